What follows belongs to an exercise in optimizing a design on an open flow for small area; a production flow would make more cautious choices.
The RTL was checked by simulation tests, not by an equivalence proof against the original design.
Runs are listed by start time; runs that overlapped did not see each other's results, and the first one shown may already differ from the original design.
Not every run is shown, and edits may drop behaviour that the tests do not exercise.
Power and IR drop assume default switching activity.

<file path="flow/run.sh">
#!/bin/bash
# synth_recipe.tcl (not shown) runs the flow's synth.tcl, then flattens the netlist and writes it again
# the make line also repeats each setting of config.mk as NAME=value (left out here)
make -C /OpenROAD-flow-scripts/flow DESIGN_CONFIG=/design/flow/config.mk WORK_HOME=/design/flow/orfs CLKGATE_MAP_FILE= SYNTH_SCRIPT=/design/flow/synth_recipe.tcl finish
</file>
<file path="flow/config.mk">
export PLATFORM = sky130hd
export DESIGN_NAME = pacman_rules
export DESIGN_NICKNAME = pacman_rules
export VERILOG_FILES = /design/flow/design.v
export SDC_FILE = /design/flow/constraint.sdc
export NUM_CORES = 4
export LEC_CHECK = 0
export CAP_MARGIN = 20
export CORE_MARGIN = 2
export CORE_UTILIZATION = 40
export PLACE_DENSITY = 0.6
export SLEW_MARGIN = 20
</file>
<file path="flow/constraint.sdc">
create_clock -name core_clock -period 10.0 [get_ports {clk}]
set_input_delay 2.0000 -clock core_clock [delete_from_list [all_inputs] [get_ports {clk}]]
set_output_delay 2.0000 -clock core_clock [all_outputs]
set_load 0.01 [all_outputs]
</file>
<file path="flow/design.v">
module game_logic (input logic Clk, Reset,
						 input [7:0] keycode,
						 input [31:0] counter,
						 input [31:0] dots_left,
						 input logic [9:0] pX, pY, rgX, rgY, bgX, bgY, ogX, ogY,
						 input logic [9:0] pSize, gSize,
						 input logic [9:0] score_from_reg,
						 input logic [3:0] fruits_from_reg,
						 input logic [7:0] lives_from_reg,
						 output logic Load_S,
						 output logic Load_F,
						 output logic Load_L,
						 output logic win, lose, pause, lifeDown,
						 output logic [3:0] fruits_to_reg,
						 output logic [9:0] score_to_reg,
						 output logic [7:0] lives_to_reg
);
	enum logic [4:0] {  Pause, 
							  Restart,
							  Run,
							  Fruit,
							  LifeDown,
							  LifeDownHold,
							  Game_over,
							  Game_won
						  }   State, Next_state;
	always_ff @ (posedge Clk)
	begin
		if (Reset) 
			State <= Restart;
		else 
			State <= Next_state;
	end
	always_comb
	begin 
		win = 1'b0;
		lose = 1'b0;
		pause = 1'b0;
		lifeDown = 1'b0;
		fruits_to_reg = 4'b0000;
		score_to_reg = 10'b0000000000;
		lives_to_reg = 8'b0;
		Load_S = 1'b0;
		Load_F = 1'b0;
		Load_L = 1'b0;
		Next_state = State;
		unique case (State)
			Restart:
				Next_state = Pause;
			Pause:
				begin
					if(keycode == 8'h28)
						Next_state = Run;
					else
						Next_state = Pause;
				end
			Run: 
				begin
					if(dots_left == 32'b11111111111111111111111111111111)
						Next_state = Game_won;
					else if(((pY+pSize) == (rgY-gSize) || (pY+pSize + 10'd1) == (rgY-gSize) || (pY+pSize - 10'd1) == (rgY-gSize) || (pY+pSize+10'd2) == (rgY-gSize) || (pY+pSize-10'd2) == (rgY-gSize)) &&
						(pX == rgX || (pX + 10'd1) == rgX || (pX - 10'd1) == rgX || (pX+10'd2) == rgX || (pX-10'd2) == rgX))
							Next_state = LifeDown;
					else if(((pY-pSize) == (rgY+gSize) || (pY-pSize + 10'd1) == (rgY+gSize) || (pY-pSize - 10'd1) == (rgY+gSize) || (pY-pSize+10'd2) == (rgY+gSize) || (pY-pSize-10'd2) == (rgY+gSize)) &&
							  (pX == rgX || (pX + 10'd1) == rgX || (pX - 10'd1) == rgX || (pX+10'd2) == rgX || (pX-10'd2) == rgX))
							Next_state = LifeDown;
					else if(((pX-pSize) == (rgX+gSize) || (pX-pSize + 10'd1) == (rgX+gSize) || (pX-pSize - 10'd1) == (rgX+gSize) || (pX-pSize+10'd2) == (rgX+gSize) || (pX-pSize-10'd2) == (rgX+gSize)) &&
							  (pY == rgY || (pY + 10'd1) == rgY || (pY - 10'd1) == rgY || (pY+10'd2) == rgY || (pY-10'd2) == rgY))
							Next_state = LifeDown;
					else if(((pX+pSize) == (rgX-gSize) || (pX+pSize + 10'd1) == (rgX-gSize) || (pX+pSize - 10'd1) == (rgX-gSize) || (pX+pSize+10'd2) == (rgX-gSize) || (pX+pSize-10'd2) == (rgX-gSize)) &&
							  (pY == rgY || (pY + 10'd1) == rgY || (pY - 10'd1) == rgY || (pY+10'd2) == rgY || (pY-10'd2) == rgY))
							Next_state = LifeDown;
					else if(((pY+pSize) == (ogY-gSize) || (pY+pSize + 10'd1) == (ogY-gSize) || (pY+pSize - 10'd1) == (ogY-gSize) || (pY+pSize+10'd2) == (ogY-gSize) || (pY+pSize-10'd2) == (ogY-gSize)) &&
						(pX == ogX || (pX + 10'd1) == ogX || (pX - 10'd1) == ogX || (pX+10'd2) == ogX || (pX-10'd2) == ogX))
							Next_state = LifeDown;
					else if(((pY-pSize) == (ogY+gSize) || (pY-pSize + 10'd1) == (ogY+gSize) || (pY-pSize - 10'd1) == (ogY+gSize) || (pY-pSize+10'd2) == (ogY+gSize) || (pY-pSize-10'd2) == (ogY+gSize)) &&
							  (pX == ogX || (pX + 10'd1) == ogX || (pX - 10'd1) == ogX || (pX+10'd2) == ogX || (pX-10'd2) == ogX))
							Next_state = LifeDown;
					else if(((pX-pSize) == (ogX+gSize) || (pX-pSize + 10'd1) == (ogX+gSize) || (pX-pSize - 10'd1) == (ogX+gSize) || (pX-pSize+10'd2) == (ogX+gSize) || (pX-pSize-10'd2) == (ogX+gSize)) &&
							  (pY == ogY || (pY + 10'd1) == ogY || (pY - 10'd1) == ogY || (pY+10'd2) == ogY || (pY-10'd2) == ogY))
							Next_state = LifeDown;
					else if(((pX+pSize) == (ogX-gSize) || (pX+pSize + 10'd1) == (ogX-gSize) || (pX+pSize - 10'd1) == (ogX-gSize) || (pX+pSize+10'd2) == (ogX-gSize) || (pX+pSize-10'd2) == (ogX-gSize)) &&
							  (pY == ogY || (pY + 10'd1) == ogY || (pY - 10'd1) == ogY || (pY+10'd2) == ogY || (pY-10'd2) == ogY))
							Next_state = LifeDown;
					else if(((pY+pSize) == (bgY-gSize) || (pY+pSize + 10'd1) == (bgY-gSize) || (pY+pSize - 10'd1) == (bgY-gSize) || (pY+pSize+10'd2) == (bgY-gSize) || (pY+pSize-10'd2) == (bgY-gSize)) &&
						(pX == bgX || (pX + 10'd1) == bgX || (pX - 10'd1) == bgX || (pX+10'd2) == bgX || (pX-10'd2) == bgX))
							Next_state = LifeDown;
					else if(((pY-pSize) == (bgY+gSize) || (pY-pSize + 10'd1) == (bgY+gSize) || (pY-pSize - 10'd1) == (bgY+gSize) || (pY-pSize+10'd2) == (bgY+gSize) || (pY-pSize-10'd2) == (bgY+gSize)) &&
							  (pX == bgX || (pX + 10'd1) == bgX || (pX - 10'd1) == bgX || (pX+10'd2) == bgX || (pX-10'd2) == bgX))
							Next_state = LifeDown;
					else if(((pX-pSize) == (bgX+gSize) || (pX-pSize + 10'd1) == (bgX+gSize) || (pX-pSize - 10'd1) == (bgX+gSize) || (pX-pSize+10'd2) == (bgX+gSize) || (pX-pSize-10'd2) == (bgX+gSize)) &&
							  (pY == bgY || (pY + 10'd1) == bgY || (pY - 10'd1) == bgY || (pY+10'd2) == bgY || (pY-10'd2) == bgY))
							Next_state = LifeDown;
					else if(((pX+pSize) == (bgX-gSize) || (pX+pSize + 10'd1) == (bgX-gSize) || (pX+pSize - 10'd1) == (bgX-gSize) || (pX+pSize+10'd2) == (bgX-gSize) || (pX+pSize-10'd2) == (bgX-gSize)) &&
							  (pY == bgY || (pY + 10'd1) == bgY || (pY - 10'd1) == bgY || (pY+10'd2) == bgY || (pY-10'd2) == bgY))
							Next_state = LifeDown;
					else
						begin
							if(pX >= 12 && pX <= 37 && pY >= 10 && pY <= 35)
								Next_state = Fruit;
							if(pX >= 370 && pX <= 395 && pY >= 10 && pY <= 35)
								Next_state = Fruit;
							if(pX >= 12 && pX <= 37 && pY >= 413 && pY <= 438)
								Next_state = Fruit;
							if(pX >= 370 && pX <= 395 && pY >= 413 && pY <= 438)
								Next_state = Fruit;
						end
					if(counter == 32'd0)
						Next_state = Game_over;
				end
			LifeDown: 
				begin
					if(lives_from_reg == 8'd2)
						Next_state = Game_over;
					else
						Next_state = LifeDownHold;
				end
			LifeDownHold:
				begin
					if(((pY+pSize) == (rgY-gSize) || (pY+pSize + 10'd1) == (rgY-gSize) || (pY+pSize - 10'd1) == (rgY-gSize) || (pY+pSize+10'd2) == (rgY-gSize) || (pY+pSize-10'd2) == (rgY-gSize)) &&
						(pX == rgX || (pX + 10'd1) == rgX || (pX - 10'd1) == rgX || (pX+10'd2) == rgX || (pX-10'd2) == rgX))
							Next_state = LifeDownHold;
					else if(((pY-pSize) == (rgY+gSize) || (pY-pSize + 10'd1) == (rgY+gSize) || (pY-pSize - 10'd1) == (rgY+gSize) || (pY-pSize+10'd2) == (rgY+gSize) || (pY-pSize-10'd2) == (rgY+gSize)) &&
							  (pX == rgX || (pX + 10'd1) == rgX || (pX - 10'd1) == rgX || (pX+10'd2) == rgX || (pX-10'd2) == rgX))
							Next_state = LifeDownHold;
					else if(((pX-pSize) == (rgX+gSize) || (pX-pSize + 10'd1) == (rgX+gSize) || (pX-pSize - 10'd1) == (rgX+gSize) || (pX-pSize+10'd2) == (rgX+gSize) || (pX-pSize-10'd2) == (rgX+gSize)) &&
							  (pY == rgY || (pY + 10'd1) == rgY || (pY - 10'd1) == rgY || (pY+10'd2) == rgY || (pY-10'd2) == rgY))
							Next_state = LifeDownHold;
					else if(((pX+pSize) == (rgX-gSize) || (pX+pSize + 10'd1) == (rgX-gSize) || (pX+pSize - 10'd1) == (rgX-gSize) || (pX+pSize+10'd2) == (rgX-gSize) || (pX+pSize-10'd2) == (rgX-gSize)) &&
							  (pY == rgY || (pY + 10'd1) == rgY || (pY - 10'd1) == rgY || (pY+10'd2) == rgY || (pY-10'd2) == rgY))
							Next_state = LifeDownHold;
					else if(((pY+pSize) == (ogY-gSize) || (pY+pSize + 10'd1) == (ogY-gSize) || (pY+pSize - 10'd1) == (ogY-gSize) || (pY+pSize+10'd2) == (ogY-gSize) || (pY+pSize-10'd2) == (ogY-gSize)) &&
						(pX == ogX || (pX + 10'd1) == ogX || (pX - 10'd1) == ogX || (pX+10'd2) == ogX || (pX-10'd2) == ogX))
							Next_state = LifeDownHold;
					else if(((pY-pSize) == (ogY+gSize) || (pY-pSize + 10'd1) == (ogY+gSize) || (pY-pSize - 10'd1) == (ogY+gSize) || (pY-pSize+10'd2) == (ogY+gSize) || (pY-pSize-10'd2) == (ogY+gSize)) &&
							  (pX == ogX || (pX + 10'd1) == ogX || (pX - 10'd1) == ogX || (pX+10'd2) == ogX || (pX-10'd2) == ogX))
							Next_state = LifeDownHold;
					else if(((pX-pSize) == (ogX+gSize) || (pX-pSize + 10'd1) == (ogX+gSize) || (pX-pSize - 10'd1) == (ogX+gSize) || (pX-pSize+10'd2) == (ogX+gSize) || (pX-pSize-10'd2) == (ogX+gSize)) &&
							  (pY == ogY || (pY + 10'd1) == ogY || (pY - 10'd1) == ogY || (pY+10'd2) == ogY || (pY-10'd2) == ogY))
							Next_state = LifeDownHold;
					else if(((pX+pSize) == (ogX-gSize) || (pX+pSize + 10'd1) == (ogX-gSize) || (pX+pSize - 10'd1) == (ogX-gSize) || (pX+pSize+10'd2) == (ogX-gSize) || (pX+pSize-10'd2) == (ogX-gSize)) &&
							  (pY == ogY || (pY + 10'd1) == ogY || (pY - 10'd1) == ogY || (pY+10'd2) == ogY || (pY-10'd2) == ogY))
							Next_state = LifeDownHold;
					else if(((pY+pSize) == (bgY-gSize) || (pY+pSize + 10'd1) == (bgY-gSize) || (pY+pSize - 10'd1) == (bgY-gSize) || (pY+pSize+10'd2) == (bgY-gSize) || (pY+pSize-10'd2) == (bgY-gSize)) &&
						(pX == bgX || (pX + 10'd1) == bgX || (pX - 10'd1) == bgX || (pX+10'd2) == bgX || (pX-10'd2) == bgX))
							Next_state = LifeDownHold;
					else if(((pY-pSize) == (bgY+gSize) || (pY-pSize + 10'd1) == (bgY+gSize) || (pY-pSize - 10'd1) == (bgY+gSize) || (pY-pSize+10'd2) == (bgY+gSize) || (pY-pSize-10'd2) == (bgY+gSize)) &&
							  (pX == bgX || (pX + 10'd1) == bgX || (pX - 10'd1) == bgX || (pX+10'd2) == bgX || (pX-10'd2) == bgX))
							Next_state = LifeDownHold;
					else if(((pX-pSize) == (bgX+gSize) || (pX-pSize + 10'd1) == (bgX+gSize) || (pX-pSize - 10'd1) == (bgX+gSize) || (pX-pSize+10'd2) == (bgX+gSize) || (pX-pSize-10'd2) == (bgX+gSize)) &&
							  (pY == bgY || (pY + 10'd1) == bgY || (pY - 10'd1) == bgY || (pY+10'd2) == bgY || (pY-10'd2) == bgY))
							Next_state = LifeDownHold;
					else if(((pX+pSize) == (bgX-gSize) || (pX+pSize + 10'd1) == (bgX-gSize) || (pX+pSize - 10'd1) == (bgX-gSize) || (pX+pSize+10'd2) == (bgX-gSize) || (pX+pSize-10'd2) == (bgX-gSize)) &&
							  (pY == bgY || (pY + 10'd1) == bgY || (pY - 10'd1) == bgY || (pY+10'd2) == bgY || (pY-10'd2) == bgY))
							Next_state = LifeDownHold;
					else
						Next_state = Run;
				end
			Fruit:
				Next_state = Run;
			Game_over: ;
			Game_won: ;
			default: ;
		endcase
		case (State)
			Restart: ;
			Pause: 
				pause = 1'b1;
			LifeDown: 
				begin
					lives_to_reg = lives_from_reg + 8'd1;
					Load_L = 1'b1;
					lifeDown = 1'b1;
				end
			LifeDownHold: 
				lifeDown = 1'b1;
			Game_over:
				begin
					lose = 1'b1;
					pause = 1'b1;
				end
			Game_won:
				begin
					win = 1'b1;
					pause = 1'b1;
				end
			Run: ;
			Fruit:
				begin
					if (fruits_from_reg[0] == 0 && (pX >= 12 && pX <= 37 && pY >= 10 && pY <= 35))
						begin
							fruits_to_reg = fruits_from_reg + 4'b0001;
							Load_F = 1'b1;
							score_to_reg <= score_from_reg + 10'd50;
							Load_S <= 1'b1;
						end
					else if (fruits_from_reg[1] == 0 && (pX >= 370 && pX <= 395 && pY >= 10 && pY <= 35))
						begin
							fruits_to_reg = fruits_from_reg + 4'b0010;
							Load_F = 1'b1;
							score_to_reg <= score_from_reg + 10'd50;
							Load_S <= 1'b1;
						end
					else if (fruits_from_reg[2] == 0 && (pX >= 12 && pX <= 37 && pY >= 413 && pY <= 438))
						begin
							fruits_to_reg = fruits_from_reg + 4'b0100;
							Load_F = 1'b1;
							score_to_reg <= score_from_reg + 10'd50;
							Load_S <= 1'b1;
						end
					else if (fruits_from_reg[3] == 0 && (pX >= 370 && pX <= 395 && pY >= 413 && pY <= 438))
						begin
							fruits_to_reg = fruits_from_reg + 4'b1000;
							Load_F = 1'b1;
							score_to_reg <= score_from_reg + 10'd50;
							Load_S <= 1'b1;
						end
				end
			default: ;
		endcase
	end 
endmodule
module dot(input [9:0] x, y, pX, pY, pS,
			  input Clk, Reset,
			  output logic eaten
);
	logic Load_D, data_to_load;
	dot_reg dr(.Clk(Clk), .Reset(Reset), .Load(Load_D), .Data_in(data_to_load), .Data_out(eaten));
	always_comb
	begin
		Load_D = 1'b0;
		data_to_load = 1'b0;
		if((x == pX || x == pX+10'd1 || x == pX-10'd1 || x == pX+10'd2 || x == pX-10'd2 || x == pX+10'd3 || x == pX-10'd3 || x == pX+10'd4 || x == pX-10'd4 || x == pX+10'd5 || x == pX-10'd5) && 
			(y == pY || y == pY+10'd1 || y == pY-10'd1 || y == pY+10'd2 || y == pY-10'd2 || y == pY+10'd3 || y == pY-10'd3 || y == pY+10'd4 || y == pY-10'd4 || y == pY+10'd5 || y == pY-10'd5))
			begin
				data_to_load <= 1'b1;
				Load_D <= 1'b1;
			end
	end	  
endmodule
module dots(input Clk, Reset,
				input [9:0] pX, pY, pS,
				output logic [31:0] dots_left
);
	logic [0:31][9:0] dX;
	logic [0:31][9:0] dY;
	assign dX = {
		10'd90,    
		10'd175,
		10'd220,
		10'd307,
		10'd18,
		10'd90,
		10'd307,
		10'd379,
		10'd18,
		10'd135,
		10'd258,
		10'd379,
		10'd90,
		10'd307,
		10'd90,
		10'd307,
		10'd90,
		10'd307,
		10'd90,
		10'd307,
		10'd18,
		10'd135,
		10'd262,
		10'd379,
		10'd18,
		10'd135,
		10'd258,
		10'd379,
		10'd85,    
		10'd175,
		10'd220,
		10'd302
	};
	assign dY = {
		10'd20,
		10'd20,
		10'd20,
		10'd20,
		10'd48,
		10'd48,
		10'd48,
		10'd48,
		10'd120,
		10'd120,
		10'd120,
		10'd120,
		10'd148,
		10'd148,
		10'd186,
		10'd186,
		10'd228,
		10'd228,
		10'd258,
		10'd258,
		10'd292,
		10'd292,
		10'd292,
		10'd292,
		10'd380,
		10'd380,
		10'd380,
		10'd380,
		10'd423,
		10'd423,
		10'd423,
		10'd423
	};
	logic [31:0] data_to_dlr;
	logic [31:0] data_from_dlr;
	dot d0(.Clk(Clk), .Reset(Reset), .x(dX[0]), .y(dY[0]), .pX(pX), .pY(pY), .pS(pS), .eaten(data_to_dlr[0]));
	dot d1(.Clk(Clk), .Reset(Reset), .x(dX[1]), .y(dY[1]), .pX(pX), .pY(pY), .pS(pS), .eaten(data_to_dlr[1]));
	dot d2(.Clk(Clk), .Reset(Reset), .x(dX[2]), .y(dY[2]), .pX(pX), .pY(pY), .pS(pS), .eaten(data_to_dlr[2]));
	dot d3(.Clk(Clk), .Reset(Reset), .x(dX[3]), .y(dY[3]), .pX(pX), .pY(pY), .pS(pS), .eaten(data_to_dlr[3]));
	dot d4(.Clk(Clk), .Reset(Reset), .x(dX[4]), .y(dY[4]), .pX(pX), .pY(pY), .pS(pS), .eaten(data_to_dlr[4]));
	dot d5(.Clk(Clk), .Reset(Reset), .x(dX[5]), .y(dY[5]), .pX(pX), .pY(pY), .pS(pS), .eaten(data_to_dlr[5]));
	dot d6(.Clk(Clk), .Reset(Reset), .x(dX[6]), .y(dY[6]), .pX(pX), .pY(pY), .pS(pS), .eaten(data_to_dlr[6]));
	dot d7(.Clk(Clk), .Reset(Reset), .x(dX[7]), .y(dY[7]), .pX(pX), .pY(pY), .pS(pS), .eaten(data_to_dlr[7]));
	dot d8(.Clk(Clk), .Reset(Reset), .x(dX[8]), .y(dY[8]), .pX(pX), .pY(pY), .pS(pS), .eaten(data_to_dlr[8]));
	dot d9(.Clk(Clk), .Reset(Reset), .x(dX[9]), .y(dY[9]), .pX(pX), .pY(pY), .pS(pS), .eaten(data_to_dlr[9]));
	dot d10(.Clk(Clk), .Reset(Reset), .x(dX[10]), .y(dY[10]), .pX(pX), .pY(pY), .pS(pS), .eaten(data_to_dlr[10]));
	dot d11(.Clk(Clk), .Reset(Reset), .x(dX[11]), .y(dY[11]), .pX(pX), .pY(pY), .pS(pS), .eaten(data_to_dlr[11]));
	dot d12(.Clk(Clk), .Reset(Reset), .x(dX[12]), .y(dY[12]), .pX(pX), .pY(pY), .pS(pS), .eaten(data_to_dlr[12]));
	dot d13(.Clk(Clk), .Reset(Reset), .x(dX[13]), .y(dY[13]), .pX(pX), .pY(pY), .pS(pS), .eaten(data_to_dlr[13]));
	dot d14(.Clk(Clk), .Reset(Reset), .x(dX[14]), .y(dY[14]), .pX(pX), .pY(pY), .pS(pS), .eaten(data_to_dlr[14]));
	dot d15(.Clk(Clk), .Reset(Reset), .x(dX[15]), .y(dY[15]), .pX(pX), .pY(pY), .pS(pS), .eaten(data_to_dlr[15]));
	dot d16(.Clk(Clk), .Reset(Reset), .x(dX[16]), .y(dY[16]), .pX(pX), .pY(pY), .pS(pS), .eaten(data_to_dlr[16]));
	dot d17(.Clk(Clk), .Reset(Reset), .x(dX[17]), .y(dY[17]), .pX(pX), .pY(pY), .pS(pS), .eaten(data_to_dlr[17]));
	dot d18(.Clk(Clk), .Reset(Reset), .x(dX[18]), .y(dY[18]), .pX(pX), .pY(pY), .pS(pS), .eaten(data_to_dlr[18]));
	dot d19(.Clk(Clk), .Reset(Reset), .x(dX[19]), .y(dY[19]), .pX(pX), .pY(pY), .pS(pS), .eaten(data_to_dlr[19]));
	dot d20(.Clk(Clk), .Reset(Reset), .x(dX[20]), .y(dY[20]), .pX(pX), .pY(pY), .pS(pS), .eaten(data_to_dlr[20]));
	dot d21(.Clk(Clk), .Reset(Reset), .x(dX[21]), .y(dY[21]), .pX(pX), .pY(pY), .pS(pS), .eaten(data_to_dlr[21]));
	dot d22(.Clk(Clk), .Reset(Reset), .x(dX[22]), .y(dY[22]), .pX(pX), .pY(pY), .pS(pS), .eaten(data_to_dlr[22]));
	dot d23(.Clk(Clk), .Reset(Reset), .x(dX[23]), .y(dY[23]), .pX(pX), .pY(pY), .pS(pS), .eaten(data_to_dlr[23]));
	dot d24(.Clk(Clk), .Reset(Reset), .x(dX[24]), .y(dY[24]), .pX(pX), .pY(pY), .pS(pS), .eaten(data_to_dlr[24]));
	dot d25(.Clk(Clk), .Reset(Reset), .x(dX[25]), .y(dY[25]), .pX(pX), .pY(pY), .pS(pS), .eaten(data_to_dlr[25]));
	dot d26(.Clk(Clk), .Reset(Reset), .x(dX[26]), .y(dY[26]), .pX(pX), .pY(pY), .pS(pS), .eaten(data_to_dlr[26]));
	dot d27(.Clk(Clk), .Reset(Reset), .x(dX[27]), .y(dY[27]), .pX(pX), .pY(pY), .pS(pS), .eaten(data_to_dlr[27]));
	dot d28(.Clk(Clk), .Reset(Reset), .x(dX[28]), .y(dY[28]), .pX(pX), .pY(pY), .pS(pS), .eaten(data_to_dlr[28]));
	dot d29(.Clk(Clk), .Reset(Reset), .x(dX[29]), .y(dY[29]), .pX(pX), .pY(pY), .pS(pS), .eaten(data_to_dlr[29]));
	dot d30(.Clk(Clk), .Reset(Reset), .x(dX[30]), .y(dY[30]), .pX(pX), .pY(pY), .pS(pS), .eaten(data_to_dlr[30]));
	dot d31(.Clk(Clk), .Reset(Reset), .x(dX[31]), .y(dY[31]), .pX(pX), .pY(pY), .pS(pS), .eaten(data_to_dlr[31]));
	dots_left_reg dlr(.Clk(Clk), .Reset(Reset), .Load(1'b1), .Data_in(data_to_dlr), .Data_out(data_from_dlr));
	assign dots_left = data_from_dlr;
endmodule
module dot_reg (input Clk, Reset, Load,
					input Data_in,
					output logic Data_out
);
			always_ff @(posedge Clk)
			begin
				if(Reset)
					Data_out <= 1'b0;
				else if(Load)
					Data_out <= Data_in;
			end
endmodule
module dots_left_reg (input Clk, Reset, Load,
					input [31:0] Data_in,
					output logic [31:0] Data_out
);
			always_ff @(posedge Clk)
			begin
				if(Reset)
					Data_out <= 32'b0;
				else if(Load)
					Data_out <= Data_in;
			end
endmodule
module score_reg (input Clk, Reset, Load,
					input [9:0] Data_in,
					output logic [9:0] Data_out
);
			always_ff @(posedge Clk)
			begin
				if(Reset)
					Data_out <= 10'b0000000000;
				else if(Load)
					Data_out <= Data_in;
			end
endmodule
module lives_reg (input Clk, Reset, Load,
					input [7:0] Data_in,
					output logic [7:0] Data_out
);
			always_ff @(posedge Clk)
			begin
				if(Reset)
					Data_out <= 8'b0;
				else if(Load)
					Data_out <= Data_in;
			end
endmodule
module fruits_reg (input Clk, Reset, Load,
					input [3:0] Data_in,
					output logic [3:0] Data_out
);
			always_ff @(posedge Clk)
			begin
				if(Reset)
					Data_out <= 4'b0000;
				else if(Load)
					Data_out <= Data_in;
			end
endmodule
module pacman_rules (
	input  logic        clk,
	input  logic        reset,
	input  logic [7:0]  keycode,
	input  logic [31:0] timer,
	input  logic [9:0]  pac_x, pac_y,
	input  logic [9:0]  rg_x, rg_y,
	input  logic [9:0]  og_x, og_y,
	input  logic [9:0]  bg_x, bg_y,
	output logic        win, lose, pause, life_down,
	output logic [9:0]  score,
	output logic [3:0]  fruits,
	output logic [7:0]  lives,
	output logic [31:0] dots_left
);
	logic [9:0] pSize, gSize;
	assign pSize = 10'd13;
	assign gSize = 10'd13;
	logic Load_score, Load_fruits, Load_lives;
	logic [9:0] score_to_reg;
	logic [3:0] fruits_to_reg;
	logic [7:0] lives_to_reg;
	game_logic gl(.Clk(clk), .Reset(reset), .dots_left(dots_left), .counter(timer), .keycode(keycode),
		.pX(pac_x), .pY(pac_y), .pSize(pSize), .gSize(gSize),
		.rgX(rg_x), .rgY(rg_y), .ogX(og_x), .ogY(og_y), .bgX(bg_x), .bgY(bg_y),
		.win(win), .lose(lose), .lifeDown(life_down), .pause(pause),
		.fruits_to_reg(fruits_to_reg), .fruits_from_reg(fruits), .Load_F(Load_fruits),
		.score_to_reg(score_to_reg), .Load_S(Load_score), .score_from_reg(score),
		.lives_from_reg(lives), .Load_L(Load_lives), .lives_to_reg(lives_to_reg));
	dots d(.Clk(clk), .Reset(reset), .pX(pac_x), .pY(pac_y), .pS(pSize), .dots_left(dots_left));
	score_reg  sr(.Clk(clk), .Reset(reset), .Load(Load_score),  .Data_in(score_to_reg),  .Data_out(score));
	fruits_reg fr(.Clk(clk), .Reset(reset), .Load(Load_fruits), .Data_in(fruits_to_reg), .Data_out(fruits));
	lives_reg  lr(.Clk(clk), .Reset(reset), .Load(Load_lives),  .Data_in(lives_to_reg),  .Data_out(lives));
endmodule
</file>
==> summary.txt, run 1 <==
Run status
  – Status: no timing/DRC/antenna violations

Layout
  – Layout cells sized above 1: 5.77%
  – Post-route cell area: 26,300 µm²
  – Util after Layout: 44.9%
  – # fillers: slightly above 6,000
  – Synth-to-layout area growth: 11.3%
  – Nets: 3,564

Clocking
  – CTS buffer count: 9
  – Htree depth: 3
  – Skew-Pair Late Insertion Delay: 0.35 ns
  – Post-CTS sizing: 0
  – Cts hold-fix bufs: 0
  – CTS Sinks: 88
  – CTS Root Cell: clkbuf_16
  – Post-CTS Setup Bufs: 0
  – Longest Clk Path Bufs: 2
  – CTS clk-pin slew, worst paths: 0.07 ns
  – CTS tree: yes

Synth
  – Ys Warns: 7
  – Primary FF master, synth: dfxtp_1
  – Post-synthesis compound-gate area fraction: 18.8%
  – Main combinational cell family by area after synthesis: simple AND/OR/NAND/NOR gates
  – Register area share after synthesis: 7.45%
  – Unique masters post-synth: 109
  – Main area contributors after synthesis: xnor2_1 (19%), xor2_1 (8.6%), dfxtp_1 (7.4%)
  – Number of synthesized flops with an enable pin: 0
  – Synth Instances: 3,351
  – Syn avg cell area: approximately 7.1 µm²
  – Simple-gate portion of the synthesized area: 33.0%
  – Post-Synth XOR/XNOR Area: a little under a third
  – Post-synthesis mux area share: 1.17%
  – Synth area leader: xnor2_1
  – Asr flop ratio synth: 0%
  – Seq cells post-synth: 88
  – Cell Area, Synth: 23,700 µm²
  – Adder and majority cell fraction of the synthesized area: 2.75%
  – Top-area cell type share of the netlist area: 19.3%

STA
  – Relative slew margins: 17.2%
  – Final Skew: 0.00880 ns
  – Fin. Hold Viols: 0
  – Setup repair after global routing missed its margin: false
  – F_max: 123 MHz
  – Setup Viol. Count Final: 0
  – Max-slew violations: 0
  – Worst-margin pin slew: 1.23 ns
  – Final setup TNS: 0 ns
  – Fin crit share: 81.2%
  – Post-route worst setup slack: 1.88 ns
  – Min Tclk post-route: roughly 8 ns

Place
  – Port bufs: 178
  – Placed inst area: ~26,000 µm²
  – Post-place setup slack: 1.66 ns
  – Final GP Congestion: 1.05
  – Hpwl dp: 97,600 µm

GRT
  – Antenna violations before repair: 6
  – Number of global-route vias before repair: 26,400
  – GRT Total Usage: 39.3%
  – Global-route wire length before repair: about 180,000 µm
  – Pin count of the biggest net entering global routing: 62
  – GR Overflow Total: 0

Die
  – Initial Utilization: between 40% and 50%
  – Core area: 58,700 µm²
  – Cell row count: 89
  – Die Height: 247 µm
  – Die area: 61,100 µm²
  – Die W: 247 µm
  – I/O pins: 180

Flow run
  – Max-cap viol count: 0

Worst setup path
  – Worst-path cell chain: clkdlybuf4s50_1 -> inv_1 -> ha_1 -> xnor2_1 -> buf_4 -> inv_2 -> ha_1 -> clkinv_1 -> nor4_2 -> nand3_1 -> xnor2_1 -> nor4_1 -> a2111oi_0 -> a31oi_1 -> a221o_1 -> nor4_4 -> a41o_1 -> nor3b_1 -> a221o_1
  – R2r startpoint: fr.Data_out[0]
  – Critical Path RT: 10.23 ns
  – End of the worst register-to-register path: sr.Data_out[8]
  – Critical path class: input port to flop
  – WP data arrival: roughly 8.4 ns
  – Worst setup SP type: input port
  – Crit-path slowest cell: clkdlybuf4s50_1
  – CP Capture Type: flop
  – CP max stage delay: 0.88 ns
  – Worst reg-to-reg path cell count: 8
  – Crit Path Max Fanout: 19
  – FF-to-FF setup slack: 7.85 ns

Hold path
  – Hold endpoint: d.dlr.Data_out[22]
  – Hold Crit Start: d.d22.dr.Data_out
  – HP Class: flop to flop
  – Hold Crit Depth: 2

Power and ir drop
  – Power Dens Cells: 87.2 nW/µm²
  – Static leakage: 8.50 nW
  – Worst vdd ir: 0.0000877 V

Routing
  – Vias: 27,800
  – Via-to-Cell Ratio: 6.66
  – Drc violations: 0
  – ANT nets after route: 0
  – 1st-iter DRT viols: a little over 4,000
  – First-pass detailed-route iteration total: 7
  – Final wirelength: 124,000 µm
  – Drt wl/cell: 29.8 µm
==> layout by cell type, fill, tap and decap left out, drive strengths merged, types with 13 or more instances in the layout <==
cell,synthesis,routed
a2111oi,16,16
a211oi,32,32
a21boi,15,15
a21o,15,15
a21oi,87,87
a22oi,17,17
a31oi,54,54
and2,23,23
and3,31,31
buf,96,94
clkdlybuf4s50,0,162
dfxtp,88,88
ha,52,52
inv,60,65
mux2i,21,21
nand2,268,268
nand2b,35,35
nand3,182,182
nand3b,16,16
nand4,117,117
nor2,256,256
nor2b,63,63
nor3,173,173
nor3b,30,30
nor4,109,109
nor4b,16,16
o211ai,26,26
o21ai,121,121
o21bai,26,26
o22ai,29,29
o311ai,13,13
o31ai,27,27
or2,26,26
or3,40,40
or4,37,37
xnor2,525,525
xnor3,34,34
xor2,232,232
==> worst max-delay path by stage <==
| stage | startpoint | to | slack, ns | depth (start not counted) |
|---|---|---|---|---|
| 2_1_floorplan | pac_x[0] | gl.State[0] | 3.01 | 23 |
| 3_3_place_gp | pac_y[1] | gl.State[0] | 1.69 | 18 |
| 3_5_place_dp | pac_y[1] | gl.State[0] | 1.66 | 18 |
| 4_1_cts | pac_y[1] | gl.State[0] | 2.00 | 16 |
| 5_1_grt | pac_x[1] | gl.State[0] | 1.62 | 19 |
| 6_report | pac_x[1] | gl.State[0] | 1.88 | 19 |
==> metal layers <==
| metal | vias up | track usage, % | part of all wire (%) |
|---|---|---|---|
| li1 | 12300 | - | - |
| met3 | 490 | 8.70 | 11 |
| met4 | 10 | 24.0 | 7.6 |
| met2 | 1913 | 61.8 | 43 |
| met5 | - | 0 | 0.054 |
| met1 | 13100 | 48.9 | 38 |
==> cell usage after synthesis, types with 16 or more instances <==
master,n
a211oi_1,28
a21oi_1,84
a22oi_1,17
a31oi_1,54
and2_1,21
and3_1,31
buf_1,46
buf_2,46
clkbuf_1,132
dfxtp_1,88
ha_1,52
inv_1,56
mux2i_1,21
nand2_1,268
nand2b_1,35
nand3_1,182
nand3b_1,16
nand4_1,117
nor2_1,255
nor2b_1,63
nor3_1,168
nor3b_1,29
nor4_1,104
nor4b_1,16
o211ai_1,25
o21ai_0,111
o21bai_1,26
o22ai_1,29
o31ai_1,27
or2_2,25
or3_1,40
or4_1,36
xnor2_1,521
xnor3_1,33
xor2_1,232
==> critical path: cells and delay by family <==
family / cells / cell delay [ns]
buffers and inverters: 5 / 1.99
AO/OA/AOI/OAI: 5 / 1.47
AND/OR/NAND/NOR: 5 / 1.74
XOR/XNOR: 2 / 0.39
adder cells (fa/ha/maj): 2 / 0.73
==> power by group <==
| group | switching, mW | total, mW | internal, mW |
|---|---|---|---|
| combinational | 1.06 | 1.62 | 0.557 |
| clock | 0.152 | 0.329 | 0.176 |
| sequential | 0.000820 | 0.351 | 0.351 |
| total | 1.21 | 2.30 | 1.08 |
==> through the flow <==
stage / hold WS [ns] / std cells / power (mW)
2_1_floorplan: 0.416 / 3351 / 1.41
3_3_place_gp: 0.431 / 4152 / 1.93
3_5_place_dp: 0.444 / 4152 / 1.90
4_1_cts: 0.451 / 4168 / 2.24
5_1_grt: 0.462 / 4168 / 2.39
6_report: 0.446 / 4169 / 2.30
==> layout make-up <==
cell class / count / area (µm²) / area share, %
antenna: 1 / 2.50 / 0.00950
clock buffer: 9 / 225 / 0.855
clock inverter: 7 / 72.6 / 0.276
inverter: 63 / 236 / 0.898
multi-input combinational: 2972 / 20800 / 78.9
sequential: 88 / 1760 / 6.69
tap: 773 / 967 / 3.67
timing repair buffer: 256 / 2290 / 8.69
==> sequential cells by signal (all words and copies together) (netlist names), 3 cells and up <==
| register | flops |
|---|---|
| fr.Data_out | 4 |
| gl.State | 3 |
| d.dlr.Data_out | 32 |
| sr.Data_out | 9 |
| lr.Data_out | 8 |
==> cell families after synthesis <==
| family | count (synthesis) |
|---|---|
| simple gates | 1470 |
| xor+xnor | 795 |
| compound gates | 627 |
| buf+inv | 291 |
| flops | 88 |
| fa+ha+maj | 52 |
| mux | 27 |
| other cells | 1 |
==> inputs of run 2 (changes only) <==
==> flow/design.v (replaced) <==
module pacman_rules (
	input  logic        clk,
	input  logic        reset,
	input  logic [7:0]  keycode,
	input  logic [31:0] timer,
	input  logic [9:0]  pac_x, pac_y,
	input  logic [9:0]  rg_x, rg_y,
	input  logic [9:0]  og_x, og_y,
	input  logic [9:0]  bg_x, bg_y,
	output logic        win, lose, pause, life_down,
	output logic [9:0]  score,
	output logic [3:0]  fruits,
	output logic [7:0]  lives,
	output logic [31:0] dots_left
);
	localparam logic [2:0] S_RUN     = 3'b000,
	                       S_FRUIT   = 3'b001,
	                       S_LD      = 3'b010,
	                       S_LDH     = 3'b011,
	                       S_PAUSE   = 3'b100,
	                       S_GWON    = 3'b101,
	                       S_GOVER   = 3'b110,
	                       S_RESTART = 3'b111;
	logic [2:0] state, state_n;
	logic [1:0] lv;
	function automatic logic [9:0] rsub(input logic [9:0] a, b);
		logic br;
		br = 1'b0;
		for (int i = 0; i < 10; i++) begin
			rsub[i] = a[i] ^ b[i] ^ br;
			br = (~a[i] & b[i]) | (~(a[i] ^ b[i]) & br);
		end
	endfunction
	function automatic logic ge_c(input logic [9:0] p, input logic [9:0] c);
		ge_c = 1'b1;
		for (int i = 0; i < 10; i++)
			ge_c = c[i] ? (p[i] & ge_c) : (p[i] | ge_c);
	endfunction
	function automatic logic le_c(input logic [9:0] p, input logic [9:0] c);
		le_c = 1'b1;
		for (int i = 0; i < 10; i++)
			le_c = c[i] ? (~p[i] | le_c) : (~p[i] & le_c);
	endfunction
	function automatic logic near2(input logic [9:0] d);
		near2 = (d[9:2] == 8'h00 && !(d[1] && d[0])) || (d[9:1] == 9'h1ff);
	endfunction
	function automatic logic side26(input logic [9:0] d);
		side26 = (d[9:3] == 7'b0000011 && (!d[2] || d[1:0] == 2'b00)) ||
		         (d[9:5] == 5'b11111 && ((d[4:3] == 2'b00 && d[2]) || d[4:0] == 5'b01000));
	endfunction
	function automatic logic ghost_hit(input logic [9:0] gx, gy, px, py);
		logic [9:0] dx, dy;
		dx = rsub(gx, px);
		dy = rsub(gy, py);
		ghost_hit = (near2(dx) && side26(dy)) || (near2(dy) && side26(dx));
	endfunction
	logic hit;
	assign hit = ghost_hit(rg_x, rg_y, pac_x, pac_y) ||
	             ghost_hit(og_x, og_y, pac_x, pac_y) ||
	             ghost_hit(bg_x, bg_y, pac_x, pac_y);
	logic xl, xr, yt, yb;
	assign xl = ge_c(pac_x, 10'd12)  && le_c(pac_x, 10'd37);
	assign xr = ge_c(pac_x, 10'd370) && le_c(pac_x, 10'd395);
	assign yt = ge_c(pac_y, 10'd10)  && le_c(pac_y, 10'd35);
	assign yb = ge_c(pac_y, 10'd413) && le_c(pac_y, 10'd438);
	logic [3:0] box;
	assign box = {xr & yb, xl & yb, xr & yt, xl & yt};
	logic all_dots, time_up, go_key;
	assign all_dots = &dots_left;
	assign time_up  = timer == 32'd0;
	assign go_key   = keycode == 8'h28;
	always_comb begin
		state_n = state;
		case (state)
			S_RESTART: state_n = S_PAUSE;
			S_PAUSE:   if (go_key) state_n = S_RUN;
			S_RUN: begin
				if (time_up)       state_n = S_GOVER;
				else if (all_dots) state_n = S_GWON;
				else if (hit)      state_n = S_LD;
				else if (|box)     state_n = S_FRUIT;
			end
			S_FRUIT:   state_n = S_RUN;
			S_LD:      state_n = (lv == 2'd2) ? S_GOVER : S_LDH;
			S_LDH:     state_n = hit ? S_LDH : S_RUN;
			default:   state_n = state;
		endcase
	end
	always_ff @(posedge clk) begin
		if (reset) begin
			state  <= S_RESTART;
			lv     <= 2'd0;
			fruits <= 4'd0;
		end else begin
			state <= state_n;
			if (state == S_LD) lv <= lv + 2'd1;
			if (state == S_FRUIT) fruits <= fruits | box;
		end
	end
	assign pause     = state[2] & ~(state[1] & state[0]);
	assign lose      = state == S_GOVER;
	assign win       = state == S_GWON;
	assign life_down = ~state[2] & state[1];
	assign lives     = {6'd0, lv};
	logic [2:0] nf;
	assign nf = {2'd0, fruits[0]} + {2'd0, fruits[1]} + {2'd0, fruits[2]} + {2'd0, fruits[3]};
	always_comb begin
		case (nf)
			3'd0: score = 10'd0;
			3'd1: score = 10'd50;
			3'd2: score = 10'd100;
			3'd3: score = 10'd150;
			default: score = 10'd200;
		endcase
	end
	function automatic logic win5(input logic [9:0] p, input logic [9:0] c);
		win5 = ge_c(p, c - 10'd5) && le_c(p, c + 10'd5);
	endfunction
	localparam logic [319:0] DX = {
		10'd90, 10'd175, 10'd220, 10'd307,
		10'd18, 10'd90, 10'd307, 10'd379,
		10'd18, 10'd135, 10'd258, 10'd379,
		10'd90, 10'd307, 10'd90, 10'd307,
		10'd90, 10'd307, 10'd90, 10'd307,
		10'd18, 10'd135, 10'd262, 10'd379,
		10'd18, 10'd135, 10'd258, 10'd379,
		10'd85, 10'd175, 10'd220, 10'd302};
	localparam logic [319:0] DY = {
		10'd20, 10'd20, 10'd20, 10'd20,
		10'd48, 10'd48, 10'd48, 10'd48,
		10'd120, 10'd120, 10'd120, 10'd120,
		10'd148, 10'd148, 10'd186, 10'd186,
		10'd228, 10'd228, 10'd258, 10'd258,
		10'd292, 10'd292, 10'd292, 10'd292,
		10'd380, 10'd380, 10'd380, 10'd380,
		10'd423, 10'd423, 10'd423, 10'd423};
	logic [31:0] dhit;
	logic [4:0]  didx;
	always_comb begin
		didx = 5'd0;
		for (int i = 0; i < 32; i++) begin
			dhit[i] = win5(pac_x, DX[(31-i)*10 +: 10]) && win5(pac_y, DY[(31-i)*10 +: 10]);
			if (dhit[i]) didx = didx | 5'(i);
		end
	end
	logic       pend_v;
	logic [4:0] pend_i;
	always_ff @(posedge clk) begin
		if (reset) pend_v <= 1'b0;
		else       pend_v <= |dhit;
		pend_i <= didx;
	end
	always_ff @(posedge clk) begin
		for (int i = 0; i < 32; i++) begin
			if (reset) dots_left[i] <= 1'b0;
			else if (pend_v && pend_i == 5'(i)) dots_left[i] <= 1'b1;
		end
	end
endmodule
==> summary.txt, run 2 <==
Run status
  – Status: no timing/DRC/antenna violations

Clocking
  – CTS clk-pin slew, worst paths: 0.06 ns
  – Post-CTS Setup Bufs: 0
  – Post-CTS sizing: 0
  – CTS tree: yes
  – CTS Root Cell: clkbuf_16
  – CTS Sinks: 47
  – CTS buffer count: 5
  – Cts hold-fix bufs: 0
  – Htree depth: 2
  – Longest Clk Path Bufs: 2
  – Skew-Pair Late Insertion Delay: 0.29 ns

STA
  – Fin. Hold Viols: 0
  – Max-slew violations: 0
  – Final Skew: about 0.0076 ns
  – Setup Viol. Count Final: 0
  – Worst-margin pin slew: 0.707 ns
  – Fin crit share: 72.1%
  – F_max: 139 MHz
  – Relative slew margins: 52.7%
  – Min Tclk post-route: a little over 7 ns
  – Final setup TNS: 0 ns
  – Setup repair after global routing missed its margin: false

Layout
  – Commonest non-fill, non-tap cell in the layout: clkdlybuf4s50_1
  – Ant diodes: 0
  – Layout cells sized above 1: under 10%
  – Cell Count, Final, Fillers Out: 877
  – Largest registers: dots_left: 32 flops, pend_i: 5 flops, fruits: 4 flops
  – Synth-to-layout area growth: 37.5%
  – Most frequent cells in the layout: clkdlybuf4s50_1 (170), nor2_1 (65), a21oi_1 (55)
  – Max reg flops: 32
  – Nets: 909
  – Biggest register: dots_left

Routing
  – 1st-iter DRT viols: 293
  – Vias: 4,792
  – Final wirelength: about 14,000 µm
  – ANT nets after route: 0
  – First-pass detailed-route iteration total: 5
  – Drt wl/cell: 15.7 µm
  – Drc violations: 0
  – Via-to-Cell Ratio: between 5 and 6

Synth
  – Commonest cells post-synth: nor2_1 (65), a21oi_1 (55), inv_1 (50), fa_1 (49), dfxtp_1 (47)
  – Synth area leader: fa_1
  – Main area contributors after synthesis: fa_1 (20%), dfxtp_1 (19%), a21oi_1 (5.6%)
  – Syn avg cell area: roughly 8.5 µm²
  – Most frequent cell after synthesis: nor2_1
  – Ys Warns: 1
  – Cell Area, Synth: 4880 µm²
  – Primary FF master, synth: dfxtp_1
  – Seq cells post-synth: 47
  – Register area share after synthesis: 19.3%
  – Asr flop ratio synth: 0%
  – Unique masters post-synth: 73
  – Synth Instances: 576
  – Number of synthesized flops with an enable pin: 0
  – Top-area cell type share of the netlist area: roughly a fifth

Power and ir drop
  – Net switching power: about 0.18 mW
  – Combinational power share: 37.4%
  – Flop pwr share: 33.3%
  – Switch share: 31.1%
  – Clock power frac: 29.3%
  – P_int: 0.391 mW
  – Worst vdd ir: between 0.00006 and 0.00007 V
  – Static leakage: 2.50 nW
  – Power Dens Cells: 84.7 nW/µm²

Die
  – Core area: between 10,000 and 15,000 µm²
  – Die area: 13,100 µm²
  – Die W: 114 µm
  – I/O pins: 180
  – Initial Utilization: slightly above 40%
  – Cell row count: 40
  – Die Height: 114 µm

Worst setup path
  – CP Capture Type: flop
  – WP data arrival: 7.42 ns
  – Critical Path RT: 10.22 ns
  – Crit Path Max Fanout: 9
  – Worst setup SP type: input port
  – Critical path class: input port to flop

GRT
  – Pin count of the biggest net entering global routing: 44
  – GR Overflow Total: 0
  – Antenna violations before repair: 0
  – Global-route wire length before repair: 22,400 µm
  – Number of global-route vias before repair: ~4,800
  – GRT Total Usage: between 20% and 30%

Place
  – Port bufs: 170
  – Final GP Congestion: between 0.8 and 0.9
  – Placed cells: 869
  – Hpwl dp: 11,400 µm

Flow run
  – Max-cap viol count: 0

Hold path
  – HP Class: flop to flop
==> run 2: critical path: stages <==
cell and delay, ns:
clkdlybuf4s50_1 0.65, inv_1 0.24, fa_1 0.48, fa_1 0.39
fa_1 0.39, fa_1 0.39, fa_1 0.39, fa_1 0.36
inv_1 0.08, fa_1 0.17, fa_1 0.42, or4bb_1 0.54
nor3_1 0.20, mux2i_1 0.10, o22a_1 0.22, o2111ai_1 0.19
a21oi_1 0.07, o21ai_1 0.14
==> run 2: cells by family after synthesis <==
logic type,Yosys count,share of synthesized area (%)
DFF,47,19.3
xor gates and xnor gates,14,2.51
adders and majority gates,58,22.4
muxes,10,2.08
other,1,0.0769
and+or+nand+nor,235,27.5
AOI/OAI and AO/OA,125,17.0
buffers and inverters,86,9.08
==> run 2: cell type report <==
cell class,count,area (µm²)
well taps,147,184
fillers,1084,5260
clock buffers,5,125
clock inverters,3,25.0
flip-flops and latches,47,941
inverters,53,199
repair buffers,171,1710
multi-input cells,451,3520
==> run 2: per-layer routing <==
metal	up-vias	part of all wire (%)	track usage, %
li1	2343	-	-
met1	2250	44	28.0
met2	192	48	37.1
met3	7	7.1	3.49
met4	0	0.46	2.76
met5	-	0	0
==> run 2: power by group through the flow <==
stage                     Combinational, mW  Clock (mW)  Sequential [mW]
after floorplan                       0.132           0            0.192
after global placement                0.205           0            0.193
after detailed placement              0.211           0            0.193
after CTS                             0.212       0.171            0.189
after global routing                  0.237       0.177            0.189
final                                 0.212       0.166            0.189
==> run 2: final timing paths <==
| path | depth (start not counted) | end | from | slack (ns) |
|---|---|---|---|---|
| max | 18 | state[1] | pac_x[1] | 2.79 |
| max reg2reg | 7 | state[0] | dots_left[16] | 8.21 |
| min | 2 | dots_left[8] | dots_left[8] | 0.50 |
| min reg2reg | 2 | dots_left[8] | dots_left[8] | 0.50 |
==> run 2: stage by stage <==
step / cell area (µm²) / power (mW) / util (%) / setup slack [ns] / hold slack (ns)
floorplan: 4910 / 0.325 / - / 3.46 / 0.523
global placement: 6560 / 0.398 / 54.8 / 2.61 / 0.479
detailed placement: 6560 / 0.404 / 54.8 / 2.46 / 0.486
CTS: 6710 / 0.572 / 56.1 / 2.79 / 0.503
global route: 6710 / 0.603 / 56.1 / 2.46 / 0.523
finish: 6710 / 0.568 / 56.1 / 2.79 / 0.495
==> inputs of run 3 (changes only) <==
==> flow/flow/run.sh (new file) <==
#!/bin/bash
# Standard ORFS layout, with the port buffers made from the smallest buffer
# cell (sky130_fd_sc_hd__buf_1) instead of the cell buffer_ports picks itself.
set -o pipefail
cp standard.sh standard.sh.txt
export BUFFER_PORTS_ARGS="-buffer_cell sky130_fd_sc_hd__buf_1"
bash standard.sh > standard.log 2>&1
==> flow/standard.sh (new file) <==
#!/bin/bash
# synth_recipe.tcl (not shown) runs the flow's synth.tcl, then flattens the netlist and writes it again
# the make line also repeats each setting of config.mk as NAME=value (left out here)
make -C /OpenROAD-flow-scripts/flow DESIGN_CONFIG=/design/flow/config.mk WORK_HOME=/design/flow/orfs CLKGATE_MAP_FILE= SYNTH_SCRIPT=/design/flow/synth_recipe.tcl "${@:-finish}"
removed: flow/run.sh
==> summary.txt, run 3 <==
STA
  – Fin. Hold Viols: 0
  – Min Tclk post-route: 6.98 ns
  – Relative slew margins: 52.7%
  – Setup repair after global routing missed its margin: false
  – Final Skew: 0.00430 ns
  – Worst-margin pin slew: 0.710 ns
  – Fin crit share: 69.8%
  – Setup Viol. Count Final: 0
  – Max-slew violations: 0
  – F_max: 143 MHz
  – Post-route worst setup slack: 3.02 ns
  – Final setup TNS: 0 ns

Worst setup path
  – Worst setup SP type: input port
  – Worst-path cell chain: buf_1 -> inv_1 -> fa_1 -> fa_1 -> fa_1 -> fa_1 -> fa_1 -> fa_1 -> inv_1 -> fa_1 -> fa_1 -> or4bb_1 -> nor3_1 -> mux2i_1 -> o22a_1 -> o2111ai_1 -> nor4_1 -> a21oi_1
  – CP max stage delay: 0.54 ns
  – Critical Path RT: 10.21 ns
  – CP Launch Point: pac_x[1]
  – WP data arrival: between 7 and 8 ns
  – Crit-path slowest cell: or4bb_1
  – Worst reg-to-reg path cell count: 7
  – FF-to-FF setup slack: 8.24 ns
  – Crit path to: state[0]
  – End of the worst register-to-register path: state[0]
  – Crit-path most repeated cell: fa_1
  – Crit Path Max Fanout: 9
  – CP Capture Type: flop
  – Critical path class: input port to flop
  – R2r startpoint: dots_left[25]

Run status
  – Status: no timing/DRC/antenna violations

GRT
  – GR Overflow Total: 0
  – GRT Total Usage: 20.5%
  – Number of global-route vias before repair: 4,654
  – Global-route wire length before repair: 21,800 µm
  – Pin count of the biggest net entering global routing: 44
  – Antenna violations before repair: 0

Hold path
  – HP Class: flop to flop
  – Hold Crit Depth: 2

Layout
  – Nets: 909
  – Commonest non-fill, non-tap cell in the layout: buf_1
  – Synth-to-layout area growth: 16.2%
  – Most frequent cells in the layout: buf_1 (170), nor2_1 (65), a21oi_1 (55)
  – # fillers: between 1,000 and 1,500
  – Layout cells sized above 1: about 3.7%
  – Max reg flops: 32
  – Biggest register: dots_left
  – Post-route cell area: around 5700 µm²
  – Cell Count, Final, Fillers Out: 877
  – Util after Layout: a little under half
  – Largest registers: dots_left: 32 flops, pend_i: 5 flops, fruits: 4 flops
  – Ant diodes: 0

Die
  – Die Height: 114 µm
  – Cell row count: 40
  – Core area: between 10,000 and 15,000 µm²
  – Die area: 13,100 µm²
  – I/O pins: 180
  – Die W: 114 µm
  – Initial Utilization: between 40% and 50%

Synth
  – Post-Synth XOR/XNOR Area: 2.51%
  – Register area share after synthesis: 19.3%
  – Primary FF master, synth: dfxtp_1
  – Main area contributors after synthesis: fa_1 (20%), dfxtp_1 (19%), a21oi_1 (5.6%)
  – Synth area leader: fa_1
  – Main combinational cell family by area after synthesis: simple AND/OR/NAND/NOR gates
  – Ys Warns: 1
  – Seq cells post-synth: 47
  – Simple-gate portion of the synthesized area: 27.5%
  – Adder and majority cell fraction of the synthesized area: around 22%
  – Unique masters post-synth: 73
  – Commonest cells post-synth: nor2_1 (65), a21oi_1 (55), inv_1 (50), fa_1 (49), dfxtp_1 (47)
  – Synth Instances: about 580
  – Post-synthesis compound-gate area fraction: 17.0%
  – Number of synthesized flops with an enable pin: 0
  – Asr flop ratio synth: 0%
  – Post-synthesis mux area share: 2.08%
  – Most frequent cell after synthesis: nor2_1
  – Syn avg cell area: 8.47 µm²
  – Top-area cell type share of the netlist area: roughly 20%
  – Cell Area, Synth: just under 5000 µm²

Power and ir drop
  – Static leakage: 2.08 nW
  – Power Dens Cells: 99.2 nW/µm²
  – Worst vdd ir: 0.0000607 V

Clocking
  – Post-CTS sizing: 0
  – CTS tree: yes
  – CTS buffer count: 5
  – Htree depth: 2
  – CTS Sinks: between 40 and 50
  – Longest Clk Path Bufs: 2
  – CTS Root Cell: clkbuf_16
  – Skew-Pair Late Insertion Delay: about 0.28 ns
  – CTS clk-pin slew, worst paths: 0.06 ns
  – Cts hold-fix bufs: 0
  – Post-CTS Setup Bufs: 0

Flow run
  – Max-cap viol count: 0

Place
  – Placed cells: roughly 870
  – Post-place setup slack: between 2 and 3 ns
  – Final GP Congestion: 0.873
  – Placed inst area: around 5500 µm²
  – Hpwl dp: 11,100 µm
  – Port bufs: 170

Routing
  – 1st-iter DRT viols: 262
  – Via-to-Cell Ratio: 5.44
  – Final wirelength: 13,400 µm
  – Vias: 4,769
  – Drt wl/cell: 15.2 µm
  – Drc violations: 0
  – First-pass detailed-route iteration total: 4
  – ANT nets after route: 0
-- run 3: worst max-delay path, delay by kind of cell --
| kind | cells | cell delay, ns |
|---|---|---|
| fa+ha+maj | 8 | 3.04 |
| simple gates | 3 | 0.83 |
| buf+inv | 3 | 0.66 |
| mux | 1 | 0.10 |
| compound gates | 3 | 0.56 |
-- run 3: area by class of cell --
| type | count | area [µm²] | share of cell area, % |
|---|---|---|---|
| flip-flops and latches | 47 | 941 | 16.6 |
| clock buffers | 6 | 139 | 2.45 |
| inverters | 53 | 199 | 3.51 |
| well taps | 147 | 184 | 3.25 |
| multi-input cells | 451 | 3520 | 62.2 |
| repair buffers | 171 | 646 | 11.4 |
| clock inverters | 2 | 35.0 | 0.618 |
-- run 3: stage by stage --
step | hold WS [ns] | total power [mW]
after global routing | 0.528 | 0.597
after global placement | 0.474 | 0.366
after floorplan | 0.523 | 0.325
after CTS | 0.507 | 0.565
after detailed placement | 0.484 | 0.373
final | 0.508 | 0.562
-- run 3: worst min path at each step --
stage                                to          start
final                     dots_left[17]  dots_left[17]
after global routing      dots_left[29]  dots_left[29]
after CTS                 dots_left[17]  dots_left[17]
after detailed placement  dots_left[28]  dots_left[28]
after global placement    dots_left[24]  dots_left[24]
after floorplan           dots_left[14]  dots_left[14]
-- run 3: layer usage --
layer  global-route usage [%]  vias up  share of wire (%)
li1                         -     2333                  -
met1                     28.4     2264                 46
met2                     34.5      159                 48
met3                     2.91       13                5.4
met4                     3.74        0                1.1
met5                        0        -                  0
-- run 3: cell families (layout without fill, tap and decap cells) --
kind of cell | Yosys count | in the layout
adders and majority gates | 58 | 58
DFF | 47 | 47
buffers and inverters | 86 | 232
muxes | 10 | 10
other | 1 | 9
and+or+nand+nor | 235 | 235
AOI/OAI and AO/OA | 125 | 125
xor gates and xnor gates | 14 | 14
-- run 3: report_power, final --
group / switching [mW] / internal (mW)
logic: 0.103 / 0.0784
clock network: 0.0678 / 0.124
registers: 0.00139 / 0.188
==> inputs of run 4 (changes only) <==
==> flow/flow/run.sh (replaced) <==
#!/bin/bash
set -o pipefail
export BUFFER_PORTS_ARGS="-buffer_cell sky130_fd_sc_hd__buf_1"
export CTS_ARGS="-sink_clustering_enable -repair_clock_nets -dont_use_dummy_load -buf_list sky130_fd_sc_hd__clkbuf_8"
bash standard.sh > standard.log 2>&1
==> summary.txt, run 4 <==
Run status
  – Status: no timing/DRC/antenna violations

Clocking
  – Post-CTS Setup Bufs: 0
  – Htree depth: 2
  – Longest Clk Path Bufs: 2
  – Cts hold-fix bufs: 0
  – CTS tree: yes
  – Skew-Pair Late Insertion Delay: 0.29 ns
  – CTS buffer count: 5
  – CTS clk-pin slew, worst paths: 0.08 ns
  – CTS Sinks: 47
  – CTS Root Cell: clkbuf_8
  – Post-CTS sizing: 0

STA
  – Worst-margin pin slew: 0.700 ns
  – Min Tclk post-route: around 7 ns
  – Setup repair after global routing missed its margin: false
  – Final Skew: 0.0131 ns
  – WHS: 0.494 ns
  – Relative slew margins: around 53%
  – Setup Viol. Count Final: 0
  – Fin crit share: 69.3%
  – Max-slew violations: 0
  – Post-route worst setup slack: 3.07 ns
  – F_max: 144 MHz
  – Fin. Hold Viols: 0
  – Final setup TNS: 0 ns

Layout
  – Area taken by multi-input logic gates: 3520 µm²
  – Synth-to-layout area growth: 14.0%
  – Most frequent cells in the layout: buf_1 (170), nor2_1 (65), a21oi_1 (55)
  – Max reg flops: 32
  – Commonest non-fill, non-tap cell in the layout: buf_1
  – Register area: 941 µm²
  – Biggest register: dots_left
  – Largest registers: dots_left: 32 flops, pend_i: 5 flops, fruits: 4 flops
  – Nets: approximately 900
  – # fillers: 1,203
  – Layout cells sized above 1: 3.30%
  – Post-route cell area: 5560 µm²
  – Util after Layout: between 40% and 50%
  – Ant diodes: 0

Routing
  – Final wirelength: approximately 13,000 µm
  – Drt wl/cell: 15.2 µm
  – Routed wl met3: roughly 790 µm
  – Via-to-Cell Ratio: 5.45
  – Highest metal used: met4
  – WL met2: 6360 µm
  – 1st-iter DRT viols: 253
  – Drc violations: 0
  – First-pass detailed-route iteration total: 4
  – Metal-1 WL: 5990 µm
  – ANT nets after route: 0
  – Vias: between 4,000 and 5,000

Worst setup path
  – Crit Path Max Fanout: 9
  – CP Launch Point: pac_x[1]
  – Crit-path slowest cell: or4bb_1
  – Critical path class: input port to flop
  – Worst setup SP type: input port
  – Worst-path cell chain: buf_1 -> inv_1 -> fa_1 -> fa_1 -> fa_1 -> fa_1 -> fa_1 -> fa_1 -> inv_1 -> fa_1 -> fa_1 -> or4bb_1 -> nor3_1 -> mux2i_1 -> o22a_1 -> o2111ai_1 -> nor4_1 -> a21oi_1
  – Worst reg-to-reg path cell count: 7
  – End of the worst register-to-register path: state[0]
  – R2r startpoint: dots_left[25]
  – CP max stage delay: 0.54 ns
  – Crit-path most repeated cell: fa_1
  – WP data arrival: around 7.2 ns
  – CP Capture Type: flop
  – FF-to-FF setup slack: about 8.2 ns
  – Critical Path RT: 10.22 ns

GRT
  – GRT Total Usage: 20.6%
  – Pin count of the biggest net entering global routing: 44
  – Global-route wire length before repair: ~22,000 µm
  – Antenna violations before repair: 0
  – GR Overflow Total: 0
  – Number of global-route vias before repair: 4,649

Synth
  – Commonest cells post-synth: nor2_1 (65), a21oi_1 (55), inv_1 (50), fa_1 (49), dfxtp_1 (47)
  – Post-Synth XOR/XNOR Area: between 2 and 3%
  – Syn avg cell area: 8.47 µm²
  – Register area share after synthesis: 19.3%
  – Asr flop ratio synth: 0%
  – Post-synthesis compound-gate area fraction: 17.0%
  – Most frequent cell after synthesis: nor2_1
  – Post-synthesis mux area share: 2.08%
  – Main area contributors after synthesis: fa_1 (20%), dfxtp_1 (19%), a21oi_1 (5.6%)
  – Number of synthesized flops with an enable pin: 0
  – Unique masters post-synth: 73
  – Top-area cell type share of the netlist area: 20.1%
  – Synth Instances: 576
  – Seq cells post-synth: 47
  – Cell Area, Synth: 4880 µm²
  – Synth area leader: fa_1
  – Adder and majority cell fraction of the synthesized area: between 20% and 30%
  – Simple-gate portion of the synthesized area: ~27%
  – Main combinational cell family by area after synthesis: simple AND/OR/NAND/NOR gates
  – Ys Warns: 1
  – Primary FF master, synth: dfxtp_1

Die
  – Core area: 12,000 µm²
  – Die Height: 114 µm
  – Cell row count: 40
  – Initial Utilization: 40.8%
  – Die W: 114 µm
  – Die area: about 13,000 µm²
  – I/O pins: 180

Power and ir drop
  – Power Dens Cells: 84.8 nW/µm²
  – Static leakage: 2.03 nW
  – Worst vdd ir: 0.0000401 V

Hold path
  – Hold endpoint: dots_left[28]
  – Hold Crit Depth: 2
  – HP Class: flop to flop
  – Hold Crit Start: dots_left[28]

Place
  – Port bufs: 170
  – Post-place setup slack: roughly 2.7 ns
  – Placed inst area: 5490 µm²
  – Hpwl dp: 11,100 µm
  – Final GP Congestion: 0.873

Flow run
  – Max-cap viol count: 0
## run 4: worst max path at each step
stage | end | slack (ns) | cells after the start
after floorplan | state[1] | 3.46 | 18
after global placement | state[1] | 2.89 | 18
after detailed placement | state[0] | 2.72 | 17
after CTS | state[0] | 3.04 | 17
after global routing | state[0] | 2.73 | 18
final | state[0] | 3.07 | 18
## run 4: layer usage
metal | vias to the layer above | GRT usage (%)
met4 | 0 | 3.01
met1 | 2246 | 28.4
met2 | 173 | 34.5
li1 | 2333 | -
met3 | 13 | 3.55
met5 | - | 0
## run 4: area by class of cell
class	instances	share of cell area, %
repair buffers	171	11.6
flip-flops and latches	47	16.9
clock buffers	5	1.24
multi-input cells	451	63.3
inverters	53	3.58
well taps	147	3.31
## run 4: cells by family (layout without fill, tap and decap cells)
kind of cell    after synthesis  in the layout
compound gates              125            125
xor+xnor                     14             14
fa+ha+maj                    58             58
buf+inv                      86            229
flops                        47             47
mux                          10             10
other cells                   1              9
simple gates                235            235
## run 4: through the flow
step | total power [mW] | instances
2_1_floorplan | 0.325 | 584
3_5_place_dp | 0.373 | 869
4_1_cts | 0.474 | 874
6_report | 0.471 | 874
5_1_grt | 0.506 | 874
3_3_place_gp | 0.366 | 869
## run 4: report_power, final
group | total, mW | internal [mW] | switching, mW
Clock | 0.102 | 0.0452 | 0.0565
Combinational | 0.181 | 0.0784 | 0.102
Sequential | 0.189 | 0.188 | 0.00139
Total | 0.471 | 0.311 | 0.160
## run 4: critical path: cells and delay by family
family,cells,cell delay (ns)
buffers and inverters,3,0.63
AND/OR/NAND/NOR,3,0.84
adder cells (fa/ha/maj),8,3.04
multiplexers,1,0.10
AO/OA/AOI/OAI,3,0.55
==> inputs of run 5 (changes only) <==
==> flow/design.v (replaced) <==
module pacman_rules (
	input  logic        clk,
	input  logic        reset,
	input  logic [7:0]  keycode,
	input  logic [31:0] timer,
	input  logic [9:0]  pac_x, pac_y,
	input  logic [9:0]  rg_x, rg_y,
	input  logic [9:0]  og_x, og_y,
	input  logic [9:0]  bg_x, bg_y,
	output logic        win, lose, pause, life_down,
	output logic [9:0]  score,
	output logic [3:0]  fruits,
	output logic [7:0]  lives,
	output logic [31:0] dots_left
);
	function automatic logic ge_c(input logic [9:0] p, input logic [9:0] c);
		ge_c = 1'b1;
		for (int i = 0; i < 10; i++)
			ge_c = c[i] ? (p[i] & ge_c) : (p[i] | ge_c);
	endfunction
	function automatic logic le_c(input logic [9:0] p, input logic [9:0] c);
		le_c = 1'b1;
		for (int i = 0; i < 10; i++)
			le_c = c[i] ? (~p[i] | le_c) : (~p[i] & le_c);
	endfunction
	function automatic logic rng(input logic [9:0] p, input logic [9:0] lo, input logic [9:0] hi);
		logic [9:0] pl, lol, hil;
		pl  = {6'd0, p[3:0]};
		lol = {6'd0, lo[3:0]};
		hil = {6'd0, hi[3:0]};
		if (lo[9:4] == hi[9:4])
			rng = p[9:4] == lo[9:4] && ge_c(pl, lol) && le_c(pl, hil);
		else
			rng = (p[9:4] == lo[9:4] && ge_c(pl, lol)) ||
			      (p[9:4] == hi[9:4] && le_c(pl, hil)) ||
			      (p[9:4] > lo[9:4] && p[9:4] < hi[9:4]);
	endfunction
	function automatic logic win5(input logic [9:0] p, input logic [9:0] c);
		win5 = rng(p, c - 10'd5, c + 10'd5);
	endfunction
	function automatic logic [9:0] rsub(input logic [9:0] a, b);
		logic br;
		br = 1'b0;
		for (int i = 0; i < 10; i++) begin
			rsub[i] = a[i] ^ b[i] ^ br;
			br = (~a[i] & b[i]) | (~(a[i] ^ b[i]) & br);
		end
	endfunction
	function automatic logic [1:0] cls(input logic [9:0] d);
		logic z, o;
		logic [4:0] l;
		z = ~|d[9:5];
		o = &d[9:5];
		l = d[4:0];
		cls[0] = z & (l[4:2] == 3'b000 & ~(l[1] & l[0])) | o & (l[4:1] == 4'b1111);
		cls[1] = z & (l[4:3] == 2'b11 & ~(l[2] & (l[1] | l[0]))) |
		         o & (l[4:3] == 2'b00 & l[2] | l == 5'b01000);
	endfunction
	function automatic logic ghost_hit(input logic [9:0] gx, gy, px, py);
		logic [1:0] cx, cy;
		cx = cls(rsub(gx, px));
		cy = cls(rsub(gy, py));
		ghost_hit = cx[0] & cy[1] | cx[1] & cy[0];
	endfunction
	logic hit;
	assign hit = ghost_hit(rg_x, rg_y, pac_x, pac_y) |
	             ghost_hit(og_x, og_y, pac_x, pac_y) |
	             ghost_hit(bg_x, bg_y, pac_x, pac_y);
	localparam logic [2:0] S_RUN     = 3'b000,
	                       S_FRUIT   = 3'b001,
	                       S_LD      = 3'b010,
	                       S_LDH     = 3'b011,
	                       S_PAUSE   = 3'b100,
	                       S_GWON    = 3'b101,
	                       S_GOVER   = 3'b110,
	                       S_RESTART = 3'b111;
	logic [2:0] state, state_n;
	logic [1:0] lv;
	logic xl, xr, yt, yb;
	assign xl = rng(pac_x, 10'd12, 10'd37);
	assign xr = rng(pac_x, 10'd370, 10'd395);
	assign yt = rng(pac_y, 10'd10, 10'd35);
	assign yb = rng(pac_y, 10'd413, 10'd438);
	logic [3:0] box;
	assign box = {xr & yb, xl & yb, xr & yt, xl & yt};
	logic all_dots, time_up, go_key;
	assign all_dots = &dots_left;
	assign time_up  = timer == 32'd0;
	assign go_key   = keycode == 8'h28;
	always_comb begin
		state_n = state;
		case (state)
			S_RESTART: state_n = S_PAUSE;
			S_PAUSE:   if (go_key) state_n = S_RUN;
			S_RUN: begin
				if (time_up)       state_n = S_GOVER;
				else if (all_dots) state_n = S_GWON;
				else if (hit)      state_n = S_LD;
				else if (|box)     state_n = S_FRUIT;
			end
			S_FRUIT:   state_n = S_RUN;
			S_LD:      state_n = (lv == 2'd2) ? S_GOVER : S_LDH;
			S_LDH:     state_n = hit ? S_LDH : S_RUN;
			default:   state_n = state;
		endcase
	end
	always_ff @(posedge clk) begin
		if (reset) begin
			state  <= S_RESTART;
			lv     <= 2'd0;
			fruits <= 4'd0;
		end else begin
			state <= state_n;
			if (state == S_LD) lv <= lv + 2'd1;
			if (state == S_FRUIT) fruits <= fruits | box;
		end
	end
	assign pause     = state[2] & ~(state[1] & state[0]);
	assign lose      = state == S_GOVER;
	assign win       = state == S_GWON;
	assign life_down = ~state[2] & state[1];
	assign lives     = {6'd0, lv};
	logic odd, ge1, ge2, ge3, all4;
	assign odd  = ^fruits;
	assign ge1  = |fruits;
	assign ge2  = (fruits[0] & (fruits[1] | fruits[2] | fruits[3])) | (fruits[1] & (fruits[2] | fruits[3])) | (fruits[2] & fruits[3]);
	assign ge3  = (fruits[0] & fruits[1] & (fruits[2] | fruits[3])) | (fruits[2] & fruits[3] & (fruits[0] | fruits[1]));
	assign all4 = &fruits;
	assign score = {2'b00, ge3, ge2 & ~odd, ge1 & ~ge3, odd, all4, ge2 & ~all4, odd, 1'b0};
	localparam logic [159:0] DCODE = {
		5'd2, 5'd0, 5'd1, 5'd3,
		5'd4, 5'd6, 5'd7, 5'd5,
		5'd8, 5'd10, 5'd11, 5'd9,
		5'd12, 5'd13, 5'd14, 5'd15,
		5'd16, 5'd17, 5'd18, 5'd19,
		5'd20, 5'd22, 5'd23, 5'd21,
		5'd24, 5'd26, 5'd27, 5'd25,
		5'd30, 5'd28, 5'd29, 5'd31};
	logic y20, y48, y120, y148, y186, y228, y258, y292, y380, y423;
	assign y20  = win5(pac_y, 10'd20);
	assign y48  = win5(pac_y, 10'd48);
	assign y120 = win5(pac_y, 10'd120);
	assign y148 = win5(pac_y, 10'd148);
	assign y186 = win5(pac_y, 10'd186);
	assign y228 = win5(pac_y, 10'd228);
	assign y258 = win5(pac_y, 10'd258);
	assign y292 = win5(pac_y, 10'd292);
	assign y380 = win5(pac_y, 10'd380);
	assign y423 = win5(pac_y, 10'd423);
	logic x18, x85, x90, x135, x175, x220, x258, x262, x302, x307, x379;
	assign x18  = win5(pac_x, 10'd18);
	assign x85  = win5(pac_x, 10'd85);
	assign x90  = win5(pac_x, 10'd90);
	assign x135 = win5(pac_x, 10'd135);
	assign x175 = win5(pac_x, 10'd175);
	assign x220 = win5(pac_x, 10'd220);
	assign x258 = win5(pac_x, 10'd258);
	assign x262 = win5(pac_x, 10'd262);
	assign x302 = win5(pac_x, 10'd302);
	assign x307 = win5(pac_x, 10'd307);
	assign x379 = win5(pac_x, 10'd379);
	logic dvalid;
	assign dvalid = y20 & (x90 | x175 | x220 | x307) | y48 & (x18 | x90 | x307 | x379) |
	                (y120 | y380) & (x18 | x135 | x258 | x379) | (y148 | y186 | y228 | y258) & (x90 | x307) |
	                y292 & (x18 | x135 | x262 | x379) | y423 & (x85 | x175 | x220 | x302);
	logic xB, xC, xE, xF, xG, xH;
	assign xB = rng(pac_x, 10'd80, 10'd95);
	assign xC = x135;
	assign xE = x220;
	assign xF = rng(pac_x, 10'd253, 10'd267);
	assign xG = rng(pac_x, 10'd297, 10'd312);
	assign xH = x379;
	logic [4:0] didx;
	assign didx[4] = y228 | y258 | y292 | y380 | y423;
	assign didx[3] = y120 | y148 | y186 | y380 | y423;
	assign didx[2] = y48 | y148 | y186 | y292 | y423;
	assign didx[1] = y186 | y258 | (~y148 & ~y228 & (xB | xC | xF | xG));
	assign didx[0] = xE | xF | xG | xH;
	logic       pend_v;
	logic [4:0] pend_i;
	always_ff @(posedge clk) begin
		if (reset) pend_v <= 1'b0;
		else       pend_v <= dvalid;
		pend_i <= didx;
	end
	always_ff @(posedge clk) begin
		for (int i = 0; i < 32; i++) begin
			if (reset) dots_left[i] <= 1'b0;
			else if (pend_v && pend_i == DCODE[(31-i)*5 +: 5]) dots_left[i] <= 1'b1;
		end
	end
endmodule
==> flow/flow/run.sh (replaced) <==
#!/bin/bash
# The standard ORFS layout (standard.sh, synthesis included), with
# two changes that only pick smaller cells:
# - the port buffers that buffer_ports inserts are sky130_fd_sc_hd__buf_1
#   instead of the larger cell it picks by default;
# - clock tree synthesis uses sky130_fd_sc_hd__clkbuf_8 (instead of
#   clkbuf_16) and adds no dummy loads.
# All of ORFS's output goes to standard.log in this folder; ORFS's own
# per-step logs are under orfs/logs/.
set -o pipefail
export BUFFER_PORTS_ARGS="-buffer_cell sky130_fd_sc_hd__buf_1"
export CTS_ARGS="-sink_clustering_enable -repair_clock_nets -dont_use_dummy_load -buf_list sky130_fd_sc_hd__clkbuf_8"
bash standard.sh > standard.log 2>&1
==> summary.txt, run 5 <==
Routing
  – Final wirelength: 13,500 µm
  – First-pass detailed-route iteration total: 5
  – Drt wl/cell: 15.7 µm
  – Via-to-Cell Ratio: ~5.6
  – Vias: 4,793
  – Drc violations: 0
  – 1st-iter DRT viols: 257
  – ANT nets after route: 0

Worst setup path
  – Worst setup SP type: input port
  – Critical path class: input port to flop
  – Critical Path RT: between 10 and 15 ns
  – CP Capture Type: flop
  – Crit Path Max Fanout: 11
  – WP data arrival: around 7.6 ns
  – Worst reg-to-reg path cell count: 7

GRT
  – Pin count of the biggest net entering global routing: 43
  – GR Overflow Total: 0
  – GRT Total Usage: 20.9%
  – Antenna violations before repair: 0
  – Number of global-route vias before repair: 4,614
  – Global-route wire length before repair: 21,900 µm

Clocking
  – Post-CTS sizing: 0
  – Post-CTS Setup Bufs: 0
  – CTS tree: yes
  – CTS buffer count: 5
  – Cts hold-fix bufs: 0
  – CTS clk-pin slew, worst paths: 0.08 ns
  – CTS Sinks: 47
  – Longest Clk Path Bufs: 2
  – Htree depth: 2
  – CTS Root Cell: clkbuf_8
  – Skew-Pair Late Insertion Delay: approximately 0.29 ns

STA
  – Setup Viol. Count Final: 0
  – Fin crit share: 74.0%
  – F_max: approximately 140 MHz
  – Final setup TNS: 0 ns
  – Fin. Hold Viols: 0
  – Final Skew: approximately 0.019 ns
  – Worst-margin pin slew: 0.745 ns
  – Max-slew violations: 0
  – Relative slew margins: roughly half
  – Setup repair after global routing missed its margin: false
  – Min Tclk post-route: 7.40 ns

Layout
  – Biggest register: dots_left
  – Commonest non-fill, non-tap cell in the layout: buf_1
  – Register area: roughly 940 µm²
  – Largest registers: dots_left: 32 flops, pend_i: 5 flops, fruits: 4 flops
  – Most frequent cells in the layout: buf_1 (170), nor2_1 (64), a21oi_1 (52)
  – Synth-to-layout area growth: 15.3%
  – Layout cells sized above 1: 2.65%
  – # fillers: around 1,200
  – Util after Layout: between 40% and 50%
  – Max reg flops: 32
  – Area taken by multi-input logic gates: 3410 µm²
  – Cell Count, Final, Fillers Out: 859
  – Nets: 899
  – Ant diodes: 0

Synth
  – Asr flop ratio synth: 0%
  – Unique masters post-synth: 65
  – Synth Instances: around 570
  – Primary FF master, synth: dfxtp_1
  – Cell Area, Synth: 4710 µm²
  – Syn avg cell area: 8.29 µm²
  – Number of synthesized flops with an enable pin: 0
  – Synth area leader: fa_1
  – Seq cells post-synth: 47
  – Top-area cell type share of the netlist area: approximately a fifth
  – Commonest cells post-synth: nor2_1 (64), a21oi_1 (52), fa_1 (48), inv_1 (48), dfxtp_1 (47)
  – Register area share after synthesis: 20.0%
  – Ys Warns: 1
  – Most frequent cell after synthesis: nor2_1
  – Main area contributors after synthesis: fa_1 (20%), dfxtp_1 (20%), a21oi_1 (5.5%)

Die
  – Die area: 12,700 µm²
  – Initial Utilization: 41.1%
  – Die Height: 113 µm
  – Die W: 113 µm
  – Core area: between 10,000 and 15,000 µm²
  – I/O pins: 180
  – Cell row count: 39

Power and ir drop
  – Static leakage: 1.93 nW
  – PnR Total Power: 0.472 mW
  – Power Dens Cells: slightly below 90 nW/µm²
  – Worst vdd ir: just over 0.00009 V

Place
  – Hpwl dp: 11,400 µm
  – Port bufs: 170
  – Placed cells: roughly 850
  – Final GP Congestion: 0.844

Run status
  – Status: no timing/DRC/antenna violations

Hold path
  – Hold Crit Depth: 2
  – HP Class: flop to flop

Flow run
  – Max-cap viol count: 0
[run 5: cell type report]
cell class | instances | area share [%]
flip-flops and latches | 47 | 17.3
inverters | 48 | 3.32
repair buffers | 171 | 11.9
clock buffers | 5 | 1.27
multi-input cells | 445 | 62.9
well taps | 143 | 3.30
[run 5: logic make-up (layout without fill, tap and decap cells)]
family          Yosys count  count (layout)  share of synthesized area [%]
other cells               1               9                         0.0796
compound gates          123             123                           16.5
mux                       5               5                           1.09
buf+inv                  84             224                           8.16
simple gates            234             234                           27.4
fa+ha+maj                59              59                           23.3
xor+xnor                 15              15                           3.43
flops                    47              47                           20.0
[run 5: report_power, final]
| group | switching (mW) | internal, mW | total (mW) |
|---|---|---|---|
| Combinational | 0.106 | 0.0755 | 0.181 |
| Clock | 0.0552 | 0.0451 | 0.100 |
| Sequential | 0.00212 | 0.189 | 0.191 |
| Total | 0.163 | 0.309 | 0.472 |
[run 5: final timing paths]
path                 start           end  slack [ns]
max               pac_x[1]      state[0]        2.60
max reg2reg  dots_left[15]      state[0]        8.27
min reg2reg   dots_left[0]  dots_left[0]        0.50
min           dots_left[0]  dots_left[0]        0.50
[run 5: worst max-delay path, cell delays in order]
cell     delay (ns)
buf_1          0.31
inv_1          0.24
fa_1           0.47
fa_1           0.39
fa_1           0.39
fa_1           0.39
fa_1           0.39
fa_1           0.40
fa_1           0.40
fa_1           0.47
or4_1          0.57
or4_1          0.51
nor3_2         0.12
o22ai_1        0.12
nand4_2        0.17
a31oi_1        0.10
a22oi_1        0.18
[run 5: stage by stage]
stage          hold WS, ns  worst slack (ns)  instance area (µm²)
6_report             0.499              2.60                 5430
5_1_grt              0.536              2.37                 5430
4_1_cts              0.505              2.63                 5430
3_5_place_dp         0.487              2.35                 5360
3_3_place_gp         0.474              2.49                 5360
2_1_floorplan        0.523              2.76                 4740
[run 5: per-layer routing]
| layer | routed length [µm] | up-vias | GRT usage, % |
|---|---|---|---|
| met4 | 155 | 0 | 3.82 |
| met1 | 5870 | 2255 | 27.6 |
| met3 | 868 | 16 | 3.08 |
| li1 | - | 2314 | - |
| met5 | 0 | - | 0 |
| met2 | 6580 | 208 | 36.9 |
==> inputs of run 6 (changes only) <==
--- a/flow/design.v
+++ b/flow/design.v
@@ -120,13 +120,19 @@
 	assign win       = state == S_GWON;
 	assign life_down = ~state[2] & state[1];
 	assign lives     = {6'd0, lv};
-	logic odd, ge1, ge2, ge3, all4;
-	assign odd  = ^fruits;
-	assign ge1  = |fruits;
-	assign ge2  = (fruits[0] & (fruits[1] | fruits[2] | fruits[3])) | (fruits[1] & (fruits[2] | fruits[3])) | (fruits[2] & fruits[3]);
-	assign ge3  = (fruits[0] & fruits[1] & (fruits[2] | fruits[3])) | (fruits[2] & fruits[3] & (fruits[0] | fruits[1]));
-	assign all4 = &fruits;
-	assign score = {2'b00, ge3, ge2 & ~odd, ge1 & ~ge3, odd, all4, ge2 & ~all4, odd, 1'b0};
+	logic [2:0] n;
+	always_comb begin
+		logic s1, c1, s2, c2, c3;
+		s1 = fruits[0] ^ fruits[1];
+		c1 = fruits[0] & fruits[1];
+		s2 = fruits[2] ^ fruits[3];
+		c2 = fruits[2] & fruits[3];
+		c3 = s1 & s2;
+		n[0] = s1 ^ s2;
+		n[1] = c1 ^ c2 ^ c3;
+		n[2] = (c1 & c2) | (c1 & c3) | (c2 & c3);
+	end
+	assign score = {2'b00, n[2] | (n[1] & n[0]), n[2] | (n[1] & ~n[0]), n[1] ^ n[0], n[0], n[2], n[1], n[0], 1'b0};
 	localparam logic [159:0] DCODE = {
 		5'd2, 5'd0, 5'd1, 5'd3,
 		5'd4, 5'd6, 5'd7, 5'd5,
@@ -164,11 +170,11 @@
 	                (y120 | y380) & (x18 | x135 | x258 | x379) | (y148 | y186 | y228 | y258) & (x90 | x307) |
 	                y292 & (x18 | x135 | x262 | x379) | y423 & (x85 | x175 | x220 | x302);
 	logic xB, xC, xE, xF, xG, xH;
-	assign xB = rng(pac_x, 10'd80, 10'd95);
+	assign xB = x85 | x90;
 	assign xC = x135;
 	assign xE = x220;
-	assign xF = rng(pac_x, 10'd253, 10'd267);
-	assign xG = rng(pac_x, 10'd297, 10'd312);
+	assign xF = x258 | x262;
+	assign xG = x302 | x307;
 	assign xH = x379;
 	logic [4:0] didx;
 	assign didx[4] = y228 | y258 | y292 | y380 | y423;
==> flow/flow/run.sh (replaced) <==
#!/bin/bash
# Layout flow: the standard ORFS flow (standard.sh) with three changes
# that only affect which cells implement the same netlist:
# 1. synthesis is ORFS's synth.tcl, run exactly as standard.sh runs it (same
#    front end, -nofsm -noshare, flattening, register mapping and renaming),
#    except that the final ABC technology mapping uses the area-oriented
#    script flow/abc_area.script instead of abc_speed.script. ABC only maps
#    the combinational logic, so the registers are the standard synthesis's;
# 2. the port buffers that buffer_ports inserts are sky130_fd_sc_hd__buf_1
#    instead of the larger cell it picks by default;
# 3. clock tree synthesis uses sky130_fd_sc_hd__clkbuf_8 (instead of
#    clkbuf_16) and adds no dummy loads.
# Logs: make's full output goes to flow.log here; ORFS's per-step logs are
# under orfs/logs/.
set -euo pipefail
HERE=$(pwd)

# synthesis script: ORFS's synth.tcl with the ABC script swapped
python3 - "$FLOW_HOME/scripts/synth.tcl" "$HERE/synth_area.tcl" "$HERE/flow/abc_area.script" <<'PY'
import sys
src, dst, script = sys.argv[1:4]
s = open(src).read()
anchor = 'source $::env(SCRIPTS_DIR)/synth_preamble.tcl\n'
assert s.count(anchor) == 1
s = s.replace(anchor, anchor + 'set abc_args [lreplace $abc_args 1 1 {%s}]\nputs "ABC script: [lindex $abc_args 1]"\n' % script)
open(dst, 'w').write(s)
PY
sed 's|source $::env(SCRIPTS_DIR)/synth.tcl|source '"$HERE"'/synth_area.tcl|' synth_recipe.tcl > synth_top.tcl
grep -q "synth_area.tcl" synth_top.tcl
sed 's|SYNTH_SCRIPT=[^ ]*synth_recipe.tcl|SYNTH_SCRIPT='"$HERE"'/synth_top.tcl|' standard.sh > flow_std.sh
grep -q "synth_top.tcl" flow_std.sh

export BUFFER_PORTS_ARGS="-buffer_cell sky130_fd_sc_hd__buf_1"
export CTS_ARGS="-sink_clustering_enable -repair_clock_nets -dont_use_dummy_load -buf_list sky130_fd_sc_hd__clkbuf_8"
bash flow_std.sh > flow.log 2>&1
==> flow/flow/abc_area.script (new file) <==
&get -n
&st
&st; &dc2; &dch -f; &nf -R 1000; &st; &dc2; &dch -f; &nf -R 1000; &st; &dc2; &dch -f; &nf -R 1000
&put
topo
stime -c
dnsize -c
==> summary.txt, run 6 <==
Routing
  – Vias: 4,660
  – Final wirelength: between 10,000 and 15,000 µm
  – 1st-iter DRT viols: around 230
  – Drc violations: 0
  – ANT nets after route: 0
  – Drt wl/cell: between 15 and 20 µm
  – Via-to-Cell Ratio: between 5 and 6
  – First-pass detailed-route iteration total: 5

Worst setup path
  – Crit Path Max Fanout: 8
  – FF-to-FF setup slack: 8.26 ns
  – Critical Path RT: 10.18 ns
  – CP Capture Type: flop
  – Worst setup SP type: input port
  – WP data arrival: slightly below 8 ns
  – Critical path class: input port to flop

Synth
  – Top-area cell type share of the netlist area: 22.7%
  – Main area contributors after synthesis: fa_1 (23%), dfxtp_1 (22%), nor2_1 (5.7%)
  – Unique masters post-synth: 47
  – Commonest cells post-synth: nor2_1 (66), clkinv_1 (50), fa_1 (49), dfxtp_1 (47), a31oi_1 (39)
  – Most frequent cell after synthesis: nor2_1
  – Number of synthesized flops with an enable pin: 0
  – Ys Warns: 1
  – Synth area leader: fa_1
  – Cell Area, Synth: ~4300 µm²
  – Seq cells post-synth: 47
  – Syn avg cell area: 8.27 µm²
  – Asr flop ratio synth: 0%
  – Register area share after synthesis: between 20 and 25%
  – Synth Instances: 523
  – Primary FF master, synth: dfxtp_1

STA
  – Max-slew violations: 0
  – Relative slew margins: 25.9%
  – Final setup TNS: 0 ns
  – Setup Viol. Count Final: 0
  – Final Skew: ~0.031 ns
  – F_max: approximately 130 MHz
  – Fin. Hold Viols: 0
  – Post-route worst setup slack: approximately 2.4 ns
  – Setup repair after global routing missed its margin: false
  – Min Tclk post-route: 7.60 ns
  – Fin crit share: 76.0%
  – Worst-margin pin slew: ~1.1 ns

Layout
  – # fillers: roughly 1,100
  – Nets: roughly 880
  – Biggest register: dots_left
  – Layout cells sized above 1: 0.861%
  – Max reg flops: 32
  – Commonest non-fill, non-tap cell in the layout: buf_1
  – Most frequent cells in the layout: buf_1 (170), nor2_1 (66), clkinv_1 (50)
  – Synth-to-layout area growth: 19.4%
  – Register area: between 900 and 1000 µm²
  – Largest registers: dots_left: 32 flops, pend_i: 5 flops, fruits: 4 flops
  – Ant diodes: 0
  – Area taken by multi-input logic gates: 3150 µm²

Die
  – Die Height: 108 µm
  – Core area: 10,400 µm²
  – Initial Utilization: around 42%
  – Die W: approximately 110 µm
  – Cell row count: 37
  – I/O pins: 180
  – Die area: 11,700 µm²

GRT
  – GR Overflow Total: 0
  – Number of global-route vias before repair: ~4,500
  – Antenna violations before repair: 0
  – Global-route wire length before repair: 20,900 µm
  – GRT Total Usage: 22.5%
  – Pin count of the biggest net entering global routing: 43

Power and ir drop
  – PnR Total Power: between 0.4 and 0.5 mW
  – Power Dens Cells: 90.5 nW/µm²
  – Static leakage: 1.69 nW
  – Worst vdd ir: 0.0000510 V

Clocking
  – Post-CTS Setup Bufs: 0
  – Cts hold-fix bufs: 0
  – CTS buffer count: 5
  – CTS tree: yes
  – CTS clk-pin slew, worst paths: ~0.070 ns
  – Longest Clk Path Bufs: 2
  – Htree depth: 2
  – CTS Sinks: 47
  – Post-CTS sizing: 0
  – Skew-Pair Late Insertion Delay: 0.30 ns
  – CTS Root Cell: clkbuf_8

Hold path
  – HP Class: flop to flop

Place
  – Final GP Congestion: 0.873
  – Hpwl dp: 11,000 µm
  – Port bufs: between 150 and 200
  – Post-place setup slack: 2.13 ns

Run status
  – Status: no timing/DRC/antenna violations

Flow run
  – Max-cap viol count: 0
run 6: routing by layer:
metal  track usage, %  share of wire, %  vias up
met5                0                 0        -
met4             5.13               1.2        0
met3             4.82               8.2       12
met2             37.3                47      226
met1             30.2                44     2169
li1                 -                 -     2253
run 6: logic make-up (layout without fill, tap and decap cells):
family,after synthesis,in the layout,share of synthesized area [%]
buffers and inverters,60,226,6.08
other,1,9,0.0867
adder cells (fa/ha/maj),61,61,26.2
XOR/XNOR,13,13,2.63
AND/OR/NAND/NOR,216,216,24.7
AO/OA/AOI/OAI,125,125,18.6
flip-flops,47,47,21.8
run 6: report_power, final:
| group | internal, mW | switching, mW | leakage, nW |
|---|---|---|---|
| registers | 0.189 | 0.00173 | 0.380 |
| clock network | 0.0451 | 0.0563 | 0.0359 |
| logic | 0.0695 | 0.106 | 1.27 |
run 6: path summary, 6_finish.rpt:
path | startpoint | to | cells past startpoint
max | pac_y[1] | state[0] | 20
min | dots_left[11] | dots_left[11] | 2
max reg2reg | dots_left[23] | state[0] | 6
min reg2reg | dots_left[11] | dots_left[11] | 2
run 6: metrics by stage:
stage / cells / utilization [%] / cell area [µm²] / hold slack [ns]
floorplan: 531 / - / 4350 / 0.523
global placement: 828 / 48.9 / 5090 / 0.477
detailed placement: 828 / 48.9 / 5090 / 0.486
CTS: 833 / 49.6 / 5160 / 0.505
global route: 833 / 49.6 / 5160 / 0.539
finish: 833 / 49.6 / 5160 / 0.501
run 6: critical path: stages:
cell and delay (ns):
buf_1 0.26, clkinv_1 0.30, fa_1 0.49, fa_1 0.40, fa_1 0.39, fa_1 0.39, fa_1 0.40, fa_1 0.40
fa_1 0.39, fa_1 0.39, xnor2_1 0.15, xnor2_1 0.15, or2_0 0.25, o32ai_1 0.55, a221o_1 0.23, nor2_1 0.07
clkinv_1 0.07, a21o_1 0.12, o221ai_1 0.12, a211o_1 0.27
run 6: area by class of cell:
cell class | count | area share (%)
clock buffers | 5 | 1.33
well taps | 136 | 3.30
repair buffers | 171 | 12.5
inverters | 50 | 3.64
multi-input cells | 424 | 61.0
flip-flops and latches | 47 | 18.2
==> inputs of run 7 (changes only) <==
--- a/flow/config.mk
+++ b/flow/config.mk
@@ -7,6 +7,6 @@
 export LEC_CHECK = 0
 export CAP_MARGIN = 20
 export CORE_MARGIN = 2
-export CORE_UTILIZATION = 40
-export PLACE_DENSITY = 0.6
+export CORE_UTILIZATION = 60
+export PLACE_DENSITY = 0.75
 export SLEW_MARGIN = 20
==> summary.txt, run 7 <==
Run status
  – Status: no timing/DRC/antenna violations

Place
  – Port bufs: 170
  – Hpwl dp: 10,400 µm
  – Placed inst area: between 5000 and 6000 µm²
  – Final GP Congestion: 0.874

Layout
  – Nets: 882
  – Post-route cell area: 5110 µm²
  – Biggest register: dots_left
  – Max reg flops: 32
  – Layout cells sized above 1: 1.00%
  – Largest registers: dots_left: 32 flops, pend_i: 5 flops, fruits: 4 flops
  – Synth-to-layout area growth: 18.3%
  – Most frequent cells in the layout: buf_1 (170), nor2_1 (66), clkinv_1 (50)
  – Commonest non-fill, non-tap cell in the layout: buf_1
  – Ant diodes: 0

Clocking
  – Post-CTS Setup Bufs: 0
  – Skew-Pair Late Insertion Delay: 0.31 ns
  – CTS Sinks: 47
  – Longest Clk Path Bufs: 2
  – Cts hold-fix bufs: 0
  – CTS buffer count: 5
  – CTS tree: yes
  – CTS Root Cell: clkbuf_8
  – Htree depth: 2
  – Post-CTS sizing: 0
  – CTS clk-pin slew, worst paths: 0.08 ns

Worst setup path
  – Critical Path RT: 10.19 ns
  – End of the worst register-to-register path: state[0]
  – Crit-path most repeated cell: fa_1
  – Worst reg-to-reg path cell count: 6
  – CP Capture Type: flop
  – Crit Path Max Fanout: 8
  – CP Launch Point: pac_y[1]
  – R2r startpoint: dots_left[3]
  – CP Depth: 22
  – Crit-path slowest cell: fa_1
  – Worst setup SP type: input port
  – WP data arrival: 7.77 ns
  – Crit path max-delay family: adder cells
  – FF-to-FF setup slack: just over 8 ns
  – Buf/Inv on CP: 3
  – Critical path class: input port to flop
  – Worst-path cell chain: buf_1 -> clkinv_1 -> fa_1 -> fa_1 -> fa_1 -> fa_1 -> fa_1 -> fa_1 -> fa_1 -> fa_1 -> xnor2_1 -> xnor2_1 -> or2_0 -> a2111oi_0 -> a31oi_1 -> nor2_1 -> a221o_1 -> nor2_1 -> clkinv_1 -> nand4_1 -> o221ai_1 -> a211o_1
  – CP max stage delay: 0.50 ns

Synth
  – Synth area leader: fa_1
  – Syn avg cell area: 8.27 µm²
  – Ys Warns: 1
  – Most frequent cell after synthesis: nor2_1
  – Register area share after synthesis: around 22%
  – Synth Instances: 523
  – Unique masters post-synth: 47
  – Number of synthesized flops with an enable pin: 0
  – Top-area cell type share of the netlist area: 22.7%
  – Cell Area, Synth: 4320 µm²
  – Primary FF master, synth: dfxtp_1
  – Commonest cells post-synth: nor2_1 (66), clkinv_1 (50), fa_1 (49), dfxtp_1 (47), a31oi_1 (39)
  – Seq cells post-synth: 47
  – Asr flop ratio synth: 0%
  – Main area contributors after synthesis: fa_1 (23%), dfxtp_1 (22%), nor2_1 (5.7%)

STA
  – F_max: 132 MHz
  – Relative slew margins: 33.0%
  – Setup Viol. Count Final: 0
  – Final Skew: 0.0240 ns
  – Min Tclk post-route: 7.59 ns
  – Fin. Hold Viols: 0
  – Worst-margin pin slew: 0.993 ns
  – Max-slew violations: 0
  – Fin crit share: 75.9%
  – Final setup TNS: 0 ns
  – Setup repair after global routing missed its margin: false

Routing
  – First-pass detailed-route iteration total: 5
  – 1st-iter DRT viols: 376
  – Vias: between 4,000 and 5,000
  – Drc violations: 0
  – Via-to-Cell Ratio: roughly 6.1
  – ANT nets after route: 0
  – Drt wl/cell: around 16 µm
  – Final wirelength: about 12,000 µm

GRT
  – Global-route wire length before repair: 19,500 µm
  – GR Overflow Total: 0
  – Antenna violations before repair: 0
  – GRT Total Usage: a little under a third
  – Pin count of the biggest net entering global routing: 43
  – Number of global-route vias before repair: 4,408

Die
  – I/O pins: 180
  – Core area: 6870 µm²
  – Die area: 7900 µm²
  – Initial Utilization: a little over three fifths
  – Cell row count: 30
  – Die W: 88.9 µm
  – Die Height: 88.9 µm

Power and ir drop
  – PnR Total Power: 0.469 mW
  – Worst vdd ir: 0.0000574 V
  – Power Dens Cells: 91.7 nW/µm²
  – Static leakage: 1.69 nW

Flow run
  – Max-cap viol count: 0

Hold path
  – HP Class: flop to flop
  – Hold Crit Start: dots_left[4]
  – Hold Crit Depth: 2
  – Hold endpoint: dots_left[4]
[run 7: cell count changes in the layout (fill, tap and decap cells not counted)]
cell / delta
nor2b_1: -1
nor2b_2: +1
[run 7: cell families after synthesis]
group | synth area share (%)
AO/OA/AOI/OAI | 18.6
XOR/XNOR | 2.63
adder cells (fa/ha/maj) | 26.2
buffers and inverters | 6.08
flip-flops | 21.8
other | 0.0867
AND/OR/NAND/NOR | 24.7
[run 7: worst max path at each step]
stage          slack [ns]       end
2_1_floorplan        2.93  state[0]
3_3_place_gp         2.38  state[0]
3_5_place_dp         2.15  state[0]
4_1_cts              2.45  state[0]
5_1_grt              2.05  state[0]
6_report             2.41  state[0]
[run 7: cell type report]
cell class | count | area, µm²
flip-flops and latches | 47 | 941
multi-input cells | 424 | 3150
inverters | 50 | 188
clock buffers | 5 | 68.8
fillers | 560 | 1750
repair buffers | 171 | 646
well taps | 96 | 120
[run 7: power breakdown]
group	total (mW)	internal [mW]	switching, mW
clock	0.103	0.0452	0.0581
sequential	0.190	0.189	0.00173
combinational	0.175	0.0696	0.106
[run 7: layer usage]
layer | GRT usage, % | routed length, µm
met2 | 54.0 | 6130
met3 | 5.13 | 1120
met1 | 41.8 | 5050
met5 | 0 | 0
met4 | 7.30 | 158
[run 7: worst reg2reg max path: cells and delay by family, from the launching register on]
| kind | cells | cell delay, ns |
|---|---|---|
| AND/OR/NAND/NOR | 3 | 0.76 |
| AO/OA/AOI/OAI | 3 | 0.53 |
| flip-flops | 1 | 0.39 |
[run 7: metrics by stage]
step           hold slack (ns)  worst slack (ns)  util (%)  instances
6_report                 0.505              2.41      74.5        793
5_1_grt                  0.533              2.05      74.5        793
4_1_cts                  0.506              2.45      74.4        793
3_5_place_dp             0.484              2.15      73.4        788
3_3_place_gp             0.475              2.38      73.4        788
2_1_floorplan            0.523              2.93         -        531
==> inputs of run 8 (changes only) <==
--- a/flow/flow/run.sh
+++ b/flow/flow/run.sh
@@ -31,5 +31,6 @@
 grep -q "synth_top.tcl" flow_std.sh
 
 export BUFFER_PORTS_ARGS="-buffer_cell sky130_fd_sc_hd__buf_1"
+export SKIP_REPAIR_TIE_FANOUT=1
 export CTS_ARGS="-sink_clustering_enable -repair_clock_nets -dont_use_dummy_load -buf_list sky130_fd_sc_hd__clkbuf_8"
 bash flow_std.sh > flow.log 2>&1
--- a/flow/config.mk
+++ b/flow/config.mk
@@ -7,6 +7,6 @@
 export LEC_CHECK = 0
 export CAP_MARGIN = 20
 export CORE_MARGIN = 2
-export CORE_UTILIZATION = 60
-export PLACE_DENSITY = 0.75
+export CORE_UTILIZATION = 40
+export PLACE_DENSITY = 0.6
 export SLEW_MARGIN = 20
==> summary.txt, run 8 <==
Power and ir drop
  – Switch share: 35.1%
  – Combinational power share: a little under two fifths
  – Power Dens Cells: roughly 90 nW/µm²
  – Flop pwr share: ~41%
  – Static leakage: around 1.7 nW
  – Clock power frac: between 20 and 25%
  – Net switching power: ~0.16 mW
  – Worst vdd ir: 0.0000519 V
  – P_int: between 0.3 and 0.4 mW

Worst setup path
  – Crit Path Max Fanout: 8
  – WP data arrival: 7.72 ns
  – Critical Path RT: just over 10 ns
  – R2r startpoint: dots_left[23]
  – CP Launch Point: pac_y[1]
  – Crit path to: state[0]
  – Worst reg-to-reg path cell count: 6
  – Worst setup SP type: input port
  – CP Capture Type: flop
  – End of the worst register-to-register path: state[0]
  – Critical path class: input port to flop
  – FF-to-FF setup slack: ~8.3 ns

Clocking
  – CTS Root Cell: clkbuf_8
  – CTS tree: yes
  – Cts hold-fix bufs: 0
  – Post-CTS sizing: 0
  – Post-CTS Setup Bufs: 0
  – Skew-Pair Late Insertion Delay: 0.30 ns
  – CTS Sinks: 47
  – CTS buffer count: 5
  – CTS clk-pin slew, worst paths: roughly 0.07 ns
  – Htree depth: 2
  – Longest Clk Path Bufs: 2

Layout
  – # fillers: 1,070
  – Ant diodes: 0
  – Max reg flops: 32
  – Largest registers: dots_left: 32 flops, pend_i: 5 flops, fruits: 4 flops
  – Layout cells sized above 1: less than 1%
  – Biggest register: dots_left
  – Synth-to-layout area growth: 18.7%
  – Post-route cell area: 5130 µm²
  – Most frequent cells in the layout: buf_1 (170), nor2_1 (66), clkinv_1 (50)
  – Nets: 874
  – Commonest non-fill, non-tap cell in the layout: buf_1

Place
  – Port bufs: between 150 and 200
  – Final GP Congestion: around 0.86
  – Hpwl dp: around 11,000 µm
  – Post-place setup slack: 2.14 ns
  – Placed inst area: 5060 µm²

Die
  – I/O pins: 180
  – Core area: ~10,000 µm²
  – Initial Utilization: around two fifths
  – Cell row count: 37
  – Die Height: between 100 and 150 µm
  – Die area: roughly 12,000 µm²
  – Die W: roughly 110 µm

Routing
  – Drt wl/cell: ~15 µm
  – Final wirelength: 12,700 µm
  – 1st-iter DRT viols: ~220
  – ANT nets after route: 0
  – Via-to-Cell Ratio: 5.62
  – Drc violations: 0
  – First-pass detailed-route iteration total: 5
  – Vias: 4,636

GRT
  – Met1 usage: 29.3%
  – Met2 global-route usage: 36.9%
  – Antenna violations before repair: 0
  – Pin count of the biggest net entering global routing: 43
  – Top Usage Layer GRT: met2
  – Number of global-route vias before repair: 4,402
  – GRT Total Usage: ~22%
  – Global-route wire length before repair: 20,300 µm
  – GR Overflow Total: 0
  – Grt met3 use: 3.80%

STA
  – WHS: 0.500 ns
  – Max-slew violations: 0
  – Worst-margin pin slew: roughly 1.0 ns
  – Min Tclk post-route: between 7 and 8 ns
  – Setup Viol. Count Final: 0
  – Final setup TNS: 0 ns
  – Final Skew: 0.0182 ns
  – Fin crit share: 75.4%
  – Fin. Hold Viols: 0
  – Setup repair after global routing missed its margin: false
  – F_max: 133 MHz
  – Relative slew margins: 30.2%
  – Post-route worst setup slack: 2.46 ns

Synth
  – Unique masters post-synth: 47
  – Cell Area, Synth: 4320 µm²
  – Primary FF master, synth: dfxtp_1
  – Main area contributors after synthesis: fa_1 (23%), dfxtp_1 (22%), nor2_1 (5.7%)
  – Ys Warns: 1
  – Syn avg cell area: about 8.3 µm²
  – Top-area cell type share of the netlist area: 22.7%
  – Synth area leader: fa_1
  – Most frequent cell after synthesis: nor2_1
  – Commonest cells post-synth: nor2_1 (66), clkinv_1 (50), fa_1 (49), dfxtp_1 (47), a31oi_1 (39)
  – Register area share after synthesis: 21.8%
  – Asr flop ratio synth: 0%
  – Seq cells post-synth: 47
  – Synth Instances: between 500 and 600
  – Number of synthesized flops with an enable pin: 0

Flow run
  – Max-cap viol count: 0

Run status
  – Status: no timing/DRC/antenna violations

Hold path
  – HP Class: flop to flop
run 8: kinds of logic (layout without fill, tap and decap cells):
family / after synthesis / in the layout / share of synthesized area [%]
AO/OA/AOI/OAI: 125 / 125 / 18.6
AND/OR/NAND/NOR: 216 / 216 / 24.7
XOR/XNOR: 13 / 13 / 2.63
buffers and inverters: 60 / 226 / 6.08
flip-flops: 47 / 47 / 21.8
other: 1 / 1 / 0.0867
adder cells (fa/ha/maj): 61 / 61 / 26.2
run 8: metal layers:
| layer | part of all wire (%) | vias up |
|---|---|---|
| met5 | 0 | - |
| met2 | 47 | 206 |
| met1 | 44 | 2173 |
| met4 | 1.6 | 0 |
| met3 | 7.8 | 18 |
| li1 | - | 2239 |
run 8: power groups by stage:
stage               sequential, mW  clock, mW  combinational [mW]
finish                       0.190      0.102               0.174
global route                 0.191      0.113               0.197
floorplan                    0.194          0               0.114
detailed placement           0.195          0               0.172
CTS                          0.190      0.105               0.173
global placement             0.195          0               0.166
run 8: stage by stage:
| step | power (mW) | utilization (%) | cells |
|---|---|---|---|
| after global placement | 0.360 | 48.6 | 820 |
| after floorplan | 0.309 | - | 523 |
| after detailed placement | 0.367 | 48.6 | 820 |
| after CTS | 0.468 | 49.3 | 825 |
| final | 0.467 | 49.3 | 825 |
| after global routing | 0.501 | 49.3 | 825 |
run 8: worst min-delay path by stage:
stage / from / to / slack (ns) / depth (start not counted)
3_5_place_dp: dots_left[24] / dots_left[24] / 0.49 / 2
2_1_floorplan: dots_left[10] / dots_left[10] / 0.52 / 2
6_report: dots_left[12] / dots_left[12] / 0.50 / 2
5_1_grt: dots_left[30] / dots_left[30] / 0.53 / 2
3_3_place_gp: dots_left[30] / dots_left[30] / 0.48 / 2
4_1_cts: dots_left[11] / dots_left[11] / 0.50 / 2
run 8: worst max-delay path: stages:
cell and delay (ns):
buf_1 0.25, clkinv_1 0.31, fa_1 0.49, fa_1 0.39
fa_1 0.38, fa_1 0.39, fa_1 0.39, fa_1 0.39
fa_1 0.39, fa_1 0.38, xnor2_1 0.19, xnor2_1 0.16
or2_0 0.18, a2111oi_0 0.08, a31oi_1 0.18, nor2_1 0.06
a221o_1 0.26, nor2_1 0.20, clkinv_1 0.13, nand4_1 0.14
o221ai_1 0.13, a211o_1 0.26
run 8: final cells by class:
type / count / area, µm² / area share (%)
inverter: 50 / 188 / 3.66
sequential: 47 / 941 / 18.3
multi-input combinational: 416 / 3120 / 60.8
tap: 136 / 170 / 3.32
timing repair buffer: 171 / 646 / 12.6
clock buffer: 5 / 68.8 / 1.34
==> inputs of run 9 (changes only) <==
--- a/flow/flow/run.sh
+++ b/flow/flow/run.sh
@@ -32,5 +32,5 @@
 
 export BUFFER_PORTS_ARGS="-buffer_cell sky130_fd_sc_hd__buf_1"
 export SKIP_REPAIR_TIE_FANOUT=1
-export CTS_ARGS="-sink_clustering_enable -repair_clock_nets -dont_use_dummy_load -buf_list sky130_fd_sc_hd__clkbuf_8"
+export CTS_ARGS="-sink_clustering_enable -repair_clock_nets -dont_use_dummy_load -buf_list {sky130_fd_sc_hd__clkbuf_2 sky130_fd_sc_hd__clkbuf_4 sky130_fd_sc_hd__clkbuf_8}"
 bash flow_std.sh > flow.log 2>&1
==> summary.txt, run 9 <==
Run status
  – Status: no timing/DRC/antenna violations

Synth
  – Unique masters post-synth: 47
  – Cell Area, Synth: 4320 µm²
  – Most frequent cell after synthesis: nor2_1
  – Synth area leader: fa_1
  – Syn avg cell area: 8.27 µm²
  – Asr flop ratio synth: 0%
  – Ys Warns: 1
  – Register area share after synthesis: 21.8%
  – Main area contributors after synthesis: fa_1 (23%), dfxtp_1 (22%), nor2_1 (5.7%)
  – Primary FF master, synth: dfxtp_1
  – Top-area cell type share of the netlist area: 22.7%
  – Seq cells post-synth: 47
  – Synth Instances: 523
  – Commonest cells post-synth: nor2_1 (66), clkinv_1 (50), fa_1 (49), dfxtp_1 (47), a31oi_1 (39)
  – Number of synthesized flops with an enable pin: 0

Worst setup path
  – Crit-path most repeated cell: fa_1
  – Crit-path slowest cell: fa_1
  – Worst-path cell chain: buf_1 -> clkinv_1 -> fa_1 -> fa_1 -> fa_1 -> fa_1 -> fa_1 -> fa_1 -> fa_1 -> fa_1 -> xnor2_1 -> xnor2_1 -> or2_0 -> a2111oi_0 -> a31oi_1 -> nor2_1 -> a221o_1 -> nor2_1 -> clkinv_1 -> nand4_1 -> o221ai_1 -> a211o_1
  – CP max stage delay: 0.49 ns
  – FF-to-FF setup slack: 8.27 ns
  – Critical Path RT: 10.18 ns
  – Critical path class: input port to flop
  – Worst setup SP type: input port
  – End of the worst register-to-register path: state[0]
  – Worst reg-to-reg path cell count: 6
  – CP Capture Type: flop
  – WP data arrival: 7.72 ns
  – Crit Path Max Fanout: 8
  – R2r startpoint: dots_left[23]

STA
  – Relative slew margins: 30.2%
  – WHS: 0.500 ns
  – Post-route worst setup slack: 2.46 ns
  – Fin crit share: 75.4%
  – Final Skew: 0.0182 ns
  – Setup repair after global routing missed its margin: false
  – Min Tclk post-route: 7.54 ns
  – Max-slew violations: 0
  – Final setup TNS: 0 ns
  – Worst-margin pin slew: 1.04 ns
  – Fin. Hold Viols: 0
  – Setup Viol. Count Final: 0
  – F_max: 133 MHz

Die
  – Cell row count: 37
  – Core area: roughly 10,000 µm²
  – I/O pins: 180
  – Die Height: roughly 110 µm
  – Initial Utilization: ~42%
  – Die area: 11,700 µm²
  – Die W: 108 µm

Routing
  – ANT nets after route: 0
  – Drc violations: 0
  – Final wirelength: approximately 13,000 µm
  – Via-to-Cell Ratio: 5.62
  – Vias: 4,636
  – 1st-iter DRT viols: about 220
  – First-pass detailed-route iteration total: 5
  – Drt wl/cell: 15.4 µm

Clocking
  – Longest Clk Path Bufs: 2
  – Cts hold-fix bufs: 0
  – Post-CTS Setup Bufs: 0
  – Skew-Pair Late Insertion Delay: 0.30 ns
  – Post-CTS sizing: 0
  – CTS Sinks: 47
  – CTS clk-pin slew, worst paths: approximately 0.070 ns
  – CTS buffer count: 5
  – CTS Root Cell: clkbuf_8
  – Htree depth: 2
  – CTS tree: yes

Layout
  – Commonest non-fill, non-tap cell in the layout: buf_1
  – Cell Count, Final, Fillers Out: a little over 800
  – # fillers: 1,070
  – Post-route cell area: 5130 µm²
  – Max reg flops: 32
  – Layout cells sized above 1: 0.871%
  – Nets: 874
  – Biggest register: dots_left
  – Most frequent cells in the layout: buf_1 (170), nor2_1 (66), clkinv_1 (50)
  – Ant diodes: 0
  – Largest registers: dots_left: 32 flops, pend_i: 5 flops, fruits: 4 flops
  – Synth-to-layout area growth: 18.7%

Place
  – Placed inst area: between 5000 and 6000 µm²
  – Final GP Congestion: 0.862
  – Placed cells: 820
  – Post-place setup slack: 2.14 ns
  – Hpwl dp: between 10,000 and 15,000 µm
  – Port bufs: 170

Hold path
  – HP Class: flop to flop
  – Hold Crit Start: dots_left[12]
  – Hold Crit Depth: 2
  – Hold endpoint: dots_left[12]

GRT
  – Global-route wire length before repair: 20,300 µm
  – Antenna violations before repair: 0
  – GRT Total Usage: 21.8%
  – GR Overflow Total: 0
  – Number of global-route vias before repair: between 4,000 and 5,000
  – Pin count of the biggest net entering global routing: 43

Power and ir drop
  – Power Dens Cells: between 90 and 100 nW/µm²
  – Static leakage: approximately 1.7 nW
  – Worst vdd ir: 0.0000519 V

Flow run
  – Max-cap viol count: 0
run 9: cell counts in the layout (fill, tap and decap cells not counted):
Identical to the previous run, type by type.
run 9: routing by layer:
metal / track usage (%) / wire, µm / part of all wire, % / vias to the layer above
met4: 5.04 / 209 / 1.6 / 0
met5: 0 / 0 / 0 / -
met1: 29.3 / 5580 / 44 / 2173
met3: 3.80 / 985 / 7.8 / 18
li1: - / - / - / 2239
met2: 36.9 / 5930 / 47 / 206
run 9: cells by family (layout without fill, tap and decap cells):
family                     Yosys count  count (layout)  synth area share [%]
AOI/OAI and AO/OA                  125             125                  18.6
xor gates and xnor gates            13              13                  2.63
adders and majority gates           61              61                  26.2
buffers and inverters               60             226                  6.08
DFF                                 47              47                  21.8
other                                1               1                0.0867
and+or+nand+nor                    216             216                  24.7
run 9: critical path: cells and delay by family:
kind	cells	cell delay [ns]
AOI/OAI and AO/OA	5	0.91
xor gates and xnor gates	2	0.35
adders and majority gates	8	3.20
buffers and inverters	3	0.69
and+or+nand+nor	4	0.58
run 9: where the power goes:
part / total [mW] / internal (mW) / switching, mW
Sequential: 0.190 / 0.189 / 0.00168
Combinational: 0.174 / 0.0692 / 0.105
Clock: 0.102 / 0.0451 / 0.0572
Total: 0.467 / 0.303 / 0.164
run 9: final cells by class:
class | instances | area (µm²) | area share, %
clock buffer | 5 | 68.8 | 1.34
inverter | 50 | 188 | 3.66
multi-input combinational | 416 | 3120 | 60.8
sequential | 47 | 941 | 18.3
tap | 136 | 170 | 3.32
timing repair buffer | 171 | 646 | 12.6
run 9: how the worst max path moves through the flow:
stage | start | end
6_report | pac_y[1] | state[0]
5_1_grt | pac_y[1] | state[0]
4_1_cts | pac_y[1] | state[0]
3_5_place_dp | pac_y[1] | state[0]
3_3_place_gp | pac_y[1] | state[0]
2_1_floorplan | pac_y[1] | state[0]
run 9: per-stage QoR:
stage                     power [mW]  utilization [%]
after floorplan                0.309                -
after global placement         0.360             48.6
after detailed placement       0.367             48.6
after CTS                      0.468             49.3
after global routing           0.501             49.3
final                          0.467             49.3
==> inputs of run 10 (changes only) <==
==> flow/flow/run.sh (replaced) <==
#!/bin/bash
set -euo pipefail
HERE=$(pwd)

# synthesis script: ORFS's synth.tcl with the ABC script swapped
python3 - "$FLOW_HOME/scripts/synth.tcl" "$HERE/synth_area.tcl" "$HERE/flow/abc_area.script" <<'PY'
import sys
src, dst, script = sys.argv[1:4]
s = open(src).read()
anchor = 'source $::env(SCRIPTS_DIR)/synth_preamble.tcl\n'
assert s.count(anchor) == 1
s = s.replace(anchor, anchor + 'set abc_args [lreplace $abc_args 1 1 {%s}]\nputs "ABC script: [lindex $abc_args 1]"\n' % script)
open(dst, 'w').write(s)
PY
sed 's|source $::env(SCRIPTS_DIR)/synth.tcl|source '"$HERE"'/synth_area.tcl|' synth_recipe.tcl > synth_top.tcl
grep -q "synth_area.tcl" synth_top.tcl
sed 's|SYNTH_SCRIPT=[^ ]*synth_recipe.tcl|SYNTH_SCRIPT='"$HERE"'/synth_top.tcl|' standard.sh > flow_std.sh
grep -q "synth_top.tcl" flow_std.sh

export BUFFER_PORTS_ARGS="-buffer_cell sky130_fd_sc_hd__buf_1"
export SKIP_REPAIR_TIE_FANOUT=1
export CTS_ARGS="-sink_clustering_enable -repair_clock_nets -dont_use_dummy_load -buf_list sky130_fd_sc_hd__clkbuf_8"
bash flow_std.sh > flow.log 2>&1
==> summary.txt, run 10 <==
Die
  – Core area: 10,400 µm²
  – Die Height: 108 µm
  – Die area: 11,700 µm²
  – I/O pins: 180
  – Initial Utilization: 41.5%
  – Die W: 108 µm
  – Cell row count: 37

Synth
  – Cell Area, Synth: 4320 µm²
  – Commonest cells post-synth: nor2_1 (66), clkinv_1 (50), fa_1 (49), dfxtp_1 (47), a31oi_1 (39)
  – Asr flop ratio synth: 0%
  – Synth area leader: fa_1
  – Main area contributors after synthesis: fa_1 (23%), dfxtp_1 (22%), nor2_1 (5.7%)
  – Synth Instances: 523
  – Unique masters post-synth: 47
  – Most frequent cell after synthesis: nor2_1
  – Ys Warns: 1
  – Top-area cell type share of the netlist area: 22.7%
  – Seq cells post-synth: 47
  – Register area share after synthesis: between 20% and 30%
  – Syn avg cell area: 8.27 µm²
  – Number of synthesized flops with an enable pin: 0
  – Primary FF master, synth: dfxtp_1

Clocking
  – Longest Clk Path Bufs: 2
  – CTS clk-pin slew, worst paths: 0.07 ns
  – Skew-Pair Late Insertion Delay: 0.30 ns
  – CTS tree: yes
  – CTS Root Cell: clkbuf_8
  – Post-CTS Setup Bufs: 0
  – Htree depth: 2
  – Post-CTS sizing: 0
  – Cts hold-fix bufs: 0
  – CTS buffer count: 5
  – CTS Sinks: 47

Routing
  – Drc violations: 0
  – Via-to-Cell Ratio: approximately 5.6
  – Final wirelength: about 13,000 µm
  – Vias: 4,636
  – 1st-iter DRT viols: 217
  – ANT nets after route: 0
  – First-pass detailed-route iteration total: 5
  – Drt wl/cell: 15.4 µm

Power and ir drop
  – Static leakage: 1.66 nW
  – Switch share: between 30% and 40%
  – Clock power frac: 21.9%
  – Combinational power share: 37.3%
  – Worst vdd ir: 0.0000519 V
  – Net switching power: 0.164 mW
  – Flop pwr share: 40.8%
  – P_int: 0.303 mW
  – Power Dens Cells: 90.9 nW/µm²

Layout
  – Cell Count, Final, Fillers Out: 825
  – Max reg flops: 32
  – Layout cells sized above 1: 0.871%
  – Ant diodes: 0
  – Largest registers: dots_left: 32 flops, pend_i: 5 flops, fruits: 4 flops
  – Commonest non-fill, non-tap cell in the layout: buf_1
  – # fillers: 1,070
  – Biggest register: dots_left
  – Nets: 874
  – Post-route cell area: slightly above 5000 µm²
  – Synth-to-layout area growth: 18.7%
  – Most frequent cells in the layout: buf_1 (170), nor2_1 (66), clkinv_1 (50)

Hold path
  – HP Class: flop to flop
  – Hold endpoint: dots_left[12]
  – Hold Crit Start: dots_left[12]
  – Hold Crit Depth: 2

STA
  – Min Tclk post-route: 7.54 ns
  – Max-slew violations: 0
  – F_max: between 100 and 150 MHz
  – Fin. Hold Viols: 0
  – Final Skew: 0.0182 ns
  – Relative slew margins: 30.2%
  – Setup Viol. Count Final: 0
  – Fin crit share: 75.4%
  – Final setup TNS: 0 ns
  – Setup repair after global routing missed its margin: false
  – Worst-margin pin slew: 1.04 ns

Run status
  – Status: no timing/DRC/antenna violations

Worst setup path
  – Critical path class: input port to flop
  – Worst setup SP type: input port
  – Crit-path most repeated cell: fa_1
  – FF-to-FF setup slack: between 8 and 9 ns
  – Worst reg-to-reg path cell count: 6
  – CP Capture Type: flop
  – Critical Path RT: 10.18 ns
  – End of the worst register-to-register path: state[0]
  – Worst-path cell chain: buf_1 -> clkinv_1 -> fa_1 -> fa_1 -> fa_1 -> fa_1 -> fa_1 -> fa_1 -> fa_1 -> fa_1 -> xnor2_1 -> xnor2_1 -> or2_0 -> a2111oi_0 -> a31oi_1 -> nor2_1 -> a221o_1 -> nor2_1 -> clkinv_1 -> nand4_1 -> o221ai_1 -> a211o_1
  – R2r startpoint: dots_left[23]
  – WP data arrival: about 7.7 ns
  – Crit-path slowest cell: fa_1
  – CP max stage delay: 0.49 ns
  – Crit Path Max Fanout: 8

Place
  – Final GP Congestion: 0.862
  – Placed inst area: just over 5000 µm²
  – Placed cells: 820
  – Port bufs: 170
  – Hpwl dp: 10,700 µm

GRT
  – Pin count of the biggest net entering global routing: 43
  – Number of global-route vias before repair: 4,402
  – Global-route wire length before repair: 20,300 µm
  – GR Overflow Total: 0
  – GRT Total Usage: 21.8%
  – Antenna violations before repair: 0

Flow run
  – Max-cap viol count: 0
run 10: logic make-up (layout without fill, tap and decap cells):
family / Yosys count / in the layout / synth area share, %
flip-flops: 47 / 47 / 21.8
buffers and inverters: 60 / 226 / 6.08
AO/OA/AOI/OAI: 125 / 125 / 18.6
other: 1 / 1 / 0.0867
AND/OR/NAND/NOR: 216 / 216 / 24.7
adder cells (fa/ha/maj): 61 / 61 / 26.2
XOR/XNOR: 13 / 13 / 2.63
run 10: critical path: cells and delay by family:
family	cells	cell delay, ns
XOR/XNOR	2	0.35
adder cells (fa/ha/maj)	8	3.20
AND/OR/NAND/NOR	4	0.58
buffers and inverters	3	0.69
AO/OA/AOI/OAI	5	0.91
run 10: power by group through the flow:
stage	Sequential (mW)	Combinational [mW]	Clock, mW
after floorplan	0.194	0.114	0
after global placement	0.195	0.166	0
after detailed placement	0.195	0.172	0
after CTS	0.190	0.173	0.105
after global routing	0.191	0.197	0.113
final	0.190	0.174	0.102
run 10: layout make-up:
cell class	count	area (µm²)	area share, %
clock buffer	5	68.8	1.34
inverter	50	188	3.66
multi-input combinational	416	3120	60.8
sequential	47	941	18.3
tap	136	170	3.32
timing repair buffer	171	646	12.6
run 10: per-stage QoR:
step	hold slack, ns	worst slack, ns	total power, mW	util [%]
CTS	0.504	2.46	0.468	49.3
detailed placement	0.485	2.14	0.367	48.6
finish	0.500	2.46	0.467	49.3
floorplan	0.523	2.93	0.309	-
global route	0.533	2.10	0.501	49.3
global placement	0.476	2.37	0.360	48.6
run 10: layer usage:
metal	global-route usage [%]	share of wire, %	up-vias
li1	-	-	2239
met4	5.04	1.6	0
met5	0	0	-
met2	36.9	47	206
met3	3.80	7.8	18
met1	29.3	44	2173
run 10: worst max-delay path by stage:
| stage | from | end | cells after the start |
|---|---|---|---|
| after floorplan | pac_y[1] | state[0] | 21 |
| after global placement | pac_y[1] | state[0] | 22 |
| after detailed placement | pac_y[1] | state[0] | 22 |
| after CTS | pac_y[1] | state[0] | 22 |
| after global routing | pac_y[1] | state[0] | 22 |
| final | pac_y[1] | state[0] | 22 |
==> inputs of run 11 (changes only) <==
--- a/flow/config.mk
+++ b/flow/config.mk
@@ -5,8 +5,8 @@
 export SDC_FILE = /design/flow/constraint.sdc
 export NUM_CORES = 4
 export LEC_CHECK = 0
-export CAP_MARGIN = 20
+export CAP_MARGIN = 0
 export CORE_MARGIN = 2
 export CORE_UTILIZATION = 40
 export PLACE_DENSITY = 0.6
-export SLEW_MARGIN = 20
+export SLEW_MARGIN = 0
==> summary.txt, run 11 <==
Place
  – Port bufs: 170
  – Placed cells: roughly 800
  – Final GP Congestion: ~0.86
  – Placed inst area: 5060 µm²
  – Hpwl dp: 10,700 µm
  – Post-place setup slack: 2.14 ns

Synth
  – Cell Area, Synth: 4320 µm²
  – Main area contributors after synthesis: fa_1 (23%), dfxtp_1 (22%), nor2_1 (5.7%)
  – Synth area leader: fa_1
  – Register area share after synthesis: 21.8%
  – Ys Warns: 1
  – Most frequent cell after synthesis: nor2_1
  – Syn avg cell area: 8.27 µm²
  – Asr flop ratio synth: 0%
  – Primary FF master, synth: dfxtp_1
  – Commonest cells post-synth: nor2_1 (66), clkinv_1 (50), fa_1 (49), dfxtp_1 (47), a31oi_1 (39)
  – Number of synthesized flops with an enable pin: 0
  – Top-area cell type share of the netlist area: 22.7%
  – Synth Instances: 523
  – Seq cells post-synth: 47
  – Unique masters post-synth: 47

Clocking
  – Longest Clk Path Bufs: 2
  – Post-CTS sizing: 0
  – Cts hold-fix bufs: 0
  – Skew-Pair Late Insertion Delay: 0.30 ns
  – Post-CTS Setup Bufs: 0
  – CTS Root Cell: clkbuf_8
  – CTS Sinks: 47
  – CTS buffer count: 5
  – Htree depth: 2
  – CTS tree: yes
  – CTS clk-pin slew, worst paths: 0.07 ns

GRT
  – GRT Total Usage: 21.8%
  – Pin count of the biggest net entering global routing: between 40 and 50
  – Antenna violations before repair: 0
  – GR Overflow Total: 0
  – Number of global-route vias before repair: about 4,400
  – Global-route wire length before repair: 20,300 µm

Layout
  – # fillers: 1,070
  – Cell Count, Final, Fillers Out: 825
  – Ant diodes: 0
  – Most frequent cells in the layout: buf_1 (170), nor2_1 (66), clkinv_1 (50)
  – Max reg flops: 32
  – Register area: 941 µm²
  – Util after Layout: 49.3%
  – Nets: 874
  – Commonest non-fill, non-tap cell in the layout: buf_1
  – Biggest register: dots_left
  – Post-route cell area: 5130 µm²
  – Synth-to-layout area growth: 18.7%
  – Area taken by multi-input logic gates: between 3000 and 4000 µm²
  – Largest registers: dots_left: 32 flops, pend_i: 5 flops, fruits: 4 flops
  – Layout cells sized above 1: 0.871%

Routing
  – ANT nets after route: 0
  – First-pass detailed-route iteration total: 5
  – Via-to-Cell Ratio: 5.62
  – Vias: 4,636
  – 1st-iter DRT viols: about 220
  – Drt wl/cell: 15.4 µm
  – Drc violations: 0
  – Final wirelength: 12,700 µm

STA
  – Final setup TNS: 0 ns
  – Max-slew violations: 0
  – Worst-margin pin slew: roughly 1.0 ns
  – Fin crit share: 75.4%
  – Setup repair after global routing missed its margin: false
  – Relative slew margins: 30.2%
  – F_max: around 130 MHz
  – Final Skew: between 0.015 and 0.02 ns
  – Setup Viol. Count Final: 0
  – Fin. Hold Viols: 0
  – Min Tclk post-route: around 7.5 ns
  – Post-route worst setup slack: between 2 and 2.5 ns
  – WHS: 0.500 ns

Worst setup path
  – Crit-path most repeated cell: fa_1
  – Crit Path Max Fanout: 8
  – Buf/Inv on CP: 3
  – Worst-path cell chain: buf_1 -> clkinv_1 -> fa_1 -> fa_1 -> fa_1 -> fa_1 -> fa_1 -> fa_1 -> fa_1 -> fa_1 -> xnor2_1 -> xnor2_1 -> or2_0 -> a2111oi_0 -> a31oi_1 -> nor2_1 -> a221o_1 -> nor2_1 -> clkinv_1 -> nand4_1 -> o221ai_1 -> a211o_1
  – Crit path max-delay family: adder cells
  – Crit-path slowest cell: fa_1
  – Critical Path RT: 10.18 ns
  – CP Capture Type: flop
  – WP data arrival: just under 8 ns
  – CP max stage delay: approximately 0.49 ns
  – Worst setup SP type: input port
  – Critical path class: input port to flop

Die
  – I/O pins: 180
  – Die W: 108 µm
  – Die Height: 108 µm
  – Core area: 10,400 µm²
  – Die area: 11,700 µm²
  – Cell row count: 37
  – Initial Utilization: 41.5%

Power and ir drop
  – Power Dens Cells: ~91 nW/µm²
  – PnR Total Power: 0.467 mW
  – Worst vdd ir: 0.0000519 V
  – Static leakage: 1.66 nW

Run status
  – Status: no timing/DRC/antenna violations

Hold path
  – HP Class: flop to flop

Flow run
  – Max-cap viol count: 0
## run 11: cell counts after synthesis
No cell type changed its count.
## run 11: worst min-delay path, cell delays in order, from the launching register on
cell	delay (ns)
dfxtp_1	0.35
a31oi_1	0.05
nor2_1	0.07
## run 11: kinds of logic (layout without fill, tap and decap cells)
logic type / Yosys count / count (layout) / share of synthesized area, %
compound gates: 125 / 125 / 18.6
simple gates: 216 / 216 / 24.7
xor+xnor: 13 / 13 / 2.63
fa+ha+maj: 61 / 61 / 26.2
buf+inv: 60 / 226 / 6.08
other cells: 1 / 1 / 0.0867
flops: 47 / 47 / 21.8
## run 11: per-layer routing
metal / global-route usage, % / wire, µm / vias up
met2: 36.9 / 5930 / 206
met5: 0 / 0 / -
met1: 29.3 / 5580 / 2173
met4: 5.04 / 209 / 0
li1: - / - / 2239
met3: 3.80 / 985 / 18
## run 11: area by class of cell
cell class                      instances  share of cell area, %
Multi-Input combinational cell        416                   60.8
Sequential cell                        47                   18.3
Timing Repair Buffer                  171                   12.6
Inverter                               50                   3.66
Tap cell                              136                   3.32
Clock buffer                            5                   1.34
## run 11: where the power goes
group	switching (mW)	internal [mW]
clock network	0.0572	0.0451
logic	0.105	0.0692
registers	0.00168	0.189
## run 11: worst paths after layout
| check | end | slack [ns] | depth (start not counted) | start |
|---|---|---|---|---|
| setup reg to reg | state[0] | 8.27 | 6 | dots_left[23] |
| hold / removal | dots_left[12] | 0.50 | 2 | dots_left[12] |
| setup / recovery | state[0] | 2.46 | 22 | pac_y[1] |
| hold reg to reg | dots_left[12] | 0.50 | 2 | dots_left[12] |

[afterwards: timing with drivers on the ports]
In the flow no input, the clock included, has a driving cell. The finished layouts below were timed again as built, in two steps. Step 1, drivers: a clkbuf_16 drives clk and a buf_2 each remaining input, both assumed. Step 2 also shifts input and output timing later by t, the mid clock arrival at the registers, as if the neighbouring blocks saw the same clock. a / b / c = ideal ports / drivers / drivers and shift; a / b = the first two.
run | shift t [ns] | setup WS [ns] | worst register clock-pin slew, ns | worst data-port slew with drivers (ns)
run 1 | 0.385 | 1.878 / 1.898 / 1.514 | 0.07 / 0.07 | 0.11
run 2 | 0.317 | 2.793 / 2.789 / 2.472 | 0.07 / 0.07 | 0.05
run 3 | 0.311 | 3.024 / 3.019 / 2.707 | 0.06 / 0.06 | 0.04
run 4 | 0.314 | 3.069 / 3.060 / 2.746 | 0.08 / 0.08 | 0.04
run 5 | 0.309 | 2.603 / 2.607 / 2.297 | 0.09 / 0.09 | 0.07
run 6 | 0.321 | 2.405 / 2.403 / 2.082 | 0.10 / 0.10 | 0.05
run 7 | 0.319 | 2.415 / 2.417 / 2.098 | 0.09 / 0.09 | 0.05
run 8 | 0.326 | 2.455 / 2.457 / 2.132 | 0.09 / 0.09 | 0.05
run 9 | 0.326 | 2.455 / 2.457 / 2.132 | 0.09 / 0.09 | 0.05
run 10 | 0.326 | 2.455 / 2.457 / 2.132 | 0.09 / 0.09 | 0.05
run 11 | 0.326 | 2.455 / 2.457 / 2.132 | 0.09 / 0.09 | 0.05
After both steps every run listed still meets setup and hold. For run 1, which loses most, drivers alone change the setup slack by +0.020 ns; drivers and shift together by -0.364 ns.
